What follows belongs to an exercise in optimizing a design on an open flow for small area; a production flow would make more cautious choices. Where RTL was checked, it was by simulation tests only, not by an equivalence proof against the original. Runs are listed by start time; runs that overlapped did not see each other's results, and the first one shown may already differ from the original design. The series may have gaps, and a smaller design here may also do less where the tests do not look. The RTL of runs 2 to 4 was laid out without a check of its function. Power is estimated from default activity; no workload was simulated.

<file path="run.sh">
#!/bin/bash
# synth_recipe.tcl (not shown) runs the flow's synth.tcl, then flattens the netlist and writes it again
# the make line also repeats each setting of config.mk as NAME=value (left out here)
make -C /OpenROAD-flow-scripts/flow DESIGN_CONFIG=/design/flow/config.mk WORK_HOME=/design/flow/orfs CLKGATE_MAP_FILE= SYNTH_SCRIPT=/design/flow/synth_recipe.tcl finish
</file>
<file path="config.mk">
export PLATFORM = sky130hd
export DESIGN_NAME = DriverRGB
export DESIGN_NICKNAME = DriverRGB
export VERILOG_FILES = /design/flow/design.v
export SDC_FILE = /design/flow/constraint.sdc
export NUM_CORES = 4
export LEC_CHECK = 0
export CAP_MARGIN = 20
export CORE_MARGIN = 2
export CORE_UTILIZATION = 40
export SLEW_MARGIN = 20
</file>
<file path="design.v">
`timescale 1ns / 1ps
module DriverRGB(input sysclk,
    input [31:0] red,
	 input [31:0] green,
	 input [31:0] blue,
	 input [31:0] red2,
	 input [31:0] green2,
	 input [31:0] blue2,
	 input [2:0] linesel,
	 input rst,
	 input send,
	 input enable,
	 output reg R1, G1, B1, R2, G2, B2,
	 output reg [2:0] linesel_out,
	 output reg data_clk,
	 output reg regclk_out,
	 output reg output_en,
    output reg ready
    );
	reg [4:0] bitcounter;
	reg [30:0] R_temp;
	reg [30:0] G_temp;
	reg [30:0] B_temp;
	reg [30:0] R2_temp;
	reg [30:0] G2_temp;
	reg [30:0] B2_temp;
	reg [2:0] linesel_in;
	 parameter st_RESET =   5'b00001;
   parameter st_CLKOUT =  5'b00010;
	parameter st_NEXTBIT = 5'b00100;
   parameter st_REGCLK =  5'b01000;
   parameter st_FINISH =  5'b10000;
	(* FSM_ENCODING="ONE-HOT", SAFE_IMPLEMENTATION="NO" *) reg [4:0] state;
always@(posedge sysclk)
      if (rst) begin
         state <= st_RESET;
         R1 <= 0;
			G1 <= 0;
			B1 <= 0;
			R2 <= 0;
			G2 <= 0;
			B2 <= 0;
			data_clk <= 0;
			regclk_out <= 0;
			output_en <= 1;  
			ready <= 1;
			bitcounter <= 0;
			R_temp <= 0;
			G_temp <= 0;
			B_temp <= 0;
			R2_temp <= 0;
			G2_temp <= 0;
			B2_temp <= 0;
			linesel_out <= 0;
      end
      else
         (* FULL_CASE, PARALLEL_CASE *) case (state)
            st_RESET : begin
					if (!send)
                  state <= st_RESET;		 
               else 
                  state <= st_CLKOUT;		 
					linesel_in <= linesel;		 
					R_temp <= red[31:1];			 
					R1 <= red[0];					 
					G_temp <= green[31:1];		 
					G1 <= green[0];				 
					B_temp <= blue[31:1];		 
					B1 <= blue[0];					 
					R2_temp <= red2[31:1];		 
					R2 <= red2[0];					 
					G2_temp <= green2[31:1];	 
					G2 <= green2[0];				 
					B2_temp <= blue2[31:1];		 
					B2 <= blue2[0];				 
					bitcounter <= 0;				    
					ready <= 1'b1;						 
					regclk_out <= 0;
					data_clk <= 0;
					output_en <= 1'b0;						 
            end
st_CLKOUT : begin
               state <= st_NEXTBIT;
					data_clk <= 1'b1;
					ready <= 0;							 
            end
				st_NEXTBIT : begin
               if (&bitcounter)		      
                  state <= st_REGCLK;
               else
                  state <= st_CLKOUT;	   
					data_clk <= 1'b0;							 
					if (!(&bitcounter)) begin				 
					  R1 <= R_temp[0];						 
					  R_temp <= {1'b0,R_temp[30:1]};		 
					  G1 <= G_temp[0];						 
					  G_temp <= {1'b0,G_temp[30:1]};		 
					  B1 <= B_temp[0];						 
					  B_temp <= {1'b0,B_temp[30:1]};		 
					  R2 <= R2_temp[0];						 
					  R2_temp <= {1'b0,R2_temp[30:1]};		 
					  G2 <= G2_temp[0];						 
					  G2_temp <= {1'b0,G2_temp[30:1]};		 
					  B2 <= B2_temp[0];						 
					  B2_temp <= {1'b0,B2_temp[30:1]};		 
					  bitcounter <= bitcounter + 1'b1;		 
					end
					else
						output_en <= 1'b1;	 
            end
				st_REGCLK : begin
               if (!regclk_out)							 
                  state <= st_REGCLK;
               else 
                  state <= st_FINISH;					 
					regclk_out <= ~regclk_out;
					if (!regclk_out)
					  linesel_out <= linesel_in;
            end
				st_FINISH : begin
               state <= st_RESET;						 
					ready <= 1'b1;
					end
         endcase
endmodule
</file>
<file path="constraint.sdc">
create_clock -name core_clock -period 10.0 [get_ports {sysclk}]
set_input_delay 2.0000 -clock core_clock [delete_from_list [all_inputs] [get_ports {sysclk}]]
set_output_delay 2.0000 -clock core_clock [all_outputs]
set_load 0.01 [all_outputs]
</file>
==> impl_metrics.csv, run 1 <==
group,metric,value,unit
synth,ys_types,50,
die,core,22700,sq um
timing,clock_skew,0.00785,ns
synth,synth_area,9300,sq um
timing,maxSlewHeadroom,27.8,%
cts,numCtsBuffers,24,
die,fp-row-count,55,
worst_setup_path,critPathKind,"in -> reg",
pwr,swShare,27.3,%
worst_setup_path,reg2reg_from,"bitcounter[0]",
run_status,status,"finished clean",
route,dr.pass1.iters,5,
cts,path_clk_slew,0.06,ns
finish,nFillCells,1931,
placed_design,port_buffers,210,
finish,final_nets,1141,
route,wirelength,24600,um
placed_design,hpwl,14400,um
timing,worst_slew_pin_slew,1.08,ns
worst_setup_path,crit_path_start_kind,"input port",
pwr,intPower,1.81,mW
global_routing,grt_pass1_vias,7589,
pwr,ir_drop,0.120,mV
cts,cts_hold_buf,0,
pwr,power_frac_clock,34.3,%
synth,post-synth-top-area-fraction,45.0,%
route,vias_per_cell,6.12,
die,die_h,156,um
cts,clkLatencyLatePin,0.51,ns
synth,ys_warn_count,1,
route,drt_iter0_drc,683,
pwr,power.switching,679,uW
die,die_area,24500,sq um
global_routing,grt_usage,19.5,%
cts,cts_root_buffer,"clkbuf_16",
synth,synthTopCellsByArea,"dfxtp_1 45%, o221a_2 23%, o31a_1 18%, clkbuf_1 2.7%, buf_2 1.7%",
pwr,total_power,2.49,mW
timing,fin_crit_sh,39.1,%
timing,rsz0062_at_grt,"false",
synth,synth_cells,811,
route,num_vias,7584,
route,drc_errors,0,
min_path,worstHoldStart,"G2_temp[30]",
finish,most-common-layout-cells,"210 x clkdlybuf4s50_1, 208 x dfxtp_1, 186 x o31a_1, 186 x o221a_2, 25 x clkbuf_16",
pwr,pwr-share-comb,21.8,%
cts,post_cts_resized,0,
synth,synth-main-ff-cell,"dfxtp_1",
synth,synthesis.nets,1012,
cts,cts_sinks,212,
timing,finalHoldViolCount,0,
timing,fin_tns_setup,0,ns
worst_setup_path,crit_fanout,114,
timing,fin_crit,3.91,ns
min_path,hold_class,"reg -> reg",
synth,yosysTopAreaCell,"dfxtp_1",
cts,h-tree-depth,1,
global_routing,grt_pass1_wl,39800,um
route,wl_per_cell,19.8,um
timing,setup_violations,0,
cts,post_cts_buffers,0,
synth,synth_edf_count,3,
timing,maxSlewViolCount,0,
pwr,p_per_area,205,nW/um^2
route,ant_nets,0,
worst_setup_path,required,10.44,ns
global_routing,grt_max_degree,115,
worst_setup_path,regToRegEndpoint,"B2_temp[10]",
cts,clockBufferDepth,3,
pwr,pwr-share-seq,43.9,%
global_routing,antenna_found_initial,2,
finish,final_common_cell,"clkdlybuf4s50_1",
placed_design,place.gp.congestion,0.761,
min_path,min_path_cells,2,
synth,seq_area_frac_synth,46.0,%
min_path,whs_endpoint,"G2_temp[30]",
worst_setup_path,arrival,4.35,ns
synth,synth-seq-cells,212,
run,cap_violations,0,
worst_setup_path,ff2ff_setup_slack,6.49,ns
die,die_w,156,um
die,start_util,40.9,%
die,pin_count,212,
cts,cts_tree,"yes",
worst_setup_path,rr_worst_depth,8,
finish,drive_above_1_share,25.8,%
global_routing,overflow,0,
worst_setup_path,endpoint_kind,"flip-flop",
synth,avgSynthCellArea,11.5,sq um
timing,max_freq,256,MHz
synth,async_flop_share,0,%
finish,syn_to_final_growth,30.2,%
pwr,power_leakage,4.28,nW
-- cell usage after synthesis, types with 2 or more instances --
master	number
nor3_1	4
a21oi_1	7
dfxtp_1	209
o21ai_0	11
clkbuf_1	66
buf_2	31
nor2b_1	5
o32ai_2	6
buf_4	16
o31a_1	186
o22ai_1	2
nor2_1	8
buf_6	3
nand3_1	7
o221a_2	186
nand2_1	13
nor4_1	2
ha_1	2
a2bb2oi_1	2
edfxtp_1	3
inv_1	10
mux2i_1	3
nand2b_1	2
-- logic make-up after synthesis --
logic type,count (synthesis),synth area share (%)
compound gates,413,43.7
fa+ha+maj,2,0.269
buf+inv,127,6.43
flops,212,46.0
mux,3,0.323
simple gates,54,3.34
-- worst max-delay path, stage by stage --
cell	delay, ns
clkdlybuf4s50_1	0.39
buf_4	0.23
inv_6	0.51
buf_6	0.73
o31a_1	0.27
o221a_2	0.18
-- how the worst max path moves through the flow --
stage | from | to | cells past startpoint
6_report | rst | B2_temp[18] | 6
5_1_grt | rst | R2_temp[24] | 6
4_1_cts | rst | R2_temp[24] | 6
3_5_place_dp | rst | R2_temp[24] | 6
3_3_place_gp | rst | R2_temp[6] | 6
2_1_floorplan | rst | G2_temp[0] | 5
-- through the flow --
step | hold slack [ns] | area [sq um] | setup WS, ns | utilization [%] | cells
2_1_floorplan | 0.457 | 9300 | 7.02 | - | 811
3_3_place_gp | 0.465 | 11300 | 5.36 | 49.6 | 1197
3_5_place_dp | 0.479 | 11300 | 5.30 | 49.6 | 1197
4_1_cts | 0.489 | 12000 | 5.82 | 53.0 | 1236
5_1_grt | 0.516 | 12100 | 5.93 | 53.3 | 1238
6_report | 0.490 | 12100 | 6.09 | 53.3 | 1239
-- registers in the layout (all words and copies together), names as in the netlist, 3 cells and up --
| signal | count |
|---|---|
| G2_temp | 31 |
| B_temp | 31 |
| linesel_out | 3 |
| G_temp | 31 |
| state | 5 |
| R2_temp | 31 |
| B2_temp | 31 |
| R_temp | 31 |
| linesel_in | 3 |
| bitcounter | 5 |
-- per-layer routing --
metal  wire length [um]  global-route usage [%]  vias to the layer above
met5                 13                       0                        -
met4                522                    4.85                        2
met3               1520                    4.51                       45
met2              11100                    30.7                      230
met1              11400                    27.0                     3661
li1                   -                       -                     3646
-- power groups by stage --
stage / Sequential (mW) / Combinational [mW] / Clock [mW]
2_1_floorplan: 1.07 / 0.409 / 0
3_3_place_gp: 1.12 / 0.502 / 0
3_5_place_dp: 1.12 / 0.515 / 0
4_1_cts: 1.11 / 0.519 / 0.875
5_1_grt: 1.11 / 0.588 / 0.909
6_report: 1.09 / 0.541 / 0.854
-- layout make-up --
| type | count | area, sq um | area share (%) |
|---|---|---|---|
| multi-input combinational | 472 | 4430 | 36.6 |
| sequential | 212 | 4280 | 35.3 |
| timing repair buffer | 220 | 2230 | 18.4 |
| clock buffer | 35 | 723 | 5.97 |
| tap | 285 | 357 | 2.94 |
| clock inverter | 4 | 45.0 | 0.372 |
| inverter | 10 | 42.5 | 0.351 |
| antenna | 1 | 2.50 | 0.0207 |
==> inputs of run 2 (changes only) <==
==> design.v (replaced) <==
`timescale 1ns / 1ps
module DriverRGB(input sysclk,
    input [31:0] red,
    input [31:0] green,
    input [31:0] blue,
    input [31:0] red2,
    input [31:0] green2,
    input [31:0] blue2,
    input [2:0] linesel,
    input rst,
    input send,
    input enable,
    output R1, G1, B1, R2, G2, B2,
    output reg [2:0] linesel_out,
    output reg data_clk,
    output reg regclk_out,
    output reg output_en,
    output reg ready
    );
    reg [31:0] wr, wg, wb, wr2, wg2, wb2;
    reg [2:0]  lin;
    reg        pol;
    reg [4:0]  bitcounter;
    reg        b;    
    wire st_idle    = ready & ~b;
    wire st_clkout  = (ready & b) | (~ready & ~output_en & ~data_clk);
    wire st_nextbit = data_clk;
    wire st_rega    = ~ready & output_en & ~regclk_out & ~b;
    wire st_regb    = regclk_out;
    wire st_fin     = ~ready & output_en & b;
    wire last       = &bitcounter;
    wire ld = st_idle & ~rst;
    wire sh = st_nextbit & ~last & ~rst;
    wire fl = ~st_idle & ~(st_nextbit & ~last) & ~rst;
    always @(posedge sysclk) begin
        wr  <= ~((red    & {32{ld}}) | ({1'b0, wr[31:1]}  & {32{sh}}) | (wr  & {32{fl}}));
        wg  <= ~((green  & {32{ld}}) | ({1'b0, wg[31:1]}  & {32{sh}}) | (wg  & {32{fl}}));
        wb  <= ~((blue   & {32{ld}}) | ({1'b0, wb[31:1]}  & {32{sh}}) | (wb  & {32{fl}}));
        wr2 <= ~((red2   & {32{ld}}) | ({1'b0, wr2[31:1]} & {32{sh}}) | (wr2 & {32{fl}}));
        wg2 <= ~((green2 & {32{ld}}) | ({1'b0, wg2[31:1]} & {32{sh}}) | (wg2 & {32{fl}}));
        wb2 <= ~((blue2  & {32{ld}}) | ({1'b0, wb2[31:1]} & {32{sh}}) | (wb2 & {32{fl}}));
        lin <= ~((linesel & {3{ld}}) | (lin & {3{~ld & ~rst}}));
        pol <= ~(pol & ~ld & ~rst);
    end
    assign R1 = wr[0]  ^ pol;
    assign G1 = wg[0]  ^ pol;
    assign B1 = wb[0]  ^ pol;
    assign R2 = wr2[0] ^ pol;
    assign G2 = wg2[0] ^ pol;
    assign B2 = wb2[0] ^ pol;
    always @(posedge sysclk) begin
        if (rst) begin
            data_clk <= 0; regclk_out <= 0; output_en <= 1; ready <= 1; b <= 0;
            linesel_out <= 0; bitcounter <= 0;
        end else begin
            if (st_idle) begin
                data_clk <= 0; regclk_out <= 0; output_en <= 0; ready <= 1; b <= send;
                bitcounter <= 0;
            end
            if (st_clkout) begin
                data_clk <= 1; ready <= 0; b <= 0;
            end
            if (st_nextbit) begin
                data_clk <= 0;
                if (!last) bitcounter <= bitcounter + 1'b1;
                else output_en <= 1;
            end
            if (st_rega) begin
                regclk_out <= 1;
                linesel_out <= ~lin;    
            end
            if (st_regb) begin
                regclk_out <= 0; b <= 1;
            end
            if (st_fin) begin
                ready <= 1; b <= 0;
            end
        end
    end
endmodule
==> run 2 against run 1 <==
Largest power group unchanged. Wire length down 26%. Clock power is 1% lower. Hold slack lost 0.061 ns. Sequential share of layout area is 7.8 points higher. Final cell count is 24% lower. Count of clock-buffer cells in the layout fell by 4. Maximum frequency down 0.68%. Area after synthesis decreased by 27%. Largest cell class is now flip-flops and latches. Global-route usage fell by 0.58 points. First-iteration DRC count is 47% higher.
==> impl_metrics.csv, run 2 <==
group,metric,value,unit
cts,cts_tree,"yes",
synth,yosysMostFrequentCell,"dfxtp_1",
placed_design,port_buffers,210,
timing,maxSlewViolCount,0,
synth,muxShareOfSynthArea,0.165,%
finish,final_nets,904,
global_routing,antenna_found_initial,0,
timing,worst_slack,6.07,ns
global_routing,grt_pass1_wl,28300,um
die,pin_count,212,
cts,cts_root_buffer,"clkbuf_16",
synth,synth_top_family_by_area,"compound AO/OA/AOI/OAI gates",
timing,maxSlewHeadroom,28.1,%
timing,worst_slew_pin_slew,1.08,ns
finish,drive_above_1_share,6.56,%
cts,clockBufferDepth,3,
placed_design,pre_cts_slack,5.75,ns
worst_setup_path,crit_path_start_kind,"flip-flop",
die,die_h,135,um
pwr,power_leakage,3.51,nW
finish,finalInstanceArea,9690,sq um
die,start_util,41.0,%
worst_setup_path,critPathKind,"reg -> out",
cts,numCtsBuffers,23,
global_routing,grt_max_degree,118,
finish,final_common_cell,"clkdlybuf4s50_1",
run_status,status,"finished clean",
synth,synthesis.nets,730,
cts,post_cts_resized,0,
die,fp-row-count,47,
synth,avgSynthCellArea,12.9,sq um
finish,antenna_cells,0,
timing,setup_violations,0,
synth,seq_area_frac_synth,61.3,%
synth,post-synth-top-area-fraction,61.3,%
worst_setup_path,arrival,1.93,ns
die,die_area,18100,sq um
placed_design,place_inst,898,
global_routing,grt_pass1_vias,5578,
cts,clkLatencyLatePin,0.49,ns
route,drt_iter0_drc,1003,
timing,finalHoldViolCount,0,
route,ant_nets,0,
finish,most-common-layout-cells,"210 x clkdlybuf4s50_1, 209 x dfxtp_1, 186 x a222oi_1, 23 x clkbuf_16, 11 x nand2_1",
route,drc_errors,0,
synth,synth_compound_area_share,29.5,%
synth,synth-main-ff-cell,"dfxtp_1",
finish,syn_to_final_growth,41.9,%
worst_setup_path,required,8.00,ns
finish,instances_no_fill,937,
timing,fin_crit_sh,39.3,%
timing,rsz0062_at_grt,"false",
cts,path_clk_slew,0.06,ns
synth,synth-simple-area-share,2.80,%
worst_setup_path,crit_fanout,7,
synth,synthTopCellsByArea,"dfxtp_1 61%, a222oi_1 27%, buf_2 3.9%, xor2_1 0.77%, a22oi_1 0.66%",
timing,clock_skew,0.00767,ns
synth,synth_cells,529,
synth,synth_area,6830,sq um
synth,ys_types,28,
min_path,hold_class,"reg -> reg",
route,wirelength,18100,um
timing,fin_crit,3.93,ns
global_routing,grt_usage,18.9,%
placed_design,dpl_cell_area,8920,sq um
cts,post_cts_buffers,0,
synth,synthTopCellsByCount,"209 x dfxtp_1, 186 x a222oi_1, 53 x buf_2",
cts,cts_hold_buf,0,
pwr,ir_drop,0.139,mV
route,num_vias,5779,
synth,yosysTopAreaCell,"dfxtp_1",
die,die_w,135,um
placed_design,place.gp.congestion,0.747,
timing,fin_tns_setup,0,ns
worst_setup_path,endpoint_kind,"output pin",
synth,synth-seq-cells,209,
synth,synth_edf_count,0,
route,wl_per_cell,19.3,um
cts,cts_sinks,209,
synth,ys_warn_count,1,
timing,max_freq,254,MHz
synth,synth-xor-area-share,0.770,%
global_routing,overflow,0,
placed_design,hpwl,11500,um
pwr,p_per_area,225,nW/um^2
cts,h-tree-depth,1,
die,core,16600,sq um
synth,async_flop_share,0,%
route,vias_per_cell,6.17,
route,dr.pass1.iters,14,
synth,synthAdderAreaFrac,0.367,%
run,cap_violations,0,
run 2: cell type report:
| type | count | area (sq um) |
|---|---|---|
| Tap cell | 220 | 275 |
| Clock inverter | 8 | 118 |
| Multi-Input combinational cell | 252 | 2310 |
| Fill cell | 1341 | 6950 |
| Sequential cell | 209 | 4180 |
| Timing Repair Buffer | 217 | 2160 |
| Clock buffer | 31 | 646 |
run 2: worst max-delay path: stages (launching register included):
cell and delay, ns:
dfxtp_1 0.66, xor2_1 0.20, clkdlybuf4s50_1 0.59
run 2: worst paths after layout:
check                           depth (start not counted)           from  slack [ns]             end
worst min register to register                          1         lin[2]        0.43  linesel_out[2]
worst min-delay path                                    1         lin[2]        0.43  linesel_out[2]
worst max register to register                          7  bitcounter[0]        7.32          wb[12]
worst max-delay path                                    2            pol        6.07              B1
run 2: cell families after synthesis:
logic type,after synthesis
flops,209
compound gates,207
buf+inv,68
simple gates,36
xor+xnor,6
fa+ha+maj,2
mux,1
run 2: report_power, final:
group | total (mW) | internal [mW] | switching [mW] | leakage, nW
Combinational | 0.290 | 0.172 | 0.118 | 1.38
Sequential | 1.05 | 0.974 | 0.0768 | 1.75
Clock | 0.844 | 0.527 | 0.318 | 0.375
run 2: per-layer routing:
metal | GRT usage (%) | wire, um
met5 | 0 | 0
met3 | 4.28 | 1330
met2 | 31.2 | 8540
met1 | 24.5 | 7670
met4 | 6.32 | 528
run 2: through the flow:
| stage | hold slack [ns] | total power, mW | utilization, % |
|---|---|---|---|
| finish | 0.430 | 2.18 | 58.2 |
| global placement | 0.420 | 1.34 | 53.6 |
| floorplan | 0.413 | 1.22 | - |
| global route | 0.450 | 2.28 | 58.2 |
| CTS | 0.435 | 2.21 | 58.2 |
| detailed placement | 0.429 | 1.35 | 53.6 |
==> inputs of run 3 (changes only) <==
==> flow/run.sh (new file) <==
#!/bin/bash
# Standard ORFS layout, but with the smallest buffer on each port.
set -euo pipefail
bash standard.sh "BUFFER_PORTS_ARGS=-buffer_cell sky130_fd_sc_hd__buf_1" finish > orfs_make.log 2>&1
==> standard.sh (new file) <==
#!/bin/bash
# synth_recipe.tcl (not shown) runs the flow's synth.tcl, then flattens the netlist and writes it again
# the make line also repeats each setting of config.mk as NAME=value (left out here)
make -C /OpenROAD-flow-scripts/flow DESIGN_CONFIG=/design/flow/config.mk WORK_HOME=/design/flow/orfs CLKGATE_MAP_FILE= SYNTH_SCRIPT=/design/flow/synth_recipe.tcl "${@:-finish}"
removed: run.sh
==> run 3 against run 2 <==
Sequential power about the same. Clock skew increased by 0.0014 ns. First-iteration DRC count increased by 16%. Largest cell class unchanged. Critical path depth increased by 4. Count of clock-buffer cells in the layout increased by 1.
==> impl_metrics.csv, run 3 <==
group,metric,value,unit
finish,most-common-layout-cells,"210 x buf_1, 209 x dfxtp_1, 186 x a222oi_1, 23 x clkbuf_16, 11 x nand2_1",
cts,cts_root_buffer,"clkbuf_16",
global_routing,antenna_found_initial,0,
pwr,p_per_area,250,nW/um^2
timing,fin_crit_sh,44.6,%
die,core,16600,sq um
placed_design,pre_cts_slack,5.07,ns
route,drt_iter0_drc,1166,
timing,max_freq,224,MHz
synth,synthTopCellsByCount,"209 x dfxtp_1, 186 x a222oi_1, 53 x buf_2",
synth,synth_cells,529,
synth,post-synth-top-area-fraction,61.3,%
cts,post_cts_buffers,0,
synth,avgSynthCellArea,12.9,sq um
min_path,min_path_cells,1,
synth,ys_warn_count,1,
placed_design,hpwl,11000,um
timing,maxSlewViolCount,0,
finish,final_nets,903,
timing,fin_crit,4.46,ns
worst_setup_path,rr_worst_depth,8,
synth,async_flop_share,0,%
timing,maxSlewHeadroom,28.1,%
synth,synth_area,6830,sq um
global_routing,grt_pass1_wl,27100,um
cts,cts_tree,"yes",
route,num_vias,5830,
synth,ys_types,28,
cts,h-tree-depth,1,
die,start_util,41.0,%
placed_design,port_buffers,210,
route,wirelength,17500,um
worst_setup_path,critPathKind,"in -> reg",
global_routing,grt_usage,17.8,%
die,die_area,18100,sq um
placed_design,place.gp.congestion,0.779,
synth,yosysMostFrequentCell,"dfxtp_1",
finish,drive_above_1_share,6.96,%
global_routing,grt_pass1_vias,5568,
cts,cts_hold_buf,0,
cts,clockBufferDepth,3,
timing,worst_slack,5.54,ns
cts,clkLatencyLatePin,0.49,ns
worst_setup_path,endpoint_kind,"flip-flop",
synth,synth-seq-cells,209,
finish,final_common_cell,"buf_1",
worst_setup_path,worstSetupStartpoint,"rst",
min_path,hold_class,"reg -> reg",
worst_setup_path,crit_fanout,73,
route,ant_nets,0,
synth,synth_edf_count,0,
synth,synth-main-ff-cell,"dfxtp_1",
min_path,worstHoldStart,"lin[2]",
die,pin_count,212,
synth,synthTopCellsByArea,"dfxtp_1 61%, a222oi_1 27%, buf_2 3.9%, xor2_1 0.77%, a22oi_1 0.66%",
finish,antenna_cells,0,
route,wl_per_cell,18.6,um
timing,rsz0062_at_grt,"false",
synth,synthesis.nets,730,
worst_setup_path,arrival,4.78,ns
pwr,ir_drop,0.143,mV
timing,finalHoldViolCount,0,
run,cap_violations,0,
global_routing,overflow,0,
pwr,power_leakage,2.93,nW
cts,post_cts_resized,0,
route,dr.pass1.iters,13,
route,drc_errors,0,
route,vias_per_cell,6.22,
cts,path_clk_slew,0.06,ns
die,die_w,135,um
timing,fin_tns_setup,0,ns
synth,seq_area_frac_synth,61.3,%
timing,worst_slew_pin_slew,1.08,ns
timing,clock_skew,0.00908,ns
worst_setup_path,crit_path_start_kind,"input port",
cts,numCtsBuffers,22,
finish,syn_to_final_growth,22.6,%
worst_setup_path,required,10.32,ns
global_routing,grt_max_degree,120,
worst_setup_path,reg2reg_from,"bitcounter[0]",
finish,nFillCells,1510,
cts,cts_sinks,209,
die,die_h,135,um
timing,setup_violations,0,
die,fp-row-count,47,
run_status,status,"finished clean",
synth,yosysTopAreaCell,"dfxtp_1",
==> run 3: cell counts after synthesis <==
No cell type changed its count.
==> run 3: metrics by stage <==
step / hold slack (ns) / instance area [sq um] / std cells / total power [mW] / util [%]
2_1_floorplan: 0.413 / 6830 / 529 / 1.22 / -
3_3_place_gp: 0.421 / 7610 / 898 / 1.28 / 45.7
6_report: 0.438 / 8370 / 938 / 2.10 / 50.3
4_1_cts: 0.437 / 8360 / 938 / 2.12 / 50.3
3_5_place_dp: 0.430 / 7610 / 898 / 1.30 / 45.7
5_1_grt: 0.448 / 8370 / 938 / 2.20 / 50.3
==> run 3: cell type report <==
class	count	area [sq um]	area share, %
flip-flops and latches	209	4180	50.0
multi-input cells	252	2310	27.6
repair buffers	217	848	10.1
clock buffers	32	679	8.12
well taps	220	275	3.29
clock inverters	8	72.6	0.867
==> run 3: worst paths after layout <==
kind | end | slack [ns]
max | wr2[18] | 5.54
min | linesel_out[2] | 0.44
min reg2reg | linesel_out[2] | 0.44
max reg2reg | wr2[18] | 6.06
==> run 3: where the power goes <==
part           switching (mW)  internal, mW
sequential             0.0792         0.974
combinational           0.118         0.112
clock                   0.315         0.497
==> run 3: kinds of logic after synthesis <==
family	share of synthesized area [%]
AOI/OAI and AO/OA	29.5
xor gates and xnor gates	0.770
adders and majority gates	0.366
buffers and inverters	5.15
DFF	61.3
muxes	0.165
and+or+nand+nor	2.80
==> run 3: per-layer routing <==
layer,track usage (%),share of wire [%]
met4,6.78,2.9
met3,3.90,7.8
met5,0,0
met2,29.5,48
met1,22.8,41
==> run 3: worst max-delay path, cell delays in order <==
cell	delay, ns
buf_1	0.07
buf_4	0.20
nor2_4	0.85
buf_4	0.72
buf_4	0.65
a222oi_1	0.24
==> inputs of run 4 (changes only) <==
==> flow/run.sh (replaced) <==
#!/bin/bash
# Standard ORFS layout with the smallest buffer on each port and a clock tree of small buffers.
set -euo pipefail
bash standard.sh "BUFFER_PORTS_ARGS=-buffer_cell sky130_fd_sc_hd__buf_1" \
  "CTS_ARGS=-sink_clustering_enable -repair_clock_nets -buf_list sky130_fd_sc_hd__clkbuf_4 -dont_use_dummy_load" \
  finish > orfs_make.log 2>&1
==> run 4 against run 3 <==
Critical path depth stayed put. Largest cell class unchanged. Final cell count is 1.4% higher. Still clean on timing, DRC and antenna. Via count is 3.1% higher. Sequential share of layout area is 2.2 points higher.
==> impl_metrics.csv, run 4 <==
group,metric,value,unit
run_status,status,"finished clean",
route,drt_iter0_drc,1238,
route,wirelength,17700,um
cts,h-tree-depth,2,
min_path,hold_class,"reg -> reg",
synth,synth_edf_count,0,
synth,seq_area_frac_synth,61.3,%
route,drc_errors,0,
synth,synth-simple-area-share,2.80,%
cts,cts_tree,"yes",
cts,cts_hold_buf,0,
synth,post-synth-top-area-fraction,61.3,%
timing,maxSlewHeadroom,28.4,%
finish,ff_latch_area,4180,sq um
synth,synthesis.nets,730,
worst_setup_path,critPathKind,"in -> reg",
synth,muxShareOfSynthArea,0.165,%
timing,setup_violations,0,
cts,clockBufferDepth,3,
pwr,power_leakage,2.80,nW
cts,post_cts_resized,0,
worst_setup_path,endpoint_kind,"flip-flop",
min_path,min_path_cells,1,
synth,async_flop_share,0,%
timing,fin_hold_ws,0.415,ns
cts,numCtsBuffers,52,
synth,synth-xor-area-share,0.770,%
synth,avgSynthCellArea,12.9,sq um
global_routing,grt_usage,18.2,%
worst_setup_path,crit_fanout,73,
die,start_util,41.0,%
global_routing,overflow,0,
timing,maxSlewViolCount,0,
route,dr.pass1.iters,14,
synth,synthTopCellsByArea,"dfxtp_1 61%, a222oi_1 27%, buf_2 3.9%, xor2_1 0.77%, a22oi_1 0.66%",
synth,synth-seq-cells,209,
worst_setup_path,arrival,4.78,ns
synth,synth_compound_area_share,29.5,%
cts,clkLatencyLatePin,0.61,ns
finish,final_common_cell,"buf_1",
global_routing,grt_max_degree,120,
route,vias_per_cell,6.32,
route,ant_nets,0,
synth,ys_types,28,
finish,most-common-layout-cells,"210 x buf_1, 209 x dfxtp_1, 186 x a222oi_1, 52 x clkbuf_4, 11 x nand2_1",
global_routing,grt_pass1_vias,5733,
timing,max_freq,230,MHz
finish,nFillCells,1557,
worst_setup_path,required,10.42,ns
timing,fin_crit_sh,43.6,%
die,pin_count,212,
finish,syn_to_final_growth,17.3,%
die,core,16600,sq um
placed_design,place.gp.congestion,0.779,
finish,multi_input_area,2310,sq um
placed_design,hpwl,11000,um
die,die_h,135,um
die,die_w,135,um
synth,ys_warn_count,1,
timing,rsz0062_at_grt,"false",
finish,final_nets,933,
placed_design,port_buffers,210,
timing,fin_tns_setup,0,ns
global_routing,antenna_found_initial,1,
run,cap_violations,0,
global_routing,grt_pass1_wl,27400,um
worst_setup_path,rr_worst_depth,8,
pwr,p_per_area,225,nW/um^2
route,wl_per_cell,18.6,um
synth,synth_cells,529,
finish,drive_above_1_share,8.77,%
timing,worst_slew_pin_slew,1.07,ns
cts,path_clk_slew,0.06,ns
cts,post_cts_buffers,0,
synth,synth_top_family_by_area,"compound AO/OA/AOI/OAI gates",
worst_setup_path,crit_path_start_kind,"input port",
synth,synthTopCellsByCount,"209 x dfxtp_1, 186 x a222oi_1, 53 x buf_2",
synth,synthAdderAreaFrac,0.367,%
synth,synth_area,6830,sq um
timing,fin_crit,4.36,ns
synth,yosysTopAreaCell,"dfxtp_1",
cts,cts_root_buffer,"clkbuf_4",
die,die_area,18100,sq um
route,num_vias,6009,
cts,cts_sinks,209,
synth,synth-main-ff-cell,"dfxtp_1",
die,fp-row-count,47,
timing,finalHoldViolCount,0,
pwr,ir_drop,0.115,mV
timing,clock_skew,0.0397,ns
synth,yosysMostFrequentCell,"dfxtp_1",
run 4: cell types whose count changed in the layout (fill, tap and decap cells not counted), sizes merged:
cell,change
bufinv,-1
clkbuf,+20
clkinv,-4
clkinvlp,-3
diode,+1
run 4: worst paths after layout:
check / startpoint / to / slack [ns]
max: rst / wg2[22] / 5.64
min reg2reg: lin[1] / linesel_out[1] / 0.41
max reg2reg: bitcounter[0] / wg2[22] / 6.04
min: lin[1] / linesel_out[1] / 0.41
run 4: critical path: stages:
cell	delay, ns
buf_1	0.07
buf_4	0.20
nor2_4	0.84
buf_4	0.71
buf_4	0.64
a222oi_1	0.24
run 4: stage by stage:
step / setup WS (ns) / total power [mW] / cell area [sq um] / utilization (%) / instances
after CTS: 5.73 / 1.83 / 8000 / 48.1 / 950
after global placement: 5.14 / 1.28 / 7610 / 45.7 / 898
after floorplan: 6.98 / 1.22 / 6830 / - / 529
final: 5.64 / 1.80 / 8010 / 48.1 / 951
after global routing: 5.46 / 1.91 / 8010 / 48.1 / 951
after detailed placement: 5.07 / 1.30 / 7610 / 45.7 / 898
run 4: final cells by class:
class,count,share of cell area (%)
antenna,1,0.0312
clock buffer,52,4.87
multi-input combinational,252,28.8
sequential,209,52.2
tap,220,3.44
timing repair buffer,217,10.6
run 4: power by group:
group	leakage (nW)	switching (mW)	internal [mW]
Combinational	0.815	0.118	0.112
Clock	0.239	0.285	0.236
Sequential	1.75	0.0787	0.974
Total	2.80	0.482	1.32
run 4: kinds of logic after synthesis:
| family | count (synthesis) |
|---|---|
| DFF | 209 |
| muxes | 1 |
| AOI/OAI and AO/OA | 207 |
| adders and majority gates | 2 |
| buffers and inverters | 68 |
| and+or+nand+nor | 36 |
| xor gates and xnor gates | 6 |
run 4: layer usage:
metal / GRT usage [%] / wire length [um] / share of wire, %
met5: 0 / 0 / 0
met1: 22.6 / 7200 / 41
met4: 8.71 / 541 / 3.1
met3: 5.59 / 1510 / 8.5
met2: 29.0 / 8450 / 48
==> inputs of run 5 (changes only) <==
==> design.v (replaced) <==
`timescale 1ns / 1ps
module DriverRGB(input sysclk,
    input [31:0] red,
    input [31:0] green,
    input [31:0] blue,
    input [31:0] red2,
    input [31:0] green2,
    input [31:0] blue2,
    input [2:0] linesel,
    input rst,
    input send,
    input enable,
    output R1, G1, B1, R2, G2, B2,
    output reg [2:0] linesel_out,
    output reg data_clk,
    output reg regclk_out,
    output reg output_en,
    output ready
    );
    reg [31:0] wr, wg, wb, wr2, wg2, wb2;
    reg [2:0]  lin;
    reg [4:0]  bitcounter;    
    reg        b;
    reg        rdy;
    assign ready = rdy;
    wire st_idle    = rdy & (output_en | ~b);
    wire st_clkout  = ~data_clk & ~output_en & (~rdy | b);
    wire st_rega    = ~rdy & output_en & ~regclk_out & ~b;
    wire st_fin     = ~rdy & output_en & b;
    wire last       = &bitcounter;
    wire inv        = ~data_clk & ~regclk_out & ~(rdy & output_en & b);
    wire ld = st_idle & ~rst;
    wire sh = data_clk & ~last & ~rst;
    wire fl = ~st_idle & ~(data_clk & ~last) & ~rst;
    wire [31:0] nr, ng, nb, nr2, ng2, nb2;
    DriverRGB_sel3 s_r [30:0] (.a(red[30:0]), .sa(ld), .b(wr[31:1]), .sb(sh), .c(wr[30:0]), .sc(fl), .y(nr[30:0]));
    DriverRGB_sel2 s_r_31 (.a(red[31]), .sa(ld), .c(wr[31]), .sc(fl), .y(nr[31]));
    DriverRGB_sel3 s_g [30:0] (.a(green[30:0]), .sa(ld), .b(wg[31:1]), .sb(sh), .c(wg[30:0]), .sc(fl), .y(ng[30:0]));
    DriverRGB_sel2 s_g_31 (.a(green[31]), .sa(ld), .c(wg[31]), .sc(fl), .y(ng[31]));
    DriverRGB_sel3 s_b [30:0] (.a(blue[30:0]), .sa(ld), .b(wb[31:1]), .sb(sh), .c(wb[30:0]), .sc(fl), .y(nb[30:0]));
    DriverRGB_sel2 s_b_31 (.a(blue[31]), .sa(ld), .c(wb[31]), .sc(fl), .y(nb[31]));
    DriverRGB_sel3 s_r2 [30:0] (.a(red2[30:0]), .sa(ld), .b(wr2[31:1]), .sb(sh), .c(wr2[30:0]), .sc(fl), .y(nr2[30:0]));
    DriverRGB_sel2 s_r2_31 (.a(red2[31]), .sa(ld), .c(wr2[31]), .sc(fl), .y(nr2[31]));
    DriverRGB_sel3 s_g2 [30:0] (.a(green2[30:0]), .sa(ld), .b(wg2[31:1]), .sb(sh), .c(wg2[30:0]), .sc(fl), .y(ng2[30:0]));
    DriverRGB_sel2 s_g2_31 (.a(green2[31]), .sa(ld), .c(wg2[31]), .sc(fl), .y(ng2[31]));
    DriverRGB_sel3 s_b2 [30:0] (.a(blue2[30:0]), .sa(ld), .b(wb2[31:1]), .sb(sh), .c(wb2[30:0]), .sc(fl), .y(nb2[30:0]));
    DriverRGB_sel2 s_b2_31 (.a(blue2[31]), .sa(ld), .c(wb2[31]), .sc(fl), .y(nb2[31]));
    always @(posedge sysclk) begin
        wr <= nr; wg <= ng; wb <= nb; wr2 <= nr2; wg2 <= ng2; wb2 <= nb2;
        lin <= ~((linesel & {3{st_idle}}) | (lin & {3{~st_idle}}));
    end
    assign R1 = wr[0]  ^ inv;
    assign G1 = wg[0]  ^ inv;
    assign B1 = wb[0]  ^ inv;
    assign R2 = wr2[0] ^ inv;
    assign G2 = wg2[0] ^ inv;
    assign B2 = wb2[0] ^ inv;
    always @(posedge sysclk) begin
        if (rst) begin
            data_clk <= 0; regclk_out <= 0; output_en <= 1; rdy <= 1; b <= 0;
            linesel_out <= 0; bitcounter <= 0;
        end else begin
            data_clk   <= st_clkout;
            regclk_out <= st_rega;
            output_en  <= (output_en & ~rdy) | (data_clk & last);
            if (st_clkout) rdy <= 0;
            if (st_fin) rdy <= 1;
            b          <= (st_idle & send) | regclk_out | st_fin;
            bitcounter <= bitcounter + data_clk;
            if (st_rega)
                linesel_out <= ~lin;    
        end
    end
endmodule
module DriverRGB_sel3(input a, input sa, input b, input sb, input c, input sc, output y);
    assign y = ~((a & sa) | (b & sb) | (c & sc));
endmodule
module DriverRGB_sel2(input a, input sa, input c, input sc, output y);
    assign y = ~((a & sa) | (c & sc));
endmodule
==> flow/run.sh (replaced) <==
#!/bin/bash
set -euo pipefail
bash standard.sh "BUFFER_PORTS_ARGS=-buffer_cell sky130_fd_sc_hd__buf_1" \
  "CTS_ARGS=-sink_clustering_enable -repair_clock_nets -buf_list sky130_fd_sc_hd__clkbuf_8 -sink_clustering_size 16 -sink_clustering_max_diameter 50 -dont_use_dummy_load" \
  finish > orfs_make.log 2>&1
--- a/config.mk
+++ b/config.mk
@@ -10,2 +10,4 @@
 export CORE_UTILIZATION = 40
 export SLEW_MARGIN = 20
+export SYNTH_HIERARCHICAL = 1
+export SYNTH_MINIMUM_KEEP_SIZE = 0
==> run 5 against run 4 <==
Maximum frequency is 5.7% higher. Critical path type unchanged. Still clean. Core utilization is 1.7 points higher. Cell area is 1.6% lower. Critical endpoint is now wr2[11].
==> impl_metrics.csv, run 5 <==
group,metric,value,unit
timing,clock_skew,0.0433,ns
timing,fin_tns_setup,0,ns
global_routing,overflow,0,
global_routing,grt_pass1_vias,5299,
die,core,15800,sq um
cts,clkLatencyLatePin,0.51,ns
cts,cts_tree,"yes",
synth,synth_edf_count,0,
route,wirelength,16200,um
route,drc_errors,0,
die,start_util,40.9,%
placed_design,port_buffers,210,
route,num_vias,5719,
route,wl_per_cell,18.0,um
cts,post_cts_buffers,0,
pwr,ir_drop,0.124,mV
finish,drive_above_1_share,5.40,%
finish,post-route-util,49.8,%
cts,path_clk_slew,0.09,ns
route,dr.pass1.iters,20,
synth,yosysTopAreaCell,"dfxtp_1",
die,die_h,131,um
route,ant_nets,0,
pwr,p_per_area,209,nW/um^2
synth,synthesis.nets,651,
synth,avgSynthCellArea,14.4,sq um
cts,cts_root_buffer,"clkbuf_8",
synth,synth_area,6470,sq um
worst_setup_path,crit_fanout,97,
finish,instances_no_fill,901,
timing,finalHoldViolCount,0,
synth,post-synth-top-area-fraction,64.4,%
timing,fin_crit_sh,41.2,%
min_path,whs_endpoint,"wb2[6]",
timing,fin_crit,4.12,ns
worst_setup_path,endpoint_kind,"flip-flop",
finish,ff_latch_area,4160,sq um
finish,final_common_cell,"buf_1",
timing,setup_violations,0,
run_status,status,"finished clean",
worst_setup_path,worstSetupStartpoint,"rst",
die,die_area,17200,sq um
timing,maxSlewHeadroom,33.2,%
synth,synthTopCellsByArea,"dfxtp_1 64%, a222oi_1 29%, a22oi_2 1.2%, xor2_1 1.1%, nor2_1 0.58%",
worst_setup_path,arrival,4.42,ns
finish,multi_input_area,2320,sq um
synth,synthTopCellsByCount,"208 x dfxtp_1, 186 x a222oi_1, 10 x nor2_1",
timing,rsz0062_at_grt,"false",
finish,syn_to_final_growth,21.9,%
global_routing,antenna_found_initial,1,
cts,numCtsBuffers,20,
synth,ys_warn_count,7,
synth,synth_top_family_by_area,"compound AO/OA/AOI/OAI gates",
worst_setup_path,rr_worst_depth,5,
run,cap_violations,0,
die,die_w,131,um
cts,clockBufferDepth,3,
timing,maxSlewViolCount,0,
synth,synth_compound_area_share,31.3,%
timing,worst_slew_pin_slew,1.00,ns
placed_design,place.gp.congestion,0.728,
finish,most-common-layout-cells,"210 x buf_1, 208 x dfxtp_1, 186 x a222oi_1, 20 x clkbuf_8",
synth,synthAdderAreaFrac,0.387,%
finish,nFillCells,1493,
synth,muxShareOfSynthArea,0.638,%
worst_setup_path,crit_path_start_kind,"input port",
pwr,power_leakage,2.66,nW
min_path,hold_class,"reg -> reg",
timing,max_freq,243,MHz
die,fp-row-count,46,
synth,seq_area_frac_synth,64.4,%
synth,synth-seq-cells,208,
synth,async_flop_share,0,%
worst_setup_path,reg2reg_from,"output_en",
cts,cts_sinks,208,
pwr,total_power,1.64,mW
finish,antenna_cells,0,
synth,synth_cells,450,
worst_setup_path,required,10.30,ns
cts,cts_hold_buf,0,
die,pin_count,212,
cts,h-tree-depth,1,
cts,post_cts_resized,0,
min_path,min_path_cells,1,
finish,final_nets,888,
synth,ys_types,24,
worst_setup_path,critPathKind,"in -> reg",
global_routing,grt_max_degree,99,
global_routing,grt_usage,17.4,%
synth,synth-simple-area-share,1.99,%
global_routing,grt_pass1_wl,25700,um
synth,synth-xor-area-share,1.22,%
synth,synth-main-ff-cell,"dfxtp_1",
route,drt_iter0_drc,983,
min_path,worstHoldStart,"wb2[7]",
placed_design,place_inst,880,
worst_setup_path,ff2ff_setup_slack,6.94,ns
worst_setup_path,regToRegEndpoint,"wr2[11]",
route,vias_per_cell,6.35,
placed_design,hpwl,10100,um
synth,yosysMostFrequentCell,"dfxtp_1",
==> run 5: cell types whose count changed in the layout (fill, tap and decap cells not counted), sizes merged, moves of 2 or more <==
cell | previous run | this run
a211oi | 5 | 3
xor2 | 6 | 8
clkbuf | 52 | 20
o21ai | 0 | 2
mux2i | 0 | 3
nand2 | 11 | 2
nor2 | 6 | 10
nand3 | 6 | 3
a21o | 3 | 0
a21oi | 4 | 2
nand2b | 3 | 1
==> run 5: worst max-delay path, stage by stage <==
cell	delay [ns]
buf_1	0.32
and3b_4	0.71
buf_16	0.31
buf_4	0.77
a222oi_1	0.21
==> run 5: cell type report <==
cell class | count | area share [%]
inverter | 1 | 0.0476
timing repair buffer | 216 | 10.8
clock buffer | 20 | 3.49
multi-input combinational | 240 | 29.4
tap | 216 | 3.43
sequential | 208 | 52.8
==> run 5: metrics by stage <==
| stage | hold slack, ns | cell area (sq um) | worst slack [ns] |
|---|---|---|---|
| CTS | 0.405 | 7860 | 5.69 |
| detailed placement | 0.433 | 7580 | 5.14 |
| finish | 0.407 | 7880 | 5.88 |
| floorplan | 0.413 | 6470 | 1.15 |
| global route | 0.416 | 7880 | 5.67 |
| global placement | 0.425 | 7580 | 5.23 |
==> run 5: how the worst max path moves through the flow <==
stage                     endpoint  slack [ns]  cells past startpoint
after global routing        wb[12]        5.67                      5
after global placement      wr[19]        5.23                      4
after floorplan             wb2[0]        1.15                      3
after CTS                    wb[1]        5.69                      4
after detailed placement     wb[1]        5.14                      4
final                      wr2[11]        5.88                      5
==> run 5: routing by layer <==
metal / wire, um / vias to the layer above / GRT usage (%) / part of all wire [%]
met3: 1840 / 28 / 6.44 / 11
met4: 297 / 2 / 4.89 / 1.8
met2: 7400 / 291 / 26.8 / 46
met1: 6650 / 2770 / 23.1 / 41
li1: - / 2628 / - / -
met5: 13 / - / 0 / 0.080
==> run 5: cells by family (layout without fill, tap and decap cells) <==
kind of cell             Yosys count  after routing
XOR/XNOR                           9              9
AND/OR/NAND/NOR                   23             23
buffers and inverters              2            237
flip-flops                       208            208
AO/OA/AOI/OAI                    202            202
multiplexers                       4              4
adder cells (fa/ha/maj)            2              2
==> run 5: Yosys stat by module, one instance, submodules excluded <==
module,times used,flops+latches,cells,area [sq um]
DriverRGB_sel2,6,0,1,12.5
DriverRGB_sel3,186,0,1,10.0
DriverRGB,1,208,258,4530
==> run 5: where the power goes <==
part / switching (mW) / internal [mW] / total [mW] / leakage (nW)
clock network: 0.255 / 0.179 / 0.434 / 0.144
logic: 0.0958 / 0.103 / 0.198 / 0.778
registers: 0.0654 / 0.946 / 1.01 / 1.74
==> inputs of run 6 (changes only) <==
--- a/design.v
+++ b/design.v
@@ -29,20 +29,25 @@
     wire st_fin     = ~rdy & output_en & b;
     wire last       = &bitcounter;
-    wire inv        = ~data_clk & ~regclk_out & ~(rdy & output_en & b);
     wire ld = st_idle & ~rst;
     wire sh = data_clk & ~last & ~rst;
     wire fl = ~st_idle & ~(data_clk & ~last) & ~rst;
     wire [31:0] nr, ng, nb, nr2, ng2, nb2;
-    DriverRGB_sel3 s_r [30:0] (.a(red[30:0]), .sa(ld), .b(wr[31:1]), .sb(sh), .c(wr[30:0]), .sc(fl), .y(nr[30:0]));
+    DriverRGB_sel3 s_r [30:1] (.a(red[30:1]), .sa(ld), .b(wr[31:2]), .sb(sh), .c(wr[30:1]), .sc(fl), .y(nr[30:1]));
+    DriverRGB_sel3p s_r_0 (.a(red[0]), .sa(ld), .b(wr[1]), .sb(sh), .c(wr[0]), .sc(fl), .y(nr[0]));
     DriverRGB_sel2 s_r_31 (.a(red[31]), .sa(ld), .c(wr[31]), .sc(fl), .y(nr[31]));
-    DriverRGB_sel3 s_g [30:0] (.a(green[30:0]), .sa(ld), .b(wg[31:1]), .sb(sh), .c(wg[30:0]), .sc(fl), .y(ng[30:0]));
+    DriverRGB_sel3 s_g [30:1] (.a(green[30:1]), .sa(ld), .b(wg[31:2]), .sb(sh), .c(wg[30:1]), .sc(fl), .y(ng[30:1]));
+    DriverRGB_sel3p s_g_0 (.a(green[0]), .sa(ld), .b(wg[1]), .sb(sh), .c(wg[0]), .sc(fl), .y(ng[0]));
     DriverRGB_sel2 s_g_31 (.a(green[31]), .sa(ld), .c(wg[31]), .sc(fl), .y(ng[31]));
-    DriverRGB_sel3 s_b [30:0] (.a(blue[30:0]), .sa(ld), .b(wb[31:1]), .sb(sh), .c(wb[30:0]), .sc(fl), .y(nb[30:0]));
+    DriverRGB_sel3 s_b [30:1] (.a(blue[30:1]), .sa(ld), .b(wb[31:2]), .sb(sh), .c(wb[30:1]), .sc(fl), .y(nb[30:1]));
+    DriverRGB_sel3p s_b_0 (.a(blue[0]), .sa(ld), .b(wb[1]), .sb(sh), .c(wb[0]), .sc(fl), .y(nb[0]));
     DriverRGB_sel2 s_b_31 (.a(blue[31]), .sa(ld), .c(wb[31]), .sc(fl), .y(nb[31]));
-    DriverRGB_sel3 s_r2 [30:0] (.a(red2[30:0]), .sa(ld), .b(wr2[31:1]), .sb(sh), .c(wr2[30:0]), .sc(fl), .y(nr2[30:0]));
+    DriverRGB_sel3 s_r2 [30:1] (.a(red2[30:1]), .sa(ld), .b(wr2[31:2]), .sb(sh), .c(wr2[30:1]), .sc(fl), .y(nr2[30:1]));
+    DriverRGB_sel3p s_r2_0 (.a(red2[0]), .sa(ld), .b(wr2[1]), .sb(sh), .c(wr2[0]), .sc(fl), .y(nr2[0]));
     DriverRGB_sel2 s_r2_31 (.a(red2[31]), .sa(ld), .c(wr2[31]), .sc(fl), .y(nr2[31]));
-    DriverRGB_sel3 s_g2 [30:0] (.a(green2[30:0]), .sa(ld), .b(wg2[31:1]), .sb(sh), .c(wg2[30:0]), .sc(fl), .y(ng2[30:0]));
+    DriverRGB_sel3 s_g2 [30:1] (.a(green2[30:1]), .sa(ld), .b(wg2[31:2]), .sb(sh), .c(wg2[30:1]), .sc(fl), .y(ng2[30:1]));
+    DriverRGB_sel3p s_g2_0 (.a(green2[0]), .sa(ld), .b(wg2[1]), .sb(sh), .c(wg2[0]), .sc(fl), .y(ng2[0]));
     DriverRGB_sel2 s_g2_31 (.a(green2[31]), .sa(ld), .c(wg2[31]), .sc(fl), .y(ng2[31]));
-    DriverRGB_sel3 s_b2 [30:0] (.a(blue2[30:0]), .sa(ld), .b(wb2[31:1]), .sb(sh), .c(wb2[30:0]), .sc(fl), .y(nb2[30:0]));
+    DriverRGB_sel3 s_b2 [30:1] (.a(blue2[30:1]), .sa(ld), .b(wb2[31:2]), .sb(sh), .c(wb2[30:1]), .sc(fl), .y(nb2[30:1]));
+    DriverRGB_sel3p s_b2_0 (.a(blue2[0]), .sa(ld), .b(wb2[1]), .sb(sh), .c(wb2[0]), .sc(fl), .y(nb2[0]));
     DriverRGB_sel2 s_b2_31 (.a(blue2[31]), .sa(ld), .c(wb2[31]), .sc(fl), .y(nb2[31]));
     always @(posedge sysclk) begin
@@ -50,10 +55,10 @@
         lin <= ~((linesel & {3{st_idle}}) | (lin & {3{~st_idle}}));
     end
-    assign R1 = wr[0]  ^ inv;
-    assign G1 = wg[0]  ^ inv;
-    assign B1 = wb[0]  ^ inv;
-    assign R2 = wr2[0] ^ inv;
-    assign G2 = wg2[0] ^ inv;
-    assign B2 = wb2[0] ^ inv;
+    assign R1 = wr[0];
+    assign G1 = wg[0];
+    assign B1 = wb[0];
+    assign R2 = wr2[0];
+    assign G2 = wg2[0];
+    assign B2 = wb2[0];
     always @(posedge sysclk) begin
         if (rst) begin
@@ -79,2 +84,5 @@
     assign y = ~((a & sa) | (c & sc));
 endmodule
+module DriverRGB_sel3p(input a, input sa, input b, input sb, input c, input sc, output y);
+    assign y = (a & sa) | (b & sb) | (c & sc);
+endmodule
==> flow/run.sh (replaced) <==
#!/bin/bash
set -euo pipefail
bash standard.sh "BUFFER_PORTS_ARGS=-buffer_cell sky130_fd_sc_hd__buf_1" \
  "CTS_ARGS=-sink_clustering_enable -repair_clock_nets -buf_list sky130_fd_sc_hd__clkbuf_8 -sink_clustering_size 19 -sink_clustering_max_diameter 55 -dont_use_dummy_load" \
  finish > orfs_make.log 2>&1
==> run 6 against run 5 <==
Global-route usage decreased by 0.54 points. Die area is 0.84% lower. Area after synthesis down 0.87%. Critical path depth down 1. Setup slack got worse by 0.051 ns. Still clean on timing, DRC and antenna. Clock skew grew 0.0038 ns. Largest power group unchanged. Largest cell class unchanged. Sequential power is essentially flat. Final cell count fell by 0.55%. Register-to-register slack better by 0.03 ns. Sequential share of layout area is 0.83 points higher.
==> impl_metrics.csv, run 6 <==
group,metric,value,unit
route,num_vias,5709,
die,core,15800,sq um
cts,post_cts_resized,0,
synth,synth-seq-cells,208,
finish,drive_above_1_share,4.85,%
synth,post-synth-top-area-fraction,64.9,%
worst_setup_path,crit_buf_inv,2,
cts,cts_sinks,208,
finish,finalInstanceArea,7760,sq um
pwr,p_per_area,205,nW/um^2
cts,clockBufferDepth,3,
synth,avgSynthCellArea,14.3,sq um
synth,synth-main-ff-cell,"dfxtp_1",
global_routing,grt_usage,16.9,%
placed_design,pre_cts_slack,5.14,ns
synth,yosysTopAreaCell,"dfxtp_1",
die,die_h,131,um
die,start_util,40.7,%
synth,synthesis.nets,650,
timing,fin_crit_sh,41.7,%
route,drt_iter0_drc,1070,
worst_setup_path,crit_chain,"buf_1 -> and3b_4 -> buf_6 -> a222oi_1",
timing,rsz0062_at_grt,"false",
placed_design,hpwl,9980,um
route,drc_errors,0,
route,ant_nets,0,
pwr,power_leakage,2.65,nW
finish,most-common-layout-cells,"210 x buf_1, 208 x dfxtp_1, 186 x a222oi_1, 17 x clkbuf_8, 8 x nor2_1",
finish,post-route-util,49.2,%
global_routing,grt_pass1_vias,5049,
timing,max_freq,240,MHz
synth,synth_area,6410,sq um
route,wirelength,15900,um
finish,multi_input_area,2240,sq um
global_routing,grt_max_degree,117,
timing,fin_crit,4.17,ns
finish,ff_latch_area,4160,sq um
route,wl_per_cell,17.7,um
die,pin_count,212,
synth,synthTopCellsByArea,"dfxtp_1 65%, a222oi_1 29%, a22oi_2 1.2%, nor2_1 0.59%, mux2i_1 0.47%",
worst_setup_path,cpLargestDelayFamily,"buffers and inverters",
synth,ys_warn_count,7,
timing,worst_slew_pin_slew,1.08,ns
route,dr.pass1.iters,19,
run,cap_violations,0,
timing,maxSlewHeadroom,28.0,%
synth,async_flop_share,0,%
worst_setup_path,critPathKind,"in -> reg",
min_path,hold_class,"reg -> reg",
die,fp-row-count,46,
finish,syn_to_final_growth,21.0,%
cts,numCtsBuffers,17,
timing,worst_slack,5.83,ns
timing,clock_skew,0.0471,ns
placed_design,dpl_cell_area,7520,sq um
worst_setup_path,required,10.28,ns
pwr,total_power,1.59,mW
synth,seq_area_frac_synth,64.9,%
cts,cts_root_buffer,"clkbuf_8",
finish,nFillCells,1482,
cts,cts_tree,"yes",
synth,yosysMostFrequentCell,"dfxtp_1",
synth,ys_types,23,
timing,maxSlewViolCount,0,
cts,post_cts_buffers,0,
global_routing,grt_pass1_wl,24100,um
global_routing,overflow,0,
die,die_w,131,um
global_routing,antenna_found_initial,0,
finish,final_nets,883,
die,die_area,17100,sq um
cts,clkLatencyLatePin,0.49,ns
cts,h-tree-depth,1,
run_status,status,"finished clean",
worst_setup_path,cpPeakStageDelay,1.05,ns
worst_setup_path,crit_fanout,116,
route,vias_per_cell,6.37,
finish,final_common_cell,"buf_1",
worst_setup_path,endpoint_kind,"flip-flop",
pwr,ir_drop,0.101,mV
timing,finalHoldViolCount,0,
synth,synth_edf_count,0,
worst_setup_path,crit_path_start_kind,"input port",
synth,synth_cells,449,
worst_setup_path,crit_slowest_cell,"and3b_4",
cts,cts_hold_buf,0,
cts,path_clk_slew,0.10,ns
placed_design,place_inst,879,
finish,antenna_cells,0,
timing,setup_violations,0,
finish,instances_no_fill,896,
worst_setup_path,arrival,4.45,ns
placed_design,place.gp.congestion,0.716,
timing,fin_hold_ws,0.407,ns
synth,synthTopCellsByCount,"208 x dfxtp_1, 186 x a222oi_1, 10 x nor2_1",
timing,fin_tns_setup,0,ns
placed_design,port_buffers,210,
==> run 6: cell count changes after synthesis, sizes merged <==
cell    change
inv         +6
xor2        -6
a311oi      -1
==> run 6: routing by layer <==
layer	vias to the layer above	wire length, um	GRT usage, %	part of all wire (%)
li1	2600	-	-	-
met1	2798	6490	22.2	41
met2	287	7290	27.3	46
met3	24	1830	5.62	12
met4	0	261	3.63	1.6
met5	-	0	0	0
==> run 6: path summary, 6_finish.rpt <==
kind	start	to	slack, ns	depth (start not counted)
worst min register to register	lin[0]	linesel_out[0]	0.41	1
worst max-delay path	rst	wg2[1]	5.83	4
worst max register to register	b	wg2[1]	6.97	5
worst min-delay path	lin[0]	linesel_out[0]	0.41	1
==> run 6: power by group <==
| part | internal, mW | switching [mW] | total (mW) |
|---|---|---|---|
| logic | 0.0963 | 0.0900 | 0.186 |
| clock network | 0.153 | 0.242 | 0.395 |
| registers | 0.945 | 0.0636 | 1.01 |
==> run 6: cells by family (layout without fill, tap and decap cells) <==
logic type / after synthesis / in the layout / synth area share, %
multiplexers: 4 / 4 / 0.644
AND/OR/NAND/NOR: 23 / 23 / 2.01
AO/OA/AOI/OAI: 201 / 201 / 31.1
XOR/XNOR: 3 / 3 / 0.410
flip-flops: 208 / 208 / 64.9
buffers and inverters: 8 / 239 / 0.468
adder cells (fa/ha/maj): 2 / 2 / 0.390
==> run 6: area by class of cell <==
type                       instances  share of cell area [%]
tap                              216                    3.48
timing repair buffer             215                    10.7
sequential                       208                    53.7
clock buffer                      17                    3.01
multi-input combinational        233                    28.8
inverter                           7                   0.339
==> run 6: modules after synthesis (local to each module, per instance) <==
module           cells  times used
DriverRGB          251           1
DriverRGB_sel3       1         180
DriverRGB_sel2       1           6
DriverRGB_sel3p      2           6
==> inputs of run 7 (changes only) <==
==> flow/run.sh (replaced) <==
#!/bin/bash
set -euo pipefail
bash standard.sh "BUFFER_PORTS_ARGS=-buffer_cell sky130_fd_sc_hd__buf_1" \
  "CTS_ARGS=-sink_clustering_enable -repair_clock_nets -buf_list sky130_fd_sc_hd__clkbuf_4 -sink_clustering_size 10 -sink_clustering_max_diameter 40 -dont_use_dummy_load" \
  finish > orfs_make.log 2>&1
==> run 7 against run 6 <==
Clock skew is 0.0048 ns higher. Largest cell class unchanged. Critical path type unchanged. Setup slack better by 0.15 ns. Register-to-register slack better by 0.03 ns.
==> impl_metrics.csv, run 7 <==
group,metric,value,unit
placed_design,dpl_cell_area,7520,sq um
timing,fin_hold_ws,0.395,ns
run,cap_violations,0,
run_status,status,"finished clean",
finish,final_common_cell,"buf_1",
cts,h-tree-depth,1,
global_routing,overflow,0,
synth,synthesis.nets,650,
min_path,min_path_cells,1,
timing,max_freq,248,MHz
timing,fin_crit,4.03,ns
timing,finalHoldViolCount,0,
finish,antenna_cells,0,
die,core,15800,sq um
route,drc_errors,0,
global_routing,grt_max_degree,117,
worst_setup_path,critPathKind,"in -> reg",
placed_design,port_buffers,210,
timing,maxSlewHeadroom,27.8,%
global_routing,antenna_found_initial,0,
cts,path_clk_slew,0.11,ns
worst_setup_path,rr_worst_depth,5,
synth,async_flop_share,0,%
finish,drive_above_1_share,6.50,%
cts,cts_sinks,208,
pwr,p_per_area,204,nW/um^2
worst_setup_path,crit_path_start_kind,"input port",
synth,synth_edf_count,0,
finish,finalInstanceArea,7740,sq um
cts,post_cts_buffers,0,
cts,clkLatencyLatePin,0.62,ns
timing,rsz0062_at_grt,"false",
synth,ys_types,23,
pwr,ir_drop,0.0962,mV
timing,setup_violations,0,
synth,synth-seq-cells,208,
timing,maxSlewViolCount,0,
cts,clockBufferDepth,3,
worst_setup_path,crit_fanout,116,
cts,post_cts_resized,0,
synth,ys_warn_count,7,
synth,seq_area_frac_synth,64.9,%
global_routing,grt_pass1_wl,24400,um
route,dr.pass1.iters,19,
die,pin_count,212,
placed_design,hpwl,9980,um
timing,worst_slew_pin_slew,1.08,ns
placed_design,place.gp.congestion,0.716,
worst_setup_path,crit_chain,"buf_1 -> and3b_4 -> buf_6 -> a222oi_1",
die,fp-row-count,46,
synth,synth-main-ff-cell,"dfxtp_1",
die,start_util,40.7,%
route,wl_per_cell,17.6,um
global_routing,grt_pass1_vias,5161,
timing,fin_crit_sh,40.3,%
pwr,power_leakage,2.66,nW
die,die_area,17100,sq um
placed_design,pre_cts_slack,5.14,ns
synth,yosysTopAreaCell,"dfxtp_1",
finish,syn_to_final_growth,20.8,%
die,die_h,131,um
worst_setup_path,crit_slowest_cell,"and3b_4",
min_path,hold_class,"reg -> reg",
finish,most-common-layout-cells,"210 x buf_1, 208 x dfxtp_1, 186 x a222oi_1, 29 x clkbuf_4, 8 x nor2_1",
timing,clock_skew,0.0519,ns
synth,post-synth-top-area-fraction,64.9,%
cts,cts_tree,"yes",
synth,synthTopCellsByArea,"dfxtp_1 65%, a222oi_1 29%, a22oi_2 1.2%, nor2_1 0.59%, mux2i_1 0.47%",
cts,cts_root_buffer,"clkbuf_4",
route,wirelength,16000,um
route,vias_per_cell,6.32,
finish,final_nets,895,
synth,synthTopCellsByCount,"208 x dfxtp_1, 186 x a222oi_1, 10 x nor2_1",
cts,cts_hold_buf,0,
timing,fin_tns_setup,0,ns
route,drt_iter0_drc,1052,
worst_setup_path,endpoint_kind,"flip-flop",
global_routing,grt_usage,17.1,%
worst_setup_path,arrival,4.45,ns
worst_setup_path,required,10.42,ns
route,ant_nets,0,
die,die_w,131,um
synth,synth_area,6410,sq um
worst_setup_path,cpPeakStageDelay,1.05,ns
cts,numCtsBuffers,29,
synth,avgSynthCellArea,14.3,sq um
timing,worst_slack,5.97,ns
synth,synth_cells,449,
route,num_vias,5743,
synth,yosysMostFrequentCell,"dfxtp_1",
==> run 7: area by class of cell <==
type | count | area, sq um
clock buffer | 29 | 218
timing repair buffer | 215 | 830
tap | 216 | 270
inverter | 7 | 26.3
fill | 1491 | 8030
multi-input combinational | 233 | 2240
sequential | 208 | 4160
==> run 7: report_power, final <==
group / switching [mW] / internal (mW) / total (mW) / leakage [nW]
clock network: 0.249 / 0.133 / 0.381 / 0.133
logic: 0.0903 / 0.0963 / 0.187 / 0.791
registers: 0.0634 / 0.945 / 1.01 / 1.74
==> run 7: worst max-delay path, delay by kind of cell <==
kind,cells,cell delay [ns]
simple gates,1,1.05
buf+inv,2,1.06
compound gates,1,0.21
==> run 7: final timing paths <==
path / startpoint / end / slack [ns]
setup / recovery: rst / wg2[15] / 5.97
hold / removal: wb[8] / wb[7] / 0.40
setup reg to reg: b / wg2[15] / 7.00
hold reg to reg: wb[8] / wb[7] / 0.40
==> run 7: layer usage <==
layer	up-vias	global-route usage, %	routed length, um
met2	266	27.2	7260
li1	2638	-	-
met1	2820	22.1	6720
met5	-	0	0
met4	0	5.13	191
met3	19	5.86	1800
==> run 7: Yosys stat by module (local to each module, per instance) <==
module	copies in the design	area [sq um]	cells
DriverRGB	1	4450	251
DriverRGB_sel3p	6	13.8	2
DriverRGB_sel2	6	12.5	1
DriverRGB_sel3	180	10.0	1
==> run 7: per-stage QoR <==
step | instances | power [mW] | utilization (%)
floorplan | 449 | 1.15 | -
global placement | 879 | 1.20 | 47.7
detailed placement | 879 | 1.21 | 47.7
CTS | 908 | 1.60 | 49.1
global route | 908 | 1.66 | 49.1
finish | 908 | 1.58 | 49.1
==> run 7: cell families (layout without fill, tap and decap cells) <==
logic type | count (synthesis) | count (layout) | share of synthesized area, %
adder cells (fa/ha/maj) | 2 | 2 | 0.390
AND/OR/NAND/NOR | 23 | 23 | 2.01
XOR/XNOR | 3 | 3 | 0.410
flip-flops | 208 | 208 | 64.9
AO/OA/AOI/OAI | 201 | 201 | 31.1
multiplexers | 4 | 4 | 0.644
buffers and inverters | 8 | 251 | 0.468
==> inputs of run 8 (changes only) <==
--- a/design.v
+++ b/design.v
@@ -35,20 +35,20 @@
     DriverRGB_sel3 s_r [30:1] (.a(red[30:1]), .sa(ld), .b(wr[31:2]), .sb(sh), .c(wr[30:1]), .sc(fl), .y(nr[30:1]));
     DriverRGB_sel3p s_r_0 (.a(red[0]), .sa(ld), .b(wr[1]), .sb(sh), .c(wr[0]), .sc(fl), .y(nr[0]));
-    DriverRGB_sel2 s_r_31 (.a(red[31]), .sa(ld), .c(wr[31]), .sc(fl), .y(nr[31]));
+    DriverRGB_sel2 s_r_31 (.a(red[31]), .s(ld), .c(wr[31]), .y(nr[31]));
     DriverRGB_sel3 s_g [30:1] (.a(green[30:1]), .sa(ld), .b(wg[31:2]), .sb(sh), .c(wg[30:1]), .sc(fl), .y(ng[30:1]));
     DriverRGB_sel3p s_g_0 (.a(green[0]), .sa(ld), .b(wg[1]), .sb(sh), .c(wg[0]), .sc(fl), .y(ng[0]));
-    DriverRGB_sel2 s_g_31 (.a(green[31]), .sa(ld), .c(wg[31]), .sc(fl), .y(ng[31]));
+    DriverRGB_sel2 s_g_31 (.a(green[31]), .s(ld), .c(wg[31]), .y(ng[31]));
     DriverRGB_sel3 s_b [30:1] (.a(blue[30:1]), .sa(ld), .b(wb[31:2]), .sb(sh), .c(wb[30:1]), .sc(fl), .y(nb[30:1]));
     DriverRGB_sel3p s_b_0 (.a(blue[0]), .sa(ld), .b(wb[1]), .sb(sh), .c(wb[0]), .sc(fl), .y(nb[0]));
-    DriverRGB_sel2 s_b_31 (.a(blue[31]), .sa(ld), .c(wb[31]), .sc(fl), .y(nb[31]));
+    DriverRGB_sel2 s_b_31 (.a(blue[31]), .s(ld), .c(wb[31]), .y(nb[31]));
     DriverRGB_sel3 s_r2 [30:1] (.a(red2[30:1]), .sa(ld), .b(wr2[31:2]), .sb(sh), .c(wr2[30:1]), .sc(fl), .y(nr2[30:1]));
     DriverRGB_sel3p s_r2_0 (.a(red2[0]), .sa(ld), .b(wr2[1]), .sb(sh), .c(wr2[0]), .sc(fl), .y(nr2[0]));
-    DriverRGB_sel2 s_r2_31 (.a(red2[31]), .sa(ld), .c(wr2[31]), .sc(fl), .y(nr2[31]));
+    DriverRGB_sel2 s_r2_31 (.a(red2[31]), .s(ld), .c(wr2[31]), .y(nr2[31]));
     DriverRGB_sel3 s_g2 [30:1] (.a(green2[30:1]), .sa(ld), .b(wg2[31:2]), .sb(sh), .c(wg2[30:1]), .sc(fl), .y(ng2[30:1]));
     DriverRGB_sel3p s_g2_0 (.a(green2[0]), .sa(ld), .b(wg2[1]), .sb(sh), .c(wg2[0]), .sc(fl), .y(ng2[0]));
-    DriverRGB_sel2 s_g2_31 (.a(green2[31]), .sa(ld), .c(wg2[31]), .sc(fl), .y(ng2[31]));
+    DriverRGB_sel2 s_g2_31 (.a(green2[31]), .s(ld), .c(wg2[31]), .y(ng2[31]));
     DriverRGB_sel3 s_b2 [30:1] (.a(blue2[30:1]), .sa(ld), .b(wb2[31:2]), .sb(sh), .c(wb2[30:1]), .sc(fl), .y(nb2[30:1]));
     DriverRGB_sel3p s_b2_0 (.a(blue2[0]), .sa(ld), .b(wb2[1]), .sb(sh), .c(wb2[0]), .sc(fl), .y(nb2[0]));
-    DriverRGB_sel2 s_b2_31 (.a(blue2[31]), .sa(ld), .c(wb2[31]), .sc(fl), .y(nb2[31]));
+    DriverRGB_sel2 s_b2_31 (.a(blue2[31]), .s(ld), .c(wb2[31]), .y(nb2[31]));
     always @(posedge sysclk) begin
         wr <= nr; wg <= ng; wb <= nb; wr2 <= nr2; wg2 <= ng2; wb2 <= nb2;
@@ -81,6 +81,6 @@
     assign y = ~((a & sa) | (b & sb) | (c & sc));
 endmodule
-module DriverRGB_sel2(input a, input sa, input c, input sc, output y);
-    assign y = ~((a & sa) | (c & sc));
+module DriverRGB_sel2(input a, input s, input c, output y);
+    assign y = s ? ~a : ~c;
 endmodule
 module DriverRGB_sel3p(input a, input sa, input b, input sb, input c, input sc, output y);
==> flow/run.sh (replaced) <==
#!/bin/bash
set -euo pipefail
bash standard.sh "BUFFER_PORTS_ARGS=-buffer_cell sky130_fd_sc_hd__buf_1" \
  "CTS_ARGS=-sink_clustering_enable -repair_clock_nets -buf_list sky130_fd_sc_hd__clkbuf_4 -sink_clustering_size 12 -sink_clustering_max_diameter 45 -dont_use_dummy_load" \
  finish > orfs_make.log 2>&1
--- a/config.mk
+++ b/config.mk
@@ -6,8 +6,8 @@
 export NUM_CORES = 4
 export LEC_CHECK = 0
-export CAP_MARGIN = 20
+export CAP_MARGIN = 10
 export CORE_MARGIN = 2
 export CORE_UTILIZATION = 40
-export SLEW_MARGIN = 20
+export SLEW_MARGIN = 10
 export SYNTH_HIERARCHICAL = 1
 export SYNTH_MINIMUM_KEEP_SIZE = 0
==> run 8 against run 7 <==
Still clean on timing, DRC and antenna. Via count fell by 0.99%. Sequential power hardly changed. Clock skew shrank 0.011 ns. Largest cell class unchanged.
==> impl_metrics.csv, run 8 <==
group,metric,value,unit
run_status,status,"finished clean",
placed_design,place.gp.congestion,0.676,
pwr,power_leakage,2.67,nW
cts,clkLatencyLatePin,0.62,ns
synth,synth-seq-cells,208,
die,pin_count,212,
die,fp-row-count,46,
global_routing,grt_pass1_wl,23000,um
route,dr.pass1.iters,22,
route,num_vias,5686,
synth,ys_warn_count,7,
finish,syn_to_final_growth,20.5,%
worst_setup_path,crit_end,"wg[5]",
cts,numCtsBuffers,27,
cts,cts_root_buffer,"clkbuf_4",
timing,maxSlewViolCount,0,
worst_setup_path,regToRegEndpoint,"wg[5]",
worst_setup_path,crit_slowest_cell,"and3b_4",
cts,clockBufferDepth,3,
timing,clock_skew,0.0409,ns
die,start_util,40.6,%
worst_setup_path,rr_worst_depth,5,
worst_setup_path,cpPeakStageDelay,1.13,ns
synth,async_flop_share,0,%
worst_setup_path,crit_path_start_kind,"input port",
worst_setup_path,path_depth,4,
route,wirelength,15600,um
synth,yosysTopAreaCell,"dfxtp_1",
pwr,total_power,1.57,mW
pwr,p_per_area,203,nW/um^2
worst_setup_path,arrival,4.60,ns
finish,drive_above_1_share,5.36,%
run,cap_violations,0,
min_path,hold_class,"reg -> reg",
placed_design,place_inst,879,
worst_setup_path,reg2reg_from,"bitcounter[2]",
worst_setup_path,cpLargestDelayFamily,"buffers and inverters",
timing,worst_slew_pin_slew,1.10,ns
worst_setup_path,crit_buf_inv,2,
synth,synth_edf_count,0,
die,die_h,130,um
synth,yosysMostFrequentCell,"dfxtp_1",
placed_design,hpwl,9730,um
timing,rsz0062_at_grt,"false",
route,vias_per_cell,6.28,
worst_setup_path,crit_chain,"buf_1 -> and3b_4 -> buf_4 -> a222oi_1",
die,core,15800,sq um
finish,final_nets,893,
worst_setup_path,ff2ff_setup_slack,6.80,ns
global_routing,overflow,0,
timing,fin_crit,4.20,ns
worst_setup_path,worstSetupStartpoint,"rst",
route,drc_errors,0,
synth,synth-main-ff-cell,"dfxtp_1",
finish,final_common_cell,"buf_1",
cts,h-tree-depth,1,
pwr,ir_drop,0.0902,mV
placed_design,port_buffers,210,
cts,path_clk_slew,0.10,ns
global_routing,antenna_found_initial,0,
synth,ys_types,22,
worst_setup_path,endpoint_kind,"flip-flop",
synth,synthesis.nets,650,
timing,fin_crit_sh,42.0,%
finish,antenna_cells,0,
worst_setup_path,required,10.40,ns
synth,synthTopCellsByCount,"208 x dfxtp_1, 186 x a222oi_1, 10 x nor2_1",
die,die_area,17000,sq um
global_routing,grt_usage,16.2,%
timing,setup_violations,0,
cts,cts_hold_buf,0,
global_routing,grt_max_degree,98,
worst_setup_path,critPathKind,"in -> reg",
synth,synth_area,6400,sq um
global_routing,grt_pass1_vias,4994,
route,drt_iter0_drc,1021,
cts,cts_sinks,208,
timing,maxSlewHeadroom,26.9,%
finish,most-common-layout-cells,"210 x buf_1, 208 x dfxtp_1, 186 x a222oi_1, 27 x clkbuf_4, 9 x mux2i_1",
cts,cts_tree,"yes",
synth,synthTopCellsByArea,"dfxtp_1 65%, a222oi_1 29%, mux2i_1 1.4%, nor2_1 0.59%, inv_1 0.41%",
die,die_w,130,um
route,wl_per_cell,17.2,um
timing,fin_tns_setup,0,ns
worst_setup_path,crit_fanout,97,
synth,avgSynthCellArea,14.2,sq um
route,ant_nets,0,
timing,finalHoldViolCount,0,
synth,synth_cells,449,
finish,post-route-util,48.9,%
synth,post-synth-top-area-fraction,65.1,%
finish,finalInstanceArea,7710,sq um
synth,seq_area_frac_synth,65.1,%
cts,post_cts_resized,0,
finish,instances_no_fill,906,
cts,post_cts_buffers,0,
timing,max_freq,238,MHz
placed_design,dpl_cell_area,7510,sq um
run 8: cell types whose count changed in the layout (fill, tap and decap cells not counted), sizes merged:
cell	delta
mux2i	+6
a22oi	-6
clkbuf	-2
run 8: logic make-up after synthesis:
| logic type | count (synthesis) | synth area share [%] |
|---|---|---|
| AO/OA/AOI/OAI | 195 | 30.0 |
| XOR/XNOR | 3 | 0.411 |
| adder cells (fa/ha/maj) | 2 | 0.391 |
| buffers and inverters | 8 | 0.469 |
| flip-flops | 208 | 65.1 |
| multiplexers | 10 | 1.58 |
| AND/OR/NAND/NOR | 23 | 2.01 |
run 8: how the worst min path moves through the flow:
stage / from / slack (ns) / end / cells past startpoint
5_1_grt: lin[2] / 0.42 / linesel_out[2] / 1
6_report: wg[3] / 0.40 / wg[2] / 1
4_1_cts: wg[3] / 0.40 / wg[2] / 1
3_5_place_dp: wb[31] / 0.43 / wb[31] / 1
3_3_place_gp: lin[0] / 0.42 / linesel_out[0] / 1
2_1_floorplan: wb2[31] / 0.41 / wb2[31] / 1
run 8: area by class of cell:
class | instances | area [sq um]
Clock buffer | 27 | 203
Sequential cell | 208 | 4160
Tap cell | 216 | 270
Fill cell | 1535 | 8060
Inverter | 7 | 26.3
Multi-Input combinational cell | 233 | 2220
Timing Repair Buffer | 215 | 826
run 8: per-layer routing:
| metal | wire length, um | vias to the layer above | GRT usage [%] |
|---|---|---|---|
| li1 | - | 2630 | - |
| met1 | 6440 | 2769 | 20.4 |
| met2 | 7020 | 262 | 25.7 |
| met3 | 1830 | 25 | 6.35 |
| met4 | 326 | 0 | 5.32 |
| met5 | 0 | - | 0 |
run 8: modules after synthesis (local to each module, per instance):
module / cells inside / flops+latches
DriverRGB_sel3p: 2 / 0
DriverRGB_sel3: 1 / 0
DriverRGB_sel2: 1 / 0
DriverRGB: 251 / 208
run 8: through the flow:
stage | hold slack [ns] | setup slack (ns)
final | 0.403 | 5.80
after global routing | 0.419 | 5.65
after CTS | 0.401 | 5.91
after detailed placement | 0.428 | 5.22
after global placement | 0.422 | 5.36
after floorplan | 0.412 | 1.12
run 8: power by group:
part	internal [mW]	switching (mW)	leakage (nW)	total [mW]
Combinational	0.0966	0.0887	0.807	0.185
Sequential	0.947	0.0633	1.74	1.01
Clock	0.124	0.249	0.124	0.373
Total	1.17	0.401	2.67	1.57
==> inputs of run 9 (changes only) <==
==> flow/run.sh (replaced) <==
#!/bin/bash
set -euo pipefail
bash standard.sh "BUFFER_PORTS_ARGS=-buffer_cell sky130_fd_sc_hd__buf_1" \
  "CTS_ARGS=-sink_clustering_enable -repair_clock_nets -buf_list sky130_fd_sc_hd__clkbuf_4 -sink_clustering_size 10 -sink_clustering_max_diameter 40 -dont_use_dummy_load" \
  finish > orfs_make.log 2>&1
--- a/config.mk
+++ b/config.mk
@@ -6,8 +6,9 @@
 export NUM_CORES = 4
 export LEC_CHECK = 0
-export CAP_MARGIN = 10
+export CAP_MARGIN = 20
 export CORE_MARGIN = 2
 export CORE_UTILIZATION = 40
-export SLEW_MARGIN = 10
+export PLACE_DENSITY = 0.7
+export SLEW_MARGIN = 20
 export SYNTH_HIERARCHICAL = 1
 export SYNTH_MINIMUM_KEEP_SIZE = 0
==> run 9 against run 8 <==
Still clean on timing, DRC and antenna. Cell area is 0.32% higher. Register-to-register slack got worse by 0.12 ns. Clock power increased by 3%. Area after synthesis stayed put. Core utilization grew 0.16 points. Sequential share of layout area down 0.17 points. Combinational power hardly changed. Critical path type unchanged. Critical endpoint is now wg[16]. Highest routed layer is now met5.
==> impl_metrics.csv, run 9 <==
group,metric,value,unit
worst_setup_path,crit_path_start_kind,"input port",
timing,maxSlewHeadroom,26.3,%
synth,ys_types,22,
finish,post-route-util,49.1,%
die,core,15800,sq um
synth,synth_area,6400,sq um
die,die_w,130,um
run_status,status,"finished clean",
route,drt_iter0_drc,841,
finish,instances_no_fill,910,
route,drc_errors,0,
worst_setup_path,endpoint_kind,"flip-flop",
worst_setup_path,rr_worst_depth,5,
route,ant_nets,0,
worst_setup_path,regToRegEndpoint,"wg[16]",
placed_design,place.gp.congestion,0.750,
cts,post_cts_buffers,0,
synth,synth-main-ff-cell,"dfxtp_1",
pwr,ir_drop,0.114,mV
die,die_area,17000,sq um
cts,post_cts_resized,0,
min_path,hold_class,"reg -> reg",
route,wl_per_cell,17.3,um
synth,synthesis.nets,650,
timing,fin_crit,4.24,ns
pwr,p_per_area,205,nW/um^2
synth,post-synth-top-area-fraction,65.1,%
synth,avgSynthCellArea,14.2,sq um
worst_setup_path,required,10.40,ns
timing,worst_slew_pin_slew,1.11,ns
worst_setup_path,critPathKind,"in -> reg",
die,fp-row-count,46,
placed_design,place_inst,879,
worst_setup_path,crit_fanout,106,
finish,final_common_cell,"buf_1",
finish,final_nets,896,
timing,maxSlewViolCount,0,
synth,synthTopCellsByArea,"dfxtp_1 65%, a222oi_1 29%, mux2i_1 1.4%, nor2_1 0.59%, inv_1 0.41%",
worst_setup_path,ff2ff_setup_slack,6.68,ns
global_routing,antenna_found_initial,2,
min_path,worstHoldStart,"lin[1]",
global_routing,overflow,0,
run,cap_violations,0,
synth,seq_area_frac_synth,65.1,%
synth,yosysMostFrequentCell,"dfxtp_1",
timing,clock_skew,0.0864,ns
route,vias_per_cell,6.31,
min_path,min_path_cells,1,
timing,fin_crit_sh,42.4,%
die,die_h,130,um
global_routing,grt_pass1_vias,5109,
placed_design,hpwl,9870,um
timing,setup_violations,0,
min_path,whs_endpoint,"linesel_out[1]",
timing,fin_tns_setup,0,ns
synth,synth_cells,449,
synth,synthTopCellsByCount,"208 x dfxtp_1, 186 x a222oi_1, 10 x nor2_1",
cts,cts_hold_buf,0,
synth,synth-seq-cells,208,
cts,path_clk_slew,0.10,ns
synth,synth_edf_count,0,
cts,cts_root_buffer,"clkbuf_4",
synth,async_flop_share,0,%
finish,syn_to_final_growth,20.9,%
cts,clockBufferDepth,3,
placed_design,port_buffers,210,
synth,ys_warn_count,7,
cts,clkLatencyLatePin,0.64,ns
cts,cts_sinks,208,
timing,rsz0062_at_grt,"false",
synth,yosysTopAreaCell,"dfxtp_1",
die,pin_count,212,
finish,drive_above_1_share,5.77,%
cts,numCtsBuffers,30,
route,num_vias,5738,
global_routing,grt_max_degree,112,
worst_setup_path,arrival,4.64,ns
cts,h-tree-depth,1,
route,dr.pass1.iters,17,
pwr,total_power,1.58,mW
finish,most-common-layout-cells,"210 x buf_1, 208 x dfxtp_1, 186 x a222oi_1, 30 x clkbuf_4, 9 x mux2i_1",
timing,max_freq,236,MHz
timing,finalHoldViolCount,0,
route,wirelength,15700,um
worst_setup_path,reg2reg_from,"bitcounter[2]",
worst_setup_path,worstSetupStartpoint,"rst",
timing,fin_hold_ws,0.372,ns
global_routing,grt_pass1_wl,23600,um
die,start_util,40.6,%
global_routing,grt_usage,16.7,%
pwr,power_leakage,2.68,nW
cts,cts_tree,"yes",
-- run 9: cell counts after synthesis --
No cell type changed its count.
-- run 9: per-module statistics from Yosys (local to each module, per instance) --
module / copies in the design / cell area, sq um / flops+latches
DriverRGB: 1 / 4450 / 208
DriverRGB_sel2: 6 / 10.0 / 0
DriverRGB_sel3: 180 / 10.0 / 0
DriverRGB_sel3p: 6 / 13.8 / 0
-- run 9: metal layers --
metal	GRT usage, %	wire, um	vias up
li1	-	-	2635
met1	20.4	6260	2773
met2	27.2	7280	293
met3	5.66	1800	35
met4	6.70	359	2
met5	0	10	-
-- run 9: kinds of logic (layout without fill, tap and decap cells) --
kind of cell,after synthesis,in the layout,share of synthesized area (%)
compound gates,195,195,30.0
simple gates,23,23,2.01
mux,10,10,1.58
flops,208,208,65.1
other cells,0,1,0
fa+ha+maj,2,2,0.391
xor+xnor,3,3,0.411
buf+inv,8,252,0.469
-- run 9: critical path, stage by stage --
cell and delay, ns:
buf_1 0.32, and3b_4 1.04, buf_4 0.91, a222oi_1 0.21
-- run 9: worst max path at each step --
stage / endpoint / depth (start not counted)
floorplan: wb2[10] / 3
global placement: wg[5] / 4
detailed placement: wr[24] / 4
CTS: wb[9] / 4
global route: wg[16] / 4
finish: wg[16] / 4
-- run 9: cell type report --
type                    instances  area [sq um]
well taps                     216           270
clock buffers                  30           225
flip-flops and latches        208          4160
diodes                          1          2.50
multi-input cells             233          2220
fillers                      1492          8030
repair buffers                215           826
inverters                       7          26.3
-- run 9: per-stage QoR --
stage	setup WS (ns)	cell area (sq um)
floorplan	1.12	6400
global placement	5.39	7510
detailed placement	5.24	7510
CTS	5.92	7730
global route	5.67	7740
finish	5.76	7740
-- run 9: where the power goes --
group	internal, mW	leakage, nW	switching, mW	total [mW]
logic	0.0963	0.807	0.0896	0.186
clock network	0.136	0.138	0.249	0.385
registers	0.947	1.74	0.0647	1.01
==> inputs of run 10 (changes only) <==
--- a/design.v
+++ b/design.v
@@ -20,13 +20,12 @@
     reg [31:0] wr, wg, wb, wr2, wg2, wb2;
     reg [2:0]  lin;
-    reg [4:0]  bitcounter;    
-    reg        b;
+    reg [4:0]  bitcounter;
     reg        rdy;
     assign ready = rdy;
-    wire st_idle    = rdy & (output_en | ~b);
-    wire st_clkout  = ~data_clk & ~output_en & (~rdy | b);
-    wire st_rega    = ~rdy & output_en & ~regclk_out & ~b;
-    wire st_fin     = ~rdy & output_en & b;
-    wire last       = &bitcounter;
+    wire st_idle    = rdy & (output_en | ~bitcounter[0]);
+    wire st_clkout  = ~data_clk & ~output_en & (~rdy | bitcounter[0]);
+    wire st_rega    = ~rdy & output_en & ~regclk_out & ~bitcounter[1];
+    wire st_fin     = ~rdy & output_en & bitcounter[1];
+    wire last       = ~|bitcounter;
     wire ld = st_idle & ~rst;
     wire sh = data_clk & ~last & ~rst;
@@ -63,5 +62,5 @@
     always @(posedge sysclk) begin
         if (rst) begin
-            data_clk <= 0; regclk_out <= 0; output_en <= 1; rdy <= 1; b <= 0;
+            data_clk <= 0; regclk_out <= 0; output_en <= 1; rdy <= 1;
             linesel_out <= 0; bitcounter <= 0;
         end else begin
@@ -71,6 +70,8 @@
             if (st_clkout) rdy <= 0;
             if (st_fin) rdy <= 1;
-            b          <= (st_idle & send) | regclk_out | st_fin;
-            bitcounter <= bitcounter + data_clk;
+            if (st_idle)
+                bitcounter <= {4'b0, send};
+            else
+                bitcounter <= bitcounter + (data_clk | regclk_out);
             if (st_rega)
                 linesel_out <= ~lin;    
==> flow/run.sh (replaced) <==
#!/bin/bash
set -euo pipefail
bash standard.sh "BUFFER_PORTS_ARGS=-buffer_cell sky130_fd_sc_hd__buf_1" \
  "CTS_ARGS=-sink_clustering_enable -repair_clock_nets -buf_list sky130_fd_sc_hd__clkbuf_4 -sink_clustering_size 12 -sink_clustering_max_diameter 45 -dont_use_dummy_load" \
  finish > orfs_make.log 2>&1
--- a/config.mk
+++ b/config.mk
@@ -6,9 +6,9 @@
 export NUM_CORES = 4
 export LEC_CHECK = 0
-export CAP_MARGIN = 20
+export CAP_MARGIN = 10
 export CORE_MARGIN = 2
 export CORE_UTILIZATION = 40
 export PLACE_DENSITY = 0.7
-export SLEW_MARGIN = 20
+export SLEW_MARGIN = 10
 export SYNTH_HIERARCHICAL = 1
 export SYNTH_MINIMUM_KEEP_SIZE = 0
==> run 10 against run 9 <==
Flip-flop and latch count down 1. First-iteration DRC count up 15%. Synthesized cell count up 0.22%. Area after synthesis about the same. Wire length down 0.80%. Sequential share of layout area about the same. Critical endpoint is now wr2[25]. Largest cell class unchanged.
==> impl_metrics.csv, run 10 <==
group,metric,value,unit
run_status,status,"finished clean",
timing,fin_hold_ws,0.382,ns
global_routing,antenna_found_initial,0,
route,wl_per_cell,17.2,um
worst_setup_path,reg2reg_from,"rdy",
pwr,p_per_area,193,nW/um^2
synth,synth_edf_count,0,
worst_setup_path,arrival,4.49,ns
global_routing,grt_usage,16.3,%
die,pin_count,212,
route,drc_errors,0,
synth,post-synth-top-area-fraction,64.7,%
placed_design,place_inst,881,
finish,drive_above_1_share,5.66,%
synth,async_flop_share,0,%
synth,synthTopCellsByCount,"207 x dfxtp_1, 186 x a222oi_1, 9 x mux2i_1",
cts,cts_hold_buf,0,
die,fp-row-count,46,
timing,worst_slew_pin_slew,1.07,ns
global_routing,met1_usage,20.6,%
pwr,power_leakage,2.65,nW
timing,finalHoldViolCount,0,
global_routing,use_met3,5.70,%
worst_setup_path,crit_fanout,108,
die,die_h,131,um
synth,synthTopCellsByArea,"dfxtp_1 65%, a222oi_1 29%, mux2i_1 1.4%, inv_1 0.47%, nor2_1 0.47%",
cts,cts_sinks,207,
cts,post_cts_resized,0,
timing,max_freq,241,MHz
timing,fin_crit,4.15,ns
die,die_area,17000,sq um
die,die_w,131,um
synth,ys_types,24,
die,start_util,40.6,%
global_routing,grt_pass1_vias,5174,
global_routing,overflow,0,
route,dr.pass1.iters,22,
global_routing,grt-busiest-layer,"met2",
cts,clockBufferDepth,3,
route,vias_per_cell,6.31,
finish,final_nets,892,
timing,setup_violations,0,
worst_setup_path,endpoint_kind,"flip-flop",
run,cap_violations,0,
cts,path_clk_slew,0.12,ns
timing,clock_skew,0.0595,ns
finish,post-route-util,48.8,%
synth,synth_area,6400,sq um
min_path,hold_class,"reg -> reg",
min_path,worstHoldStart,"wg[21]",
finish,final_common_cell,"buf_1",
cts,h-tree-depth,1,
finish,instances_no_fill,905,
finish,antenna_cells,0,
pwr,ir_drop,0.115,mV
cts,numCtsBuffers,24,
worst_setup_path,critPathKind,"in -> reg",
timing,fin_crit_sh,41.5,%
synth,ys_warn_count,7,
cts,cts_root_buffer,"clkbuf_4",
cts,clkLatencyLatePin,0.58,ns
route,ant_nets,0,
timing,rsz0062_at_grt,"false",
route,num_vias,5709,
timing,maxSlewHeadroom,28.9,%
placed_design,place.gp.congestion,0.767,
synth,seq_area_frac_synth,64.7,%
global_routing,grt_util_met2,26.8,%
cts,post_cts_buffers,0,
synth,synth-seq-cells,207,
synth,yosysTopAreaCell,"dfxtp_1",
worst_setup_path,worstSetupStartpoint,"rst",
route,wirelength,15600,um
worst_setup_path,crit_path_start_kind,"input port",
placed_design,port_buffers,210,
timing,fin_tns_setup,0,ns
placed_design,hpwl,9920,um
synth,synthesis.nets,651,
synth,yosysMostFrequentCell,"dfxtp_1",
die,core,15800,sq um
finish,most-common-layout-cells,"210 x buf_1, 207 x dfxtp_1, 186 x a222oi_1, 24 x clkbuf_4, 9 x mux2i_1",
global_routing,grt_max_degree,109,
finish,syn_to_final_growth,20.3,%
route,drt_iter0_drc,971,
worst_setup_path,required,10.34,ns
synth,synth_cells,450,
timing,maxSlewViolCount,0,
cts,cts_tree,"yes",
synth,synth-main-ff-cell,"dfxtp_1",
synth,avgSynthCellArea,14.2,sq um
global_routing,grt_pass1_wl,23600,um
==> run 10: cell count changes after synthesis, sizes merged, moves of 2 or more <==
cell | previous run | this run
nor2b | 4 | 2
nor3b | 0 | 2
nand2 | 2 | 0
nor3 | 1 | 3
o21ai | 2 | 4
or2 | 0 | 2
==> run 10: area by class of cell <==
class,count,area [sq um]
multi-input cells,234,2240
flip-flops and latches,207,4140
inverters,8,30.0
repair buffers,216,833
fillers,1489,8070
clock buffers,24,180
well taps,216,270
==> run 10: worst paths after layout <==
| check | end | slack (ns) | cells past startpoint |
|---|---|---|---|
| max | wr2[25] | 5.85 | 5 |
| min | wg[20] | 0.38 | 1 |
| max reg2reg | wr2[25] | 6.95 | 5 |
| min reg2reg | wg[20] | 0.38 | 1 |
==> run 10: report_power, final <==
part	internal, mW	switching [mW]	total, mW
sequential	0.921	0.0531	0.974
clock	0.111	0.241	0.351
combinational	0.0859	0.0768	0.163
==> run 10: metal layers <==
metal  share of wire, %  up-vias  wire length (um)
met2                 46      277              7230
met5                  0        -                 0
met4                1.7        0               270
met3                 11       27              1660
li1                   -     2637                 -
met1                 41     2768              6430
==> run 10: per-module statistics from Yosys (local to each module, per instance) <==
module | flops+latches | cells inside | times used
DriverRGB | 207 | 252 | 1
DriverRGB_sel2 | 0 | 1 | 6
DriverRGB_sel3p | 0 | 2 | 6
DriverRGB_sel3 | 0 | 1 | 180
==> run 10: logic make-up after synthesis <==
group                    count (synthesis)  share of synthesized area (%)
multiplexers                             9                           1.41
buffers and inverters                    9                          0.528
AND/OR/NAND/NOR                         22                           2.21
XOR/XNOR                                 3                          0.411
flip-flops                             207                           64.7
AO/OA/AOI/OAI                          198                           30.3
adder cells (fa/ha/maj)                  2                          0.391
==> run 10: through the flow <==
stage                     total power, mW  setup WS, ns  cell area [sq um]
after floorplan                      1.10          1.12               6400
after global placement               1.14          5.55               7520
after detailed placement             1.16          5.38               7520
after CTS                            1.51          6.02               7700
after global routing                 1.57          5.71               7700
final                                1.49          5.85               7700
==> run 10: worst max-delay path: stages <==
cell	delay (ns)
buf_1	0.35
nor2_4	0.20
buf_4	0.61
buf_4	0.91
a222oi_1	0.25
==> inputs of run 11 (changes only) <==
--- a/design.v
+++ b/design.v
@@ -20,12 +20,13 @@
     reg [31:0] wr, wg, wb, wr2, wg2, wb2;
     reg [2:0]  lin;
-    reg [4:0]  bitcounter;
+    reg [4:0]  bitcounter;    
+    reg        b;
     reg        rdy;
     assign ready = rdy;
-    wire st_idle    = rdy & (output_en | ~bitcounter[0]);
-    wire st_clkout  = ~data_clk & ~output_en & (~rdy | bitcounter[0]);
-    wire st_rega    = ~rdy & output_en & ~regclk_out & ~bitcounter[1];
-    wire st_fin     = ~rdy & output_en & bitcounter[1];
-    wire last       = ~|bitcounter;
+    wire st_idle    = rdy & (output_en | ~b);
+    wire st_clkout  = ~data_clk & ~output_en & (~rdy | b);
+    wire st_rega    = ~rdy & output_en & ~regclk_out & ~b;
+    wire st_fin     = ~rdy & output_en & b;
+    wire last       = &bitcounter;
     wire ld = st_idle & ~rst;
     wire sh = data_clk & ~last & ~rst;
@@ -62,5 +63,5 @@
     always @(posedge sysclk) begin
         if (rst) begin
-            data_clk <= 0; regclk_out <= 0; output_en <= 1; rdy <= 1;
+            data_clk <= 0; regclk_out <= 0; output_en <= 1; rdy <= 1; b <= 0;
             linesel_out <= 0; bitcounter <= 0;
         end else begin
@@ -70,8 +71,6 @@
             if (st_clkout) rdy <= 0;
             if (st_fin) rdy <= 1;
-            if (st_idle)
-                bitcounter <= {4'b0, send};
-            else
-                bitcounter <= bitcounter + (data_clk | regclk_out);
+            b          <= (st_idle & send) | regclk_out | st_fin;
+            bitcounter <= bitcounter + data_clk;
             if (st_rega)
                 linesel_out <= ~lin;    
==> flow/run.sh (replaced) <==
#!/bin/bash
set -euo pipefail
bash standard.sh "BUFFER_PORTS_ARGS=-buffer_cell sky130_fd_sc_hd__buf_1" \
  "CTS_ARGS=-sink_clustering_enable -repair_clock_nets -buf_list sky130_fd_sc_hd__clkbuf_4 -sink_clustering_size 12 -sink_clustering_max_diameter 90 -dont_use_dummy_load" \
  finish > orfs_make.log 2>&1
==> run 11 against run 10 <==
Still clean. Wire length increased by 0.50%. Power increased by 3.1%. Area after synthesis is essentially flat. First-iteration DRC count down 6.5%. Clock skew barely moved. Core utilization down 0.21 points. Critical path depth fell by 1. Cell area down 0.44%. Critical path type unchanged. Largest cell class unchanged. Largest power group unchanged.
==> impl_metrics.csv, run 11 <==
group,metric,value,unit
global_routing,antenna_found_initial,2,
placed_design,dpl_cell_area,7510,sq um
cts,post_cts_resized,0,
finish,drive_above_1_share,4.53,%
timing,finalHoldViolCount,0,
cts,cts_root_buffer,"clkbuf_4",
pwr,ir_drop,0.115,mV
synth,synth-main-ff-cell,"dfxtp_1",
route,wl_per_cell,17.4,um
timing,fin_crit_sh,42.6,%
pwr,power_leakage,2.64,nW
min_path,hold_class,"reg -> reg",
run,cap_violations,0,
timing,worst_slew_pin_slew,1.09,ns
die,fp-row-count,46,
synth,yosysTopAreaCell,"dfxtp_1",
cts,cts_sinks,208,
synth,synth_area,6400,sq um
timing,rsz0062_at_grt,"false",
run_status,status,"finished clean",
timing,maxSlewHeadroom,27.4,%
finish,final_nets,887,
timing,fin_tns_setup,0,ns
cts,cts_hold_buf,0,
cts,path_clk_slew,0.12,ns
worst_setup_path,required,10.42,ns
cts,clockBufferDepth,3,
route,drt_iter0_drc,908,
worst_setup_path,critPathKind,"in -> reg",
cts,clkLatencyLatePin,0.60,ns
synth,synthTopCellsByArea,"dfxtp_1 65%, a222oi_1 29%, mux2i_1 1.4%, nor2_1 0.59%, inv_1 0.41%",
route,dr.pass1.iters,15,
placed_design,hpwl,9870,um
cts,numCtsBuffers,21,
route,ant_nets,0,
pwr,p_per_area,200,nW/um^2
synth,synthesis.nets,650,
placed_design,port_buffers,210,
synth,async_flop_share,0,%
cts,post_cts_buffers,0,
synth,seq_area_frac_synth,65.1,%
die,start_util,40.6,%
die,pin_count,212,
global_routing,overflow,0,
die,core,15800,sq um
route,vias_per_cell,6.29,
worst_setup_path,endpoint_kind,"flip-flop",
timing,max_freq,235,MHz
route,drc_errors,0,
global_routing,grt_pass1_wl,23300,um
synth,synth-seq-cells,208,
synth,yosysMostFrequentCell,"dfxtp_1",
worst_setup_path,crit_path_start_kind,"input port",
timing,setup_violations,0,
global_routing,grt_max_degree,112,
synth,ys_warn_count,7,
timing,fin_crit,4.26,ns
worst_setup_path,arrival,4.68,ns
synth,ys_types,22,
pwr,total_power,1.53,mW
finish,most-common-layout-cells,"210 x buf_1, 208 x dfxtp_1, 186 x a222oi_1, 21 x clkbuf_4, 9 x mux2i_1",
route,num_vias,5667,
placed_design,place.gp.congestion,0.750,
synth,synth_edf_count,0,
finish,finalInstanceArea,7670,sq um
synth,synth_cells,449,
timing,maxSlewViolCount,0,
die,die_w,130,um
die,die_h,130,um
cts,cts_tree,"yes",
finish,nFillCells,1495,
global_routing,grt_usage,16.5,%
synth,synthTopCellsByCount,"208 x dfxtp_1, 186 x a222oi_1, 10 x nor2_1",
cts,h-tree-depth,1,
finish,syn_to_final_growth,19.9,%
synth,avgSynthCellArea,14.2,sq um
route,wirelength,15700,um
global_routing,grt_pass1_vias,5099,
timing,clock_skew,0.0598,ns
finish,final_common_cell,"buf_1",
worst_setup_path,crit_fanout,106,
die,die_area,17000,sq um
synth,post-synth-top-area-fraction,65.1,%
## run 11: changes by cell type after synthesis, sizes merged, moves of 2 or more
cell | previous run | this run
nand2 | 0 | 2
nor3 | 3 | 1
nor2b | 2 | 4
nor3b | 2 | 0
or2 | 2 | 0
o21ai | 4 | 2
## run 11: metrics by stage
step	cells	hold slack [ns]	setup slack [ns]	util, %
after global placement	879	0.423	5.39	47.6
after floorplan	449	0.412	1.12	-
final	901	0.436	5.74	48.6
after detailed placement	879	0.431	5.24	47.6
after global routing	901	0.454	5.64	48.6
after CTS	900	0.440	5.94	48.6
## run 11: per-module statistics from Yosys, one instance, submodules excluded
module	copies in the design	cells inside
DriverRGB_sel2	6	1
DriverRGB_sel3p	6	2
DriverRGB	1	251
DriverRGB_sel3	180	1
## run 11: metal layers
layer	wire length (um)	global-route usage, %	vias to the layer above
met1	6420	20.2	2771
met3	1560	5.17	28
met5	10	0	-
li1	-	-	2617
met4	378	6.63	2
met2	7290	27.3	249
## run 11: cell families after synthesis
kind of cell | count (synthesis) | share of synthesized area (%)
flip-flops | 208 | 65.1
multiplexers | 10 | 1.58
AO/OA/AOI/OAI | 195 | 30.0
XOR/XNOR | 3 | 0.411
AND/OR/NAND/NOR | 23 | 2.01
adder cells (fa/ha/maj) | 2 | 0.391
buffers and inverters | 8 | 0.469
## run 11: worst max-delay path, cell delays in order
cell      delay [ns]
buf_1           0.33
and3b_4         1.05
buf_4           0.90
a222oi_1        0.22
## run 11: area by class of cell
cell class                 count  area (sq um)  area share (%)
timing repair buffer         215           826            10.8
clock buffer                  21           158            2.06
multi-input combinational    233          2220            29.0
inverter                       7          26.3           0.343
sequential                   208          4160            54.3
antenna                        1          2.50          0.0326
tap                          216           270            3.52
## run 11: worst paths after layout
check	start	to	slack [ns]	depth (start not counted)
max	rst	wr[18]	5.74	4
min	lin[1]	lin[1]	0.44	1
max reg2reg	bitcounter[1]	wr[18]	6.71	5
min reg2reg	lin[1]	lin[1]	0.44	1
## run 11: where the power goes
group | internal (mW) | switching, mW
combinational | 0.0963 | 0.0899
clock | 0.0974 | 0.239
sequential | 0.947 | 0.0651
==> inputs of run 12 (changes only) <==
--- a/design.v
+++ b/design.v
@@ -20,13 +20,12 @@
     reg [31:0] wr, wg, wb, wr2, wg2, wb2;
     reg [2:0]  lin;
-    reg [4:0]  bitcounter;    
-    reg        b;
+    reg [4:0]  bitcounter;
     reg        rdy;
     assign ready = rdy;
-    wire st_idle    = rdy & (output_en | ~b);
-    wire st_clkout  = ~data_clk & ~output_en & (~rdy | b);
-    wire st_rega    = ~rdy & output_en & ~regclk_out & ~b;
-    wire st_fin     = ~rdy & output_en & b;
-    wire last       = &bitcounter;
+    wire st_idle    = rdy & (output_en | ~bitcounter[0]);
+    wire st_clkout  = ~data_clk & ~output_en & (~rdy | bitcounter[0]);
+    wire st_rega    = ~rdy & output_en & ~regclk_out & ~bitcounter[1];
+    wire st_fin     = ~rdy & output_en & bitcounter[1];
+    wire last       = ~|bitcounter;
     wire ld = st_idle & ~rst;
     wire sh = data_clk & ~last & ~rst;
@@ -63,5 +62,5 @@
     always @(posedge sysclk) begin
         if (rst) begin
-            data_clk <= 0; regclk_out <= 0; output_en <= 1; rdy <= 1; b <= 0;
+            data_clk <= 0; regclk_out <= 0; output_en <= 1; rdy <= 1;
             linesel_out <= 0; bitcounter <= 0;
         end else begin
@@ -71,6 +70,8 @@
             if (st_clkout) rdy <= 0;
             if (st_fin) rdy <= 1;
-            b          <= (st_idle & send) | regclk_out | st_fin;
-            bitcounter <= bitcounter + data_clk;
+            if (st_idle)
+                bitcounter <= {4'b0, send};
+            else
+                bitcounter <= bitcounter + (data_clk | regclk_out);
             if (st_rega)
                 linesel_out <= ~lin;    
==> run 12 against run 11 <==
Sequential power is 3% lower. Die area hardly changed. Largest cell class unchanged. Non-clock buffer count is 1 higher. Count of clock-buffer cells in the layout stayed put.
==> impl_metrics.csv, run 12 <==
group,metric,value,unit
run_status,status,"finished clean",
route,wirelength,15700,um
worst_setup_path,arrival,4.48,ns
synth,synth-xor-area-share,0.410,%
pwr,p_per_area,192,nW/um^2
worst_setup_path,crit_buf_inv,3,
finish,syn_to_final_growth,20.0,%
placed_design,pre_cts_slack,5.38,ns
pwr,ir_drop,0.122,mV
placed_design,hpwl,9920,um
timing,worst_slack,5.89,ns
synth,synth-seq-cells,207,
synth,synth_area,6400,sq um
finish,post-route-util,48.7,%
route,vias_per_cell,6.36,
worst_setup_path,crit_path_start_kind,"input port",
worst_setup_path,cpPeakStageDelay,0.91,ns
synth,synthAdderAreaFrac,0.391,%
min_path,hold_class,"reg -> reg",
pwr,power_leakage,2.63,nW
cts,h-tree-depth,1,
die,pin_count,212,
cts,cts_sinks,207,
route,dr.pass1.iters,16,
worst_setup_path,crit_top_cell,"buf_4",
global_routing,grt_usage,16.5,%
timing,setup_violations,0,
synth,yosysMostFrequentCell,"dfxtp_1",
finish,nFillCells,1487,
die,core,15800,sq um
timing,maxSlewViolCount,0,
timing,fin_crit_sh,41.1,%
global_routing,use_met3,5.90,%
synth,avgSynthCellArea,14.2,sq um
route,drc_errors,0,
die,fp-row-count,46,
cts,cts_hold_buf,0,
cts,post_cts_buffers,0,
synth,yosysTopAreaCell,"dfxtp_1",
global_routing,grt_max_degree,109,
synth,synthesis.nets,651,
worst_setup_path,critPathKind,"in -> reg",
timing,rsz0062_at_grt,"false",
synth,synth_compound_area_share,30.3,%
synth,synth_edf_count,0,
synth,synth-main-ff-cell,"dfxtp_1",
synth,ys_types,24,
synth,muxShareOfSynthArea,1.41,%
die,start_util,40.6,%
finish,most-common-layout-cells,"210 x buf_1, 207 x dfxtp_1, 186 x a222oi_1, 21 x clkbuf_4, 9 x mux2i_1",
timing,maxSlewHeadroom,28.4,%
global_routing,grt_pass1_wl,23800,um
finish,final_common_cell,"buf_1",
cts,cts_tree,"yes",
timing,clock_skew,0.0563,ns
worst_setup_path,crit_slowest_cell,"buf_4",
cts,numCtsBuffers,21,
finish,antenna_cells,0,
global_routing,grt_pass1_vias,5131,
timing,fin_tns_setup,0,ns
timing,fin_crit,4.11,ns
die,die_w,131,um
route,drt_iter0_drc,1082,
global_routing,grt_util_met2,26.9,%
worst_setup_path,endpoint_kind,"flip-flop",
worst_setup_path,crit_fanout,108,
placed_design,port_buffers,210,
cts,path_clk_slew,0.12,ns
global_routing,grt-busiest-layer,"met2",
global_routing,met1_usage,21.1,%
synth,seq_area_frac_synth,64.7,%
cts,post_cts_resized,0,
worst_setup_path,required,10.37,ns
timing,max_freq,243,MHz
worst_setup_path,cpLargestDelayFamily,"buffers and inverters",
route,ant_nets,0,
global_routing,antenna_found_initial,0,
synth,synth_cells,450,
cts,clockBufferDepth,3,
cts,clkLatencyLatePin,0.60,ns
synth,async_flop_share,0,%
die,die_h,131,um
route,num_vias,5741,
synth,synthTopCellsByCount,"207 x dfxtp_1, 186 x a222oi_1, 9 x mux2i_1",
timing,worst_slew_pin_slew,1.07,ns
timing,finalHoldViolCount,0,
die,die_area,17000,sq um
synth,synth_top_family_by_area,"compound AO/OA/AOI/OAI gates",
synth,ys_warn_count,7,
finish,final_nets,889,
synth,synth-simple-area-share,2.21,%
worst_setup_path,crit_chain,"buf_1 -> nor2_4 -> buf_4 -> buf_4 -> a222oi_1",
placed_design,place.gp.congestion,0.767,
route,wl_per_cell,17.4,um
cts,cts_root_buffer,"clkbuf_4",
synth,post-synth-top-area-fraction,64.7,%
finish,drive_above_1_share,5.25,%
synth,synthTopCellsByArea,"dfxtp_1 65%, a222oi_1 29%, mux2i_1 1.4%, inv_1 0.47%, nor2_1 0.47%",
global_routing,overflow,0,
run,cap_violations,0,
## run 12: changes by cell type after synthesis, moves of 2 or more
cell	previous run	this run
or2_2	0	2
nor3_1	1	3
nor2b_1	4	2
nor2_1	10	8
nand2_1	2	0
## run 12: modules after synthesis (local to each module, per instance)
module | cell area [sq um] | cells
DriverRGB_sel3 | 10.0 | 1
DriverRGB | 4460 | 252
DriverRGB_sel2 | 10.0 | 1
DriverRGB_sel3p | 13.8 | 2
## run 12: worst paths after layout
kind / cells past startpoint / to / slack [ns] / start
worst max-delay path: 5 / wr[30] / 5.89 / rst
worst min-delay path: 1 / wr[29] / 0.38 / wr[30]
worst max register to register: 5 / wr[30] / 6.93 / rdy
worst min register to register: 1 / wr[29] / 0.38 / wr[30]
## run 12: layout make-up
type                       count  area, sq um  share of cell area (%)
sequential                   207         4140                    54.0
inverter                       8         30.0                   0.391
tap                          216          270                    3.52
timing repair buffer         216          833                    10.9
multi-input combinational    234         2240                    29.2
clock buffer                  21          158                    2.05
## run 12: through the flow
stage | instance area, sq um | total power [mW] | instances | hold slack, ns
floorplan | 6400 | 1.10 | 450 | 0.412
CTS | 7680 | 1.49 | 902 | 0.372
detailed placement | 7520 | 1.16 | 881 | 0.430
global placement | 7520 | 1.14 | 881 | 0.421
finish | 7680 | 1.48 | 902 | 0.381
global route | 7680 | 1.56 | 902 | 0.390
## run 12: cell families after synthesis
group | Yosys count
and+or+nand+nor | 22
AOI/OAI and AO/OA | 198
muxes | 9
buffers and inverters | 9
DFF | 207
adders and majority gates | 2
xor gates and xnor gates | 3
## run 12: routing by layer
layer / vias up / routed length (um)
met5: - / 0
met4: 0 / 206
met3: 26 / 1720
met2: 280 / 7350
met1: 2808 / 6440
li1: 2627 / -
## run 12: power by group
part	switching, mW	internal (mW)
clock network	0.241	0.0971
registers	0.0534	0.921
logic	0.0772	0.0859
==> inputs of run 13 (changes only) <==
--- a/design.v
+++ b/design.v
@@ -20,12 +20,13 @@
     reg [31:0] wr, wg, wb, wr2, wg2, wb2;
     reg [2:0]  lin;
-    reg [4:0]  bitcounter;
+    reg [4:0]  bitcounter;    
+    reg        b;
     reg        rdy;
     assign ready = rdy;
-    wire st_idle    = rdy & (output_en | ~bitcounter[0]);
-    wire st_clkout  = ~data_clk & ~output_en & (~rdy | bitcounter[0]);
-    wire st_rega    = ~rdy & output_en & ~regclk_out & ~bitcounter[1];
-    wire st_fin     = ~rdy & output_en & bitcounter[1];
-    wire last       = ~|bitcounter;
+    wire st_idle    = rdy & (output_en | ~b);
+    wire st_clkout  = ~data_clk & ~output_en & (~rdy | b);
+    wire st_rega    = ~rdy & output_en & ~regclk_out & ~b;
+    wire st_fin     = ~rdy & output_en & b;
+    wire last       = &bitcounter;
     wire ld = st_idle & ~rst;
     wire sh = data_clk & ~last & ~rst;
@@ -62,5 +63,5 @@
     always @(posedge sysclk) begin
         if (rst) begin
-            data_clk <= 0; regclk_out <= 0; output_en <= 1; rdy <= 1;
+            data_clk <= 0; regclk_out <= 0; output_en <= 1; rdy <= 1; b <= 0;
             linesel_out <= 0; bitcounter <= 0;
         end else begin
@@ -70,8 +71,6 @@
             if (st_clkout) rdy <= 0;
             if (st_fin) rdy <= 1;
-            if (st_idle)
-                bitcounter <= {4'b0, send};
-            else
-                bitcounter <= bitcounter + (data_clk | regclk_out);
+            b          <= (st_idle & send) | regclk_out | st_fin;
+            bitcounter <= bitcounter + data_clk;
             if (st_rega)
                 linesel_out <= ~lin;    
==> flow/run.sh (replaced) <==
#!/bin/bash
set -euo pipefail
bash standard.sh "BUFFER_PORTS_ARGS=-buffer_cell sky130_fd_sc_hd__buf_1" \
  "CTS_ARGS=-sink_clustering_enable -repair_clock_nets -buf_list sky130_fd_sc_hd__clkbuf_4 -sink_clustering_size 12 -sink_clustering_max_diameter 140 -dont_use_dummy_load" \
  finish > orfs_make.log 2>&1
==> run 13 against run 12 <==
Count of clock-buffer cells in the layout is the same. Synthesized cell count decreased by 0.22%. Die area about the same. Maximum frequency shrank 3.5%. Final cell count down 0.11%. Combinational power up 14%. Register-to-register slack worse by 0.22 ns. Highest routed layer is now met5. Global-route usage barely moved. Still clean on timing, DRC and antenna. Critical path depth shrank 1. Area after synthesis hardly changed. Clock skew is 0.0035 ns higher.
==> impl_metrics.csv, run 13 <==
group,metric,value,unit
pwr,swShare,25.7,%
placed_design,place.gp.congestion,0.750,
global_routing,grt_pass1_wl,23300,um
synth,synthTopCellsByArea,"dfxtp_1 65%, a222oi_1 29%, mux2i_1 1.4%, nor2_1 0.59%, inv_1 0.41%",
synth,synth_cells,449,
worst_setup_path,crit_fanout,106,
timing,rsz0062_at_grt,"false",
pwr,power.switching,394,uW
die,pin_count,212,
timing,max_freq,235,MHz
min_path,hold_class,"reg -> reg",
synth,avgSynthCellArea,14.2,sq um
min_path,worstHoldStart,"lin[1]",
die,start_util,40.6,%
pwr,power_frac_clock,21.9,%
cts,post_cts_buffers,0,
cts,cts_root_buffer,"clkbuf_4",
placed_design,hpwl,9870,um
route,wl_per_cell,17.4,um
synth,synth_edf_count,0,
route,wirelength,15700,um
worst_setup_path,reg2reg_from,"bitcounter[1]",
min_path,min_path_cells,1,
worst_setup_path,critPathKind,"in -> reg",
finish,multi_input_area,2220,sq um
die,die_h,130,um
synth,async_flop_share,0,%
cts,post_cts_resized,0,
timing,maxSlewHeadroom,27.4,%
timing,finalHoldViolCount,0,
timing,worst_slew_pin_slew,1.09,ns
cts,clockBufferDepth,3,
cts,numCtsBuffers,21,
synth,synth_area,6400,sq um
synth,synthesis.nets,650,
placed_design,port_buffers,210,
pwr,p_per_area,200,nW/um^2
global_routing,grt_pass1_vias,5099,
route,dr.pass1.iters,15,
route,drt_iter0_drc,908,
finish,nFillCells,1495,
cts,cts_sinks,208,
cts,clkLatencyLatePin,0.60,ns
cts,path_clk_slew,0.12,ns
worst_setup_path,endpoint_kind,"flip-flop",
finish,ff_latch_area,4160,sq um
finish,post-route-util,48.6,%
synth,synth-main-ff-cell,"dfxtp_1",
run,cap_violations,0,
cts,cts_tree,"yes",
synth,synth-seq-cells,208,
finish,drive_above_1_share,4.53,%
pwr,pwr-share-comb,12.1,%
route,drc_errors,0,
die,fp-row-count,46,
finish,final_nets,887,
synth,ys_warn_count,7,
finish,instances_no_fill,901,
synth,seq_area_frac_synth,65.1,%
finish,most-common-layout-cells,"210 x buf_1, 208 x dfxtp_1, 186 x a222oi_1, 21 x clkbuf_4, 9 x mux2i_1",
die,core,15800,sq um
pwr,intPower,1.14,mW
finish,syn_to_final_growth,19.9,%
global_routing,grt_usage,16.5,%
worst_setup_path,required,10.42,ns
route,num_vias,5667,
timing,fin_crit,4.26,ns
die,die_w,130,um
global_routing,antenna_found_initial,2,
pwr,power_leakage,2.64,nW
timing,maxSlewViolCount,0,
synth,yosysMostFrequentCell,"dfxtp_1",
finish,final_common_cell,"buf_1",
cts,h-tree-depth,1,
timing,clock_skew,0.0598,ns
timing,setup_violations,0,
synth,ys_types,22,
min_path,whs_endpoint,"lin[1]",
worst_setup_path,crit_path_start_kind,"input port",
worst_setup_path,ff2ff_setup_slack,6.71,ns
timing,fin_tns_setup,0,ns
global_routing,grt_max_degree,112,
worst_setup_path,arrival,4.68,ns
die,die_area,17000,sq um
route,ant_nets,0,
cts,cts_hold_buf,0,
synth,synthTopCellsByCount,"208 x dfxtp_1, 186 x a222oi_1, 10 x nor2_1",
pwr,ir_drop,0.115,mV
synth,post-synth-top-area-fraction,65.1,%
pwr,pwr-share-seq,65.9,%
synth,yosysTopAreaCell,"dfxtp_1",
global_routing,overflow,0,
run_status,status,"finished clean",
placed_design,place_inst,879,
route,vias_per_cell,6.29,
worst_setup_path,regToRegEndpoint,"wr[18]",
worst_setup_path,rr_worst_depth,5,
timing,fin_crit_sh,42.6,%
==> run 13: changes by cell type after synthesis, moves of 2 or more <==
cell     change
nand2_1      +2
nor2b_1      +2
or2_2        -2
nor3_1       -2
nor2_1       +2
==> run 13: critical path: stages <==
cell,delay [ns]
buf_1,0.33
and3b_4,1.05
buf_4,0.90
a222oi_1,0.22
==> run 13: how the worst max path moves through the flow <==
stage / cells after the start / from / to / slack [ns]
2_1_floorplan: 3 / rst / wb2[10] / 1.12
3_3_place_gp: 4 / rst / wg[5] / 5.39
3_5_place_dp: 4 / rst / wr[24] / 5.24
4_1_cts: 4 / rst / wg[4] / 5.94
5_1_grt: 4 / rst / wb[21] / 5.64
6_report: 4 / rst / wr[18] / 5.74
==> run 13: per-module statistics from Yosys, one instance, submodules excluded <==
| module | area (sq um) | cells |
|---|---|---|
| DriverRGB | 4450 | 251 |
| DriverRGB_sel2 | 10.0 | 1 |
| DriverRGB_sel3 | 10.0 | 1 |
| DriverRGB_sel3p | 13.8 | 2 |
==> run 13: kinds of logic after synthesis <==
family          count (synthesis)  synth area share (%)
buf+inv                         8                 0.469
simple gates                   23                  2.01
mux                            10                  1.58
compound gates                195                  30.0
flops                         208                  65.1
fa+ha+maj                       2                 0.391
xor+xnor                        3                 0.411
==> run 13: layout make-up <==
class	instances	area share [%]
diodes	1	0.0326
clock buffers	21	2.06
inverters	7	0.343
multi-input cells	233	29.0
flip-flops and latches	208	54.3
well taps	216	3.52
repair buffers	215	10.8
==> run 13: per-layer routing <==
layer / GRT usage, % / vias up / wire, um
li1: - / 2617 / -
met1: 20.2 / 2771 / 6420
met2: 27.3 / 249 / 7290
met3: 5.17 / 28 / 1560
met4: 6.63 / 2 / 378
met5: 0 / - / 10
==> run 13: metrics by stage <==
step	worst slack (ns)	instance area, sq um	hold slack (ns)	total power [mW]
after floorplan	1.12	6400	0.412	1.15
after global placement	5.39	7510	0.423	1.20
after detailed placement	5.24	7510	0.431	1.22
after CTS	5.94	7670	0.440	1.56
after global routing	5.64	7670	0.454	1.62
final	5.74	7670	0.436	1.53
==> run 13: power by group through the flow <==
stage	registers, mW	clock network, mW	logic (mW)
final	1.01	0.337	0.186
after global routing	1.02	0.389	0.207
after CTS	1.01	0.359	0.186
after detailed placement	1.03	0	0.186
after global placement	1.02	0	0.174
after floorplan	1.01	0	0.140

==> afterwards: timing with drivers on the ports <==
The results above use ideal ports. As a check the final layouts listed here were re-extracted and re-timed, cells and wires unchanged. Step 1 assumes that a clkbuf_16 drives the clock port and a buf_2 every other input. Step 2 also shifts input and output timing later by t, the mid clock arrival at the registers, as if the neighbouring blocks saw the same clock. Three values: ideal, step 1, step 2; two values: the first two.
run | shift t [ns] | setup WS [ns] | worst setup path after step 2
run 1 | 0.550 | 6.093 / 6.116 / 5.566 | input to register
run 2 | 0.527 | 6.066 / 6.024 / 5.903 | input to register
run 3 | 0.524 | 5.535 / 5.543 / 5.019 | input to register
run 4 | 0.632 | 5.643 / 5.646 / 5.014 | input to register
run 5 | 0.519 | 5.879 / 5.889 / 5.370 | input to register
run 6 | 0.506 | 5.828 / 5.842 / 5.337 | input to register
run 7 | 0.631 | 5.973 / 5.986 / 5.354 | input to register
run 8 | 0.635 | 5.798 / 5.808 / 5.173 | input to register
run 9 | 0.634 | 5.757 / 5.767 / 5.133 | input to register
run 10 | 0.597 | 5.850 / 5.850 / 5.254 | input to register
run 11 | 0.603 | 5.742 / 5.752 / 5.149 | input to register
run 12 | 0.609 | 5.889 / 5.890 / 5.281 | input to register
run 13 | 0.603 | 5.742 / 5.752 / 5.149 | input to register
After both steps every run listed still meets setup and hold. For run 4, which loses most, drivers alone change the setup slack by +0.003 ns; drivers and shift together by -0.629 ns.
